What follows belongs to an exercise in optimizing a design on an open flow for small area; a production flow would make more cautious choices. In this exercise RTL edits were held to simulation tests only and were not proved equivalent to the original. Order is by start time. A run may have started before the one above it ended, and the first run may already hold edits. Not every run is shown, and edits may drop behaviour that the tests do not exercise. Power is estimated from default activity; no workload was simulated. No driver is modelled on the clock port, so clocking that relies on it looks cheaper here than on a real chip.

$ cat flow/design.v
module apb_master #(parameter 
			ADDR_WIDTH = 16,
			DATA_WIDTH = 32 )
(
	input 	logic						pclk,
	input 	logic						preset_n,
	input 	logic						tx_valid,
	input 	logic	[1:0] 				tx_encode,
	input 	logic	[ADDR_WIDTH-1:0] 	tx_addr,
	input 	logic	[DATA_WIDTH-1:0] 	tx_wdata,
	output 	logic	[DATA_WIDTH-1:0] 	tx_rdata,
	output 	logic						tx_rvalid,
	output 	logic						psel,
	output 	logic						penable,
	output 	logic						pwrite,
	output 	logic	[ADDR_WIDTH-1:0] 	paddr,
	output 	logic	[DATA_WIDTH-1:0] 	pwdata,
	input  	logic	[DATA_WIDTH-1:0] 	prdata,
    input  	logic						pready,
	input  	logic						pslverr
	);
	typedef enum logic [1:0] {IDLE, SETUP, ACCESS} states;
	states state; 
	wire tx_bit;		
	assign tx_bit = (tx_valid && (tx_encode == 2'b01 || tx_encode==2'b00)) ;
	always @(posedge pclk or negedge preset_n)
	begin
		if(~preset_n) begin
			state 	<= IDLE;
			psel  	<= 1'b0;
			penable	<= 1'b0;
			pwrite 	<= 1'b0;
			paddr 	<= 'b0;
			pwdata 	<= 'b0;
			tx_rdata <= 'b0;
			tx_rvalid <= 1'b0;
		end
		else begin
			case(state)
			IDLE: begin
				psel	<= 1'b0;
				penable <= 1'b0;
				paddr	<= tx_addr;
				tx_rvalid <= 1'b0;
				if(tx_bit) begin
					state	<= SETUP;
					psel	<= 1'b1;
					penable	<= 1'b0;
					if(tx_encode==2'b00) begin
						pwrite <= 1'b0;		 
					end
					else begin
						pwrite <= 1'b1;		 
						pwdata <= tx_wdata;
					end
				end
			end
			SETUP: begin
				psel	<= 1'b1;
				penable	<= 1'b1;
				tx_rvalid <= 1'b0;			
				state	<= ACCESS;				 
			end
			ACCESS: begin
				if(pready) begin				 
					if (~pwrite && ~pslverr) begin			 
						tx_rdata	<= prdata;
						tx_rvalid	<= 1'b1;
					end
					penable <= 1'b0;
					if(tx_bit) begin
						state	<= SETUP;		 
						paddr <= tx_addr;		 
						if(tx_encode==2'b00) begin		 
							pwrite <= 1'b0;
						end
						else if(tx_encode == 2'b01) begin	 
							pwrite 	<= 1'b1;
							pwdata <= tx_wdata;
						end
					end
					else begin
						state	<= IDLE;		 
						psel 	<= 1'b0;
					end	
				end
				else begin
					state	<= ACCESS;
				end	
			end
			default: state	<= IDLE;
			endcase
		end
	end
endmodule
module CSR #(parameter 
            ADDR_WIDTH = 16, 
            DATA_WIDTH = 32
            )
(
    input   logic                       pclk,
    input   logic                       preset_n,
    input   logic                       psel,       
    input   logic                       penable,
    input   logic                       pwrite, 
    input   logic     [ADDR_WIDTH-1:0]  paddr,
    input   logic     [DATA_WIDTH-1:0]  pwdata,
    output  logic     [DATA_WIDTH-1:0]  prdata,
    output  logic                       pready,
    output  logic                       pslverr,
    output  logic                       Intr,             
    input   logic                       Tx_done_i,       
    input   logic                       Rx_done_i,
    input   logic                       Arb_done_i
);    
    localparam [(8-4+1)*ADDR_WIDTH-1:0] CFG_REG_ADDR = {16'h0010, 16'h0014, 16'h0018, 16'h001C, 16'h0020};
    reg [16:0]    config_reg0; 
    reg [20:0]    config_reg1; 
    reg [2:0]     status_reg;
    reg [2:0]     Interrupt_EN;
    reg [DATA_WIDTH-1:0]    config_reg[8:4];
    reg [DATA_WIDTH-1:0]   prdata_o;
    wire write_op = psel && penable && pwrite;
    wire read_op  = psel && penable && ~pwrite;
    wire pHigh;
    assign pready = psel && penable;
    assign Intr = |(status_reg[2:0] & Interrupt_EN[2:0]) ;       
    assign prdata = prdata_o;
    assign pHigh = psel && penable && pready ;                   
    always @(posedge pclk or negedge preset_n) begin
        if(~preset_n) begin  
            config_reg0 <= 'b0;
            config_reg1 <= 'b0;
            Interrupt_EN<= 'b0;
            for (int i = 4; i <= 8; i++) begin       
                config_reg[i] <= 16'b0;
            end
        end
        else if(write_op) begin
                if(paddr == 16'h0000) begin
                    config_reg0 <= {pwdata[24:16],pwdata[7:0]};
                end
                else if(paddr == 16'h0004) begin
                    config_reg1 <= pwdata[20:0];
                end
                else if(paddr == 16'h000C) begin
                    Interrupt_EN  <= pwdata[2:0];
                end
                else begin
                    for (int i = 4; i <= 8; i++) begin
                        if (paddr == CFG_REG_ADDR[(i-4)*ADDR_WIDTH +: ADDR_WIDTH]) begin
                            config_reg[i] <= pwdata ;
                        end
                    end
                end
        end
    end
    always @(*) begin
    prdata_o  = 'b0;
            case (paddr)
                16'h0000 : begin prdata_o = {7'b0, config_reg0[16:8], 8'b0, config_reg0[7:0]}; end
                16'h0004 : begin prdata_o = {11'b0, config_reg1[20:0]}; end
                16'h0008 : begin prdata_o  = {29'b0, status_reg[2:0]} ; end
                16'h000C : begin prdata_o = {29'b0, Interrupt_EN[2:0]}; end
                default : begin
                     for (int i = 4; i <= 8; i++) begin
                        if (paddr == CFG_REG_ADDR[(i-4)*ADDR_WIDTH +: ADDR_WIDTH]) begin
                            prdata_o = config_reg[i];
                        end
                    end
                end                  
            endcase
    end
    always @(posedge pclk or negedge preset_n) begin
      if(~preset_n) begin
        status_reg  <= 'b0;
      end else begin
        status_reg  <= {Arb_done_i, Rx_done_i, Tx_done_i}; 
        if(paddr == 16'h0008) begin
            if(write_op) begin
                    status_reg[2:0] <= status_reg[2:0] & ~pwdata[2:0];
            end else if(read_op) begin
                status_reg[2:0] <= 'b0;      
            end
        end
      end
    end
    always @(*) begin
       if(pHigh && (paddr > 16'h0020)) begin
            pslverr = 1'b1;
        end
        else begin
            pslverr = 1'b0;
        end
    end
endmodule
module apb_wrapper #(parameter 
            ADDR_WIDTH = 16,
            DATA_WIDTH = 32 )
(
    input   logic                       pclk,
    input   logic                       preset_n,
    input   logic                       tx_valid,
    input   logic   [1:0]               tx_encode,
    input   logic   [ADDR_WIDTH-1:0]    tx_addr,
    input   logic   [DATA_WIDTH-1:0]    tx_wdata,
    output  logic   [DATA_WIDTH-1:0]    tx_rdata,
    output  logic                       tx_rvalid, 
    output  logic                       Intr ,            
    input   logic                       Tx_done_i,       
    input   logic                       Rx_done_i,
    input   logic                       Arb_done_i
    );
    reg                    psel;
    reg                    penable;
    reg                    pwrite;
    reg[ADDR_WIDTH-1:0]    paddr;
    reg[DATA_WIDTH-1:0]    pwdata;
    reg[DATA_WIDTH-1:0]    prdata;
    reg                    pready;
    reg                    pslverr;
    apb_master master(.pclk(pclk), .preset_n(preset_n) , .tx_valid(tx_valid), .tx_encode(tx_encode), .tx_addr(tx_addr),
        .tx_wdata (tx_wdata), .tx_rdata(tx_rdata), .tx_rvalid(tx_rvalid), .psel(psel), .penable(penable), 
        .pwrite(pwrite), .paddr(paddr), .pwdata(pwdata), .prdata(prdata), .pready(pready) , .pslverr(pslverr));
    CSR slave(.pclk(pclk), .preset_n(preset_n), .psel(psel), .penable(penable), .pwrite(pwrite), .paddr(paddr), 
        .pwdata(pwdata), .prdata(prdata), .pready(pready), .pslverr(pslverr), .Intr(Intr), .Tx_done_i(Tx_done_i),
        .Rx_done_i (Rx_done_i), .Arb_done_i(Arb_done_i) );
endmodule
$ cat flow/run.sh
#!/bin/bash
# synth_recipe.tcl (not shown) runs the flow's synth.tcl, then flattens the netlist and writes it again
# the make line also repeats each setting of config.mk as NAME=value (left out here)
make -C /OpenROAD-flow-scripts/flow DESIGN_CONFIG=/design/flow/config.mk WORK_HOME=/design/flow/orfs CLKGATE_MAP_FILE= SYNTH_SCRIPT=/design/flow/synth_recipe.tcl finish
$ cat flow/config.mk
export PLATFORM = sky130hd
export DESIGN_NAME = apb_wrapper
export DESIGN_NICKNAME = apb_wrapper
export VERILOG_FILES = /design/flow/design.v
export SDC_FILE = /design/flow/constraint.sdc
export NUM_CORES = 4
export LEC_CHECK = 0
export CAP_MARGIN = 20
export CORE_MARGIN = 2
export CORE_UTILIZATION = 40
export SLEW_MARGIN = 20
$ cat flow/constraint.sdc
create_clock -name core_clock -period 5.0 [get_ports {pclk}]
set_input_delay 1.0000 -clock core_clock [delete_from_list [all_inputs] [get_ports {pclk}]]
set_output_delay 1.0000 -clock core_clock [all_outputs]
set_load 0.01 [all_outputs]
==> results of run 1 <==
## cell usage after synthesis (17+ instances only)
| library cell | n | area [sq um] |
|---|---|---|
| sky130_fd_sc_hd__clkbuf_1 | 21 | 78.8 |
| sky130_fd_sc_hd__nand3_1 | 18 | 90.1 |
| sky130_fd_sc_hd__buf_2 | 19 | 95.1 |
| sky130_fd_sc_hd__dfrtp_1 | 290 | 7260 |
| sky130_fd_sc_hd__mux2_1 | 33 | 372 |
| sky130_fd_sc_hd__nor2_1 | 35 | 131 |
| sky130_fd_sc_hd__mux2_2 | 205 | 2310 |
| sky130_fd_sc_hd__o21ai_0 | 17 | 85.1 |
| sky130_fd_sc_hd__mux2_4 | 20 | 300 |
| sky130_fd_sc_hd__a21oi_1 | 21 | 105 |
| sky130_fd_sc_hd__a221oi_1 | 17 | 149 |
| sky130_fd_sc_hd__nand2_1 | 21 | 78.8 |
| sky130_fd_sc_hd__a22o_1 | 21 | 184 |
## where the power goes
group | internal, mW | switching, mW
logic | 0.462 | 0.549
clock network | 1.46 | 0.956
registers | 2.56 | 0.483
## cells by family (layout without fill, tap and decap cells)
logic type	Yosys count	count (layout)
flip-flops	290	290
multiplexers	271	271
AO/OA/AOI/OAI	173	173
AND/OR/NAND/NOR	164	164
buffers and inverters	68	179
adder cells (fa/ha/maj)	5	5
## path summary, 6_finish.rpt
check | end | slack, ps | cells past startpoint
max in group asynchronous | slave.config_reg[6][31] | 3370 | 2
worst min register to register | master.tx_rdata[26] | 480 | 1
worst min-delay path | master.tx_rdata[26] | 480 | 1
worst max-delay path | slave.config_reg[5][5] | 1620 | 7
worst max register to register | slave.config_reg[5][5] | 1620 | 7
min in group asynchronous | master.pwdata[10] | 510 | 1
## final cells by class
| cell class | count | area, sq um | share of cell area [%] |
|---|---|---|---|
| Sequential cell | 290 | 7260 | 46.4 |
| Multi-Input combinational cell | 613 | 5580 | 35.7 |
| Timing Repair Buffer | 116 | 1140 | 7.27 |
| Clock buffer | 51 | 1020 | 6.50 |
| Tap cell | 442 | 553 | 3.54 |
| Clock inverter | 8 | 75.1 | 0.480 |
| Inverter | 4 | 15.0 | 0.0961 |
## per-stage QoR
stage               instance area, sq um  utilization, %  hold slack (ps)
floorplan                          13200               -              449
global placement                   14500            44.7              470
detailed placement                 14500            44.7              471
CTS                                15600            48.0              489
global route                       15600            48.0              507
finish                             15600            48.0              483
## layer usage
metal	global-route usage (%)	share of wire [%]	vias up
met5	0	0	-
met4	6.39	2.9	0
met3	2.97	4.2	61
met2	33.3	48	205
met1	27.8	45	4485
li1	-	-	3829
## cells in the final DEF (no fill, tap or decap), drive strengths merged, types with 15 or more instances in the layout
cell type / n
a22o: 21
nand3: 19
nor2: 38
nand2: 22
dfrtp: 290
o31ai: 15
mux2: 258
clkbuf: 51
buf: 28
clkdlybuf4s50: 88
a21o: 15
o21ai: 21
a21oi: 21
a221oi: 17
## worst reg2reg max path, cell delays in order, from the launching register on
cell and delay [ps]:
sky130_fd_sc_hd__dfrtp_1 410, sky130_fd_sc_hd__or4_1 960, sky130_fd_sc_hd__nor3_2 270, sky130_fd_sc_hd__buf_4 240, sky130_fd_sc_hd__nand3_1 110, sky130_fd_sc_hd__nor2_2 410
sky130_fd_sc_hd__buf_4 470, sky130_fd_sc_hd__mux2_2 390
==> flow_results.org, run 1 <==
** Status
- The run finished with no timing, DRC or antenna violations.

** GRT
- The first global-routing pass estimated 53,200 um of wire.
- Via count of the first global-routing pass :: 8,829
- Number of antenna violations at the first check in global routing :: 0
- For this run the aggregate overflow at the end of global routing stands at 0.
- Largest net degree at the start of global routing :: 91
- Aggregate global-route resource usage :: 20.3%

** Worst setup path
- Top cell by count, worst path :: sky130_fd_sc_hd__buf_4
- In this run the worst path has a maximum fanout of 23.
- On the critical path the largest part of the delay comes from simple AND/OR/NAND/NOR gates.
- CP Capture Type :: flop
- STA puts the critical path data arrival time at 3750 ps.
- The slowest stage of the critical path is the sky130_fd_sc_hd__or4_1 cell.
- Critical path class :: reg -> reg
- CP bufs+invs :: 2
- Data on the critical path is required at its endpoint by 5370 ps.
- Worst r2r src :: master.paddr[6]
- In this run the worst setup path begins at master.paddr[6].
- Traced cell by cell, the critical path runs through or4_1 > nor3_2 > buf_4 > nand3_1 > nor2_2 > buf_4 > mux2_2.
- Biggest cell delay along the critical path :: 960 ps
- STA classifies the critical path startpoint as a flop.

** Synthesis
- Post-Synth Simple-Gate Area :: 8.14%
- After synthesis, the largest family of logic cells by area is multiplexers.
- Async S/R FF share, synth :: 100%
- Most frequently used flop master after synthesis :: sky130_fd_sc_hd__dfrtp_1
- Post-synth EDFFs :: 0
- Summing the sequential cell areas from Yosys gives 55.0% of the chip area.
- A synthesized cell averages 13.6 sq um.
- Yosys cell types :: 68
- The cell count after synthesis came out at 971.
- Arithmetic-cell share of the synthesized area counting full adders, half adders and majority gates :: 0.474%
- After synthesis the netlist holds a flip-flop and latch count of 290.
- Multiplexer area fraction after synthesis :: 23.6%
- Post-synthesis net count :: 1,032
- The synthesized netlist devotes 9.92% of its cell area to compound gates.
- The synthesized netlist devotes 0% of its cell area to XOR and XNOR gates.
- After synthesis the cells add up to 13,200 sq um.
- Number of warnings reported in the yosys synthesis log :: 3

** Floorplan
- Total core area :: 32,500 sq um
- Die span in y :: 186 um
- Die span in x :: 186 um
- Die footprint :: 34,500 sq um
- In this run the count of I/O pins placed on the die edge is 90.
- Starting utilization of the core area :: 40.6%
- Number of placement rows :: 66

** Layout
- Share of post-route cells with drive strength above 1 :: 31.0%
- Number of antenna cells inserted :: 0
- The area growth from synthesis to layout is 18.4%.
- Number of cells in the finished layout apart from fillers :: 1,524
- The register with the most flip-flops in the layout has 160 of them.
- Post-layout net count :: 1,120
- The filler cells instantiated in the layout total 2,937.

** Routing
- Number of vias per cell :: 5.63
- After detailed routing, the number of remaining DRC violations is 0.
- The pre-antenna-repair detailed-routing pass consisted of 5 iterations.
- Once detail routing completed, the nets flagged for antenna violations numbered 0.
- Number of vias in the routed layout :: 8,580
- For this block, the initial DRC count from the detailed router was 471.
- The routed design has 34,000 um of wire.
- In the final routed layout, each cell accounts on average for 22.3 um.

** Hold path
- Worst min-delay path category :: reg -> reg
- The worst hold path begins at master.tx_rdata[26].

** Timing
- Setup violations remaining at the end of the flow were counted as 0.
- At the pin with the least slew margin, the transition time is 1100 ps.
- The final-report hold violation count came to 0.
- Counting I/O delays and the setup requirement, the final critical path takes 3380 ps.
- The count of final max-slew check failures is 0.
- Setup slack closes at 1620 ps.
- In this run the tightest slew margin relative to its limit is 26.3%.
- Clock skew on the completed layout was measured at 19.8 ps.
- Final Cycle Share :: 67.6%
- RSZ-0062 raised after global routing :: no
- Accumulated negative setup slack :: 0 ps
- Derived from the worst setup path, the maximum achievable clock frequency is 296 MHz.

** Pwr
- VDD sags by at most 0.000257 V.
- Leakage component of the power :: 7.38 nW
- Power spread over the standard cell area amounts to 414 nW/um^2.
- Total power after layout :: 6.47 mW

** Place
- Summed over all nets, the half-perimeter wirelength after detailed placement is 22,000 um.
- Setup slack after placement :: 1580 ps
- Total placed cells including tap cells :: 1,465
- Routability-driven placement congestion ratio :: 0.791
- The count of buffers added on input and output ports is 89.

** Clock tree
- The root buffer cell chosen for the clock tree is sky130_fd_sc_hd__clkbuf_16.
- Counting the buffers created by CTS gives 34.
- Resized Gates After CTS :: 0
- TritonCTS Sinks :: 290
- CTS built an H-tree with a depth of 2.
- After clock tree synthesis, the flow added hold-fix buffers numbering 0.
- The number of setup buffers added after CTS is 0.
- Clock slew at reported path FFs :: 60 ps
- Buffer levels on the longest clock path :: 3
- TritonCTS built the clock tree.
- The later pin in the worst-skew pair is clocked with a latency of 510 ps.

** Flow run
- Max capacitance violation total :: 0
==> inputs of run 2 (changes only) <==
==> flow/design.v (replaced) <==
module apb_wrapper #(parameter
            ADDR_WIDTH = 16,
            DATA_WIDTH = 32 )
(
    input   logic                       pclk,
    input   logic                       preset_n,
    input   logic                       tx_valid,
    input   logic   [1:0]               tx_encode,
    input   logic   [ADDR_WIDTH-1:0]    tx_addr,
    input   logic   [DATA_WIDTH-1:0]    tx_wdata,
    output  logic   [DATA_WIDTH-1:0]    tx_rdata,
    output  logic                       tx_rvalid,
    output  logic                       Intr ,            
    input   logic                       Tx_done_i,       
    input   logic                       Rx_done_i,
    input   logic                       Arb_done_i
    );
    localparam [3:0] OP_RZERO = 4'd9;
    localparam [3:0] OP_WST   = 4'd10;
    localparam [3:0] OP_WIE   = 4'd11;
    localparam [3:0] OP_NONE  = 4'd15;
    reg         s_setup;
    reg         s_acc;
    reg  [3:0]  op;
    reg  [2:0]  wd3;
    reg  [16:0] cfg0;
    reg  [20:0] cfg1;
    reg  [31:0] cfg4, cfg5, cfg6, cfg7, cfg8;
    reg  [6:0]  vld;             
    reg  [2:0]  status_reg;
    reg  [2:0]  intr_en;
    wire        req    = tx_valid & ~tx_encode[1];
    wire        take   = req & ~s_setup;
    wire        is_wr  = tx_encode[0];
    wire        in_map = (tx_addr[15:6] == 10'd0) && (tx_addr[1:0] == 2'b00)
                         && (~tx_addr[5] || (tx_addr[4:2] == 3'b000));
    wire [3:0]  idx    = tx_addr[5:2];
    wire        err    = (tx_addr > 16'h0020);
    wire        wtake  = take & is_wr & in_map;
    wire        we0 = wtake && (idx == 4'd0);
    wire        we1 = wtake && (idx == 4'd1);
    wire        we4 = wtake && (idx == 4'd4);
    wire        we5 = wtake && (idx == 4'd5);
    wire        we6 = wtake && (idx == 4'd6);
    wire        we7 = wtake && (idx == 4'd7);
    wire        we8 = wtake && (idx == 4'd8);
    reg  [3:0]  op_next;
    always @(*) begin
        if (is_wr) begin
            if (in_map && idx == 4'd2)      op_next = OP_WST;
            else if (in_map && idx == 4'd3) op_next = OP_WIE;
            else                            op_next = OP_NONE;
        end else begin
            if (in_map)                     op_next = idx;
            else if (err)                   op_next = OP_NONE;
            else                            op_next = OP_RZERO;
        end
    end
    always @(posedge pclk or negedge preset_n) begin
        if (~preset_n) begin
            s_setup <= 1'b0;
            s_acc   <= 1'b0;
        end else begin
            s_setup <= take;
            s_acc   <= s_setup;
        end
    end
    always @(posedge pclk) begin
        if (~s_setup) begin
            op  <= op_next;
            wd3 <= tx_wdata[2:0];
        end
    end
    always @(posedge pclk) begin
        if (we0) cfg0 <= {tx_wdata[24:16], tx_wdata[7:0]};
        if (we1) cfg1 <= tx_wdata[20:0];
        if (we4) cfg4 <= tx_wdata;
        if (we5) cfg5 <= tx_wdata;
        if (we6) cfg6 <= tx_wdata;
        if (we7) cfg7 <= tx_wdata;
        if (we8) cfg8 <= tx_wdata;
    end
    always @(posedge pclk or negedge preset_n) begin
        if (~preset_n) vld <= 7'b0;
        else           vld <= vld | {we8, we7, we6, we5, we4, we1, we0};
    end
    wire acc_rst = s_acc && (op == 4'd2);
    wire acc_wst = s_acc && (op == OP_WST);
    wire acc_wie = s_acc && (op == OP_WIE);
    always @(posedge pclk or negedge preset_n) begin
        if (~preset_n) begin
            status_reg <= 3'b0;
            intr_en    <= 3'b0;
        end else begin
            if (acc_rst)      status_reg <= 3'b0;
            else if (acc_wst) status_reg <= status_reg & ~wd3;
            else              status_reg <= {Arb_done_i, Rx_done_i, Tx_done_i};
            if (acc_wie)      intr_en    <= wd3;
        end
    end
    assign Intr = |(status_reg & intr_en);
    wire [31:0] rmux =
          ({32{op == 4'd0 && vld[0]}} & {7'b0, cfg0[16:8], 8'b0, cfg0[7:0]})
        | ({32{op == 4'd1 && vld[1]}} & {11'b0, cfg1})
        | ({32{op == 4'd2}}           & {29'b0, status_reg})
        | ({32{op == 4'd3}}           & {29'b0, intr_en})
        | ({32{op == 4'd4 && vld[2]}} & cfg4)
        | ({32{op == 4'd5 && vld[3]}} & cfg5)
        | ({32{op == 4'd6 && vld[4]}} & cfg6)
        | ({32{op == 4'd7 && vld[5]}} & cfg7)
        | ({32{op == 4'd8 && vld[6]}} & cfg8);
    always @(posedge pclk) begin
        tx_rdata <= rmux;
    end
    always @(posedge pclk or negedge preset_n) begin
        if (~preset_n) tx_rvalid <= 1'b0;
        else           tx_rvalid <= s_acc && !(op[3] && op[1]);
    end
endmodule
==> run 2 against run 1 <==
Net effect: clock skew shrank 11 ps; sequential share of layout area increased by 19 points; critical path depth fell by 2; sequential power shrank 25%; critical path type is now in -> reg; highest routed layer unchanged.
==> flow_results.org, run 2 <==
** GRT
- Via count of the first global-routing pass :: 5,182
- Aggregate global-route resource usage :: 16.0%
- Number of antenna violations at the first check in global routing :: 0
- For this run the aggregate overflow at the end of global routing stands at 0.
- The first global-routing pass estimated 29,100 um of wire.
- Largest net degree at the start of global routing :: 34

** Hold path
- Hold-critical path depth :: 0
- For hold timing, the worst endpoint is s_acc.
- Worst Min Path Start :: s_setup
- The path class of the tightest hold or removal check is reg -> reg.

** Timing
- Setup violations remaining at the end of the flow were counted as 0.
- Headroom to the max-slew limit came out at 29.0%.
- Min Tclk post-route :: 3180 ps
- Based on the critical path, the design can be clocked at up to 314 MHz.
- Across the routed clock network, the largest skew measured is 9.15 ps.
- Accumulated negative setup slack :: 0 ps
- In the finished design, the share of the clock period the worst path needs comes to 63.7%.
- The final-report hold violation count was 0.
- RSZ-0062 raised after global routing :: no
- Slew Viols, Final :: 0
- Hold_ws :: 439 ps
- At the pin with the least slew margin, the transition time is 1060 ps.

** Synthesis
- The number of nets in the synthesized netlist is 559.
- Leading cell types by total area after synthesis :: sky130_fd_sc_hd__edfxtp_1 (69%), sky130_fd_sc_hd__dfxtp_1 (7.2%), sky130_fd_sc_hd__a22oi_1 (5.6%)
- Synthesis inferred 253 register bits.
- The synthesized design devotes to its leading area cell type 69.1% of total area.
- Yosys cell types :: 48
- Cells after Synth :: 503
- Cell types with the highest counts after synthesis :: sky130_fd_sc_hd__edfxtp_1 (205), sky130_fd_sc_hd__a22oi_1 (67), sky130_fd_sc_hd__dfxtp_1 (32), sky130_fd_sc_hd__nand3_1 (32), sky130_fd_sc_hd__buf_2 (19)
- After synthesis, the largest family of logic cells by area is compound AO/OA/AOI/OAI gates.
- Summing the sequential cell areas from Yosys gives 80.7% of the chip area.
- Post-synth EDFFs :: 205
- Netlist Area Pre-Place :: 8910 sq um
- The most used flip-flop cell after synthesis is sky130_fd_sc_hd__edfxtp_1.
- Summing the areas of all xor and xnor instances in the mapped netlist gives 0% of the synthesized area.
- Measured against the total synthesized area, the mux share comes to 0.758%.
- Number of warnings reported in the yosys synthesis log :: 1
- Average instance area after synthesis :: 17.7 sq um
- For this run, asynchronously set or reset flops after synthesis account for 6.32%.
- In the post-synthesis netlist, the cell with the most instances is sky130_fd_sc_hd__edfxtp_1.
- Summing the areas of all compound-gate instances in the mapped netlist gives 9.18% of the synthesized area.
- Arithmetic-cell share of the synthesized area counting full adders, half adders and majority gates :: 0%
- Cell type with the highest aggregate area in the netlist :: sky130_fd_sc_hd__edfxtp_1
- Post-Synth Simple-Gate Area :: 7.59%

** Worst setup path
- CP required :: 5160 ps
- End of the worst register-to-register path :: tx_rdata[6]
- CP Capture Type :: flop
- The worst register-to-register path has a setup slack of 2350 ps.
- Data arrival time of the critical path :: 3340 ps
- Critical path peak fanout :: 33
- In this run the critical register-to-register path is launched from op[3].
- By startpoint and endpoint, the worst setup path is classified as in -> reg.
- The worst register-to-register path has a depth of 5.
- Type of origin of the critical path :: input port

** Layout
- Most common cell after layout, fill and taps aside :: sky130_fd_sc_hd__edfxtp_1
- Share of post-route cells with drive strength above 1 :: 11.3%
- For this run, the number of standard cells in the final layout without fillers is 907.
- Area growth, synth to finish :: 23.6%
- In the final design database the tool counted 663 nets.
- The number of antenna diodes in the final layout is 0.
- In the layout the commonest cells are sky130_fd_sc_hd__edfxtp_1 (205), sky130_fd_sc_hd__clkdlybuf4s50_1 (89), sky130_fd_sc_hd__a22oi_1 (67), sky130_fd_sc_hd__nand3_1 (32), sky130_fd_sc_hd__dfxtp_1 (32).

** Floorplan
- Die span in x :: 153 um
- Die footprint :: 23,500 sq um
- Die span in y :: 153 um
- Total core area :: 21,800 sq um
- In this run the core area contains 54 standard-cell rows.
- Starting utilization of the core area :: 40.8%
- Top-Level Pins :: 90

** Pwr
- In this run the static leakage power is 3.75 nW.
- Worst vdd rail ir drop :: 0.000217 V
- Power Density :: 390 nW/um^2
- Total power after layout :: 4.30 mW

** Routing
- Post-detailed-route wirelength per cell :: 20.7 um
- Antenna-violating nets left :: 0
- In the routed design, unresolved DRC markers number 0.
- Final Routed Wirelength :: 18,800 um
- The first routing iteration left 481 violations.
- Using the TritonRoute via totals, the vias-per-cell ratio works out to 5.49.
- First-pass iteration count of the detailed router :: 5
- Number of vias in the routed layout :: 4,976

** Clock tree
- Total clock buffers created by CTS :: 26
- In this run, post-CTS repair resized a total of 0 instances.
- Clock latency on the worst-skew pair, taken at its later pin, is 530 ps.
- Buffer levels on the longest clock path :: 3
- Clock slew at reported path FFs :: 60 ps
- Depth of the CTS H-tree :: 1
- Root Buffer :: sky130_fd_sc_hd__clkbuf_16
- Hold repair after CTS inserted 0 buffers.
- Once the clock tree was built, the setup fixing pass inserted 0 buffers.
- Clock tree from TritonCTS :: done
- TritonCTS Sinks :: 253

** Place
- Once detailed placement completed, the half-perimeter wirelength came to 10,800 um.
- At the end of routability-driven placement, the weighted congestion stood at 0.769.
- Port buffering added 89 buffers.
- Total placed cells including tap cells :: 859

** Flow run
- The tool flagged a number of max-cap violations equal to 0.

** Status
- Outcome :: finished clean
run 2: cells by family after synthesis:
kind of cell           count (synthesis)
flip-flops                           253
AND/OR/NAND/NOR                      112
AO/OA/AOI/OAI                        103
buffers and inverters                 29
multiplexers                           6
run 2: area by class of cell:
| cell class | instances | area (sq um) |
|---|---|---|
| sequential | 253 | 7200 |
| fill | 1791 | 10800 |
| multi-input combinational | 221 | 1600 |
| clock inverter | 10 | 136 |
| inverter | 3 | 11.3 |
| tap | 280 | 350 |
| timing repair buffer | 102 | 988 |
| clock buffer | 38 | 736 |
run 2: worst max path at each step:
stage	start	to	slack, ps	cells after the start
floorplan	tx_addr[11]	cfg8[0]	620	4
global placement	tx_encode[0]	cfg6[21]	1370	5
detailed placement	tx_encode[0]	cfg6[23]	1320	5
CTS	tx_encode[0]	cfg6[29]	1860	5
global route	tx_encode[0]	cfg6[7]	1670	5
finish	tx_encode[0]	cfg6[26]	1820	5
run 2: through the flow:
stage | cell area [sq um] | worst slack [ps] | utilization (%)
floorplan | 8910 | 623 | -
global placement | 10100 | 1370 | 46.5
detailed placement | 10100 | 1320 | 46.5
CTS | 11000 | 1860 | 50.5
global route | 11000 | 1670 | 50.5
finish | 11000 | 1820 | 50.5
run 2: report_power, final:
| group | internal [mW] | switching (mW) |
|---|---|---|
| clock network | 1.18 | 0.753 |
| registers | 2.28 | 0.00370 |
| logic | 0.0456 | 0.0419 |
run 2: critical path, cell delays in order:
cell	delay [ps]
sky130_fd_sc_hd__clkdlybuf4s50_1	620
sky130_fd_sc_hd__nand4bb_1	210
sky130_fd_sc_hd__or4_1	720
sky130_fd_sc_hd__nor4_4	280
sky130_fd_sc_hd__buf_4	500
run 2: metal layers:
metal | track usage (%) | routed length [um] | up-vias
li1 | - | - | 2255
met1 | 21.6 | 8170 | 2515
met2 | 27.0 | 9250 | 176
met3 | 2.50 | 998 | 30
met4 | 4.63 | 338 | 0
met5 | 0 | 0 | -
==> inputs of run 3 (changes only) <==
--- a/flow/config.mk
+++ b/flow/config.mk
@@ -5,6 +5,7 @@
 export SDC_FILE = /design/flow/constraint.sdc
 export NUM_CORES = 4
 export LEC_CHECK = 0
+export ABC_AREA = 1
 export CAP_MARGIN = 20
 export CORE_MARGIN = 2
 export CORE_UTILIZATION = 40
==> run 3 against run 2 <==
Net effect: total power is 3.7% lower; critical endpoint is now cfg5[9]; combinational power is 2% higher; critical path type unchanged; register-to-register slack worse by 130 ps; largest power group unchanged; sequential share of layout area is 2.2 points lower; hold slack worse by 34 ps; clock power is 8% lower; clock skew is 3.3 ps lower.
==> flow_results.org, run 3 <==
** Synthesis
- Post-synthesis net count :: 790
- Cell type with the highest aggregate area in the netlist :: sky130_fd_sc_hd__edfxtp_1
- Summed over its instances, the top area cell type makes up 65.9% of the synthesized netlist area.
- Average instance area after synthesis :: 12.7 sq um
- After synthesis the netlist holds a flip-flop and latch count of 253.
- After technology mapping, the gate count stands at 734.
- After synthesis the cells add up to 9350 sq um.
- Yosys cell types :: 28
- Counting flops with an async set or reset pin after synthesis yields a share of 6.32%.
- Cell types with the highest counts after synthesis :: sky130_fd_sc_hd__edfxtp_1 (205), sky130_fd_sc_hd__nand2_1 (158), sky130_fd_sc_hd__inv_1 (71), sky130_fd_sc_hd__nand3_1 (62), sky130_fd_sc_hd__nor2_1 (52)
- Most frequently used cell type in the post-synthesis netlist :: sky130_fd_sc_hd__edfxtp_1
- Register area share after synthesis :: 77.0%
- Number of warnings reported in the yosys synthesis log :: 1
- Leading cell types by total area after synthesis :: sky130_fd_sc_hd__edfxtp_1 (66%), sky130_fd_sc_hd__dfxtp_1 (6.9%), sky130_fd_sc_hd__nand2_1 (6.3%)
- Most frequently used flop master after synthesis :: sky130_fd_sc_hd__edfxtp_1
- In this run, synthesis inferred 205 flip-flops with an integrated enable.

** Layout
- Most common cell after layout, fill and taps aside :: sky130_fd_sc_hd__edfxtp_1
- In the final layout, flip-flops and latches occupy 7200 sq um.
- The finished cells cover 11,400 sq um.
- Area growth, synth to finish :: 22.0%
- Footprint of the multi-input gates :: 1790 sq um
- Counting the fill cells in the layout gives 2,032.
- Of the cells placed in the final design, the portion with a size suffix greater than 1 is 8.16%.
- In the layout the commonest cells are sky130_fd_sc_hd__edfxtp_1 (205), sky130_fd_sc_hd__nand2_1 (158), sky130_fd_sc_hd__clkdlybuf4s50_1 (89), sky130_fd_sc_hd__inv_1 (71), sky130_fd_sc_hd__nand3_1 (62).
- Post-layout net count :: 894
- Number of cells in the finished layout apart from fillers :: 1,171
- The repair_antennas step left the layout with diodes totalling 0.
- Cells fill 50.1% of the core in the end.

** Timing
- Setup repair after global routing left no endpoint under its margin.
- Min Tclk post-route :: 3220 ps
- Highest attainable clock frequency :: 311 MHz
- The final-report hold violation count is 0.
- Setup violations, final :: 0
- The worst pin sits at a relative slew slack of 33.4%.
- For the pin with the worst max-slew slack, the measured transition is 997 ps.
- Clock Skews :: 5.88 ps
- The count of final max-slew check failures was 0.
- Final Cycle Share :: 64.4%

** Floorplan
- Number of placement rows :: 55
- Die footprint :: 24,600 sq um
- In this run the count of I/O pins placed on the die edge is 90.
- The die is 157 um tall.
- Once the floorplan was initialized, standard cells occupied 41.0% of the core.
- The die is 157 um wide.
- Total core area :: 22,800 sq um

** Worst setup path
- Critical path peak fanout :: 25
- Slowest-stage cell, CP :: sky130_fd_sc_hd__nor2_4
- Type of origin of the critical path :: input port
- The critical path goes through clkdlybuf4s50_1 > nor2_2 > nand2_1 > nand2_1 > nand3_2 > nor2_1 > nand3_1 > nor2_4 > buf_4.
- The critical path is of the in -> reg type.
- Register-to-Register Setup Slack :: 2220 ps
- CP required :: 5220 ps
- Top cell family by delay on the critical path :: simple AND/OR/NAND/NOR gates
- CP Capture Type :: flop
- CP bufs+invs :: 2
- For the worst setup path, the data arrival time is 3440 ps.
- The largest single stage delay on the critical path is 700 ps.
- The cell that appears most often on the critical path is sky130_fd_sc_hd__nand2_1.

** Pwr
- Leakage component of the power :: 4.24 nW
- Power Density :: 363 nW/um^2
- VDD sags by at most 0.000282 V.

** Place
- DP HPWL :: 11,100 um
- Counting tap cells, the placed design contains a total of 1,123 instances.
- The placed instances occupy a cell area of 10,600 sq um.
- Routability-driven placement finished with a final weighted congestion of 0.800.
- Number of port buffers :: 89

** Clock tree
- Total clock buffers created by CTS :: 26
- Clock tree synthesis selected as its root buffer the cell sky130_fd_sc_hd__clkbuf_16.
- Clock-pin slew was measured on the worst setup and hold paths at 60 ps.
- TritonCTS Sinks :: 253
- Clock tree from TritonCTS :: done
- Buffers inserted by post-CTS timing repair :: 0
- Once the clock tree was built, the resizer swapped 0 gates to a different size.
- The clock passes through at most 3 buffers.
- Insertion delay of the later-clocked pin in the worst-skew pair :: 510 ps
- # hold bufs at CTS :: 0
- In this run the number of H-tree levels came out at 1.

** Flow run
- Across the run, the number of max-cap violations was 0.

** Hold path
- The path class of the tightest hold or removal check is reg -> reg.

** GRT
- Global routing finished with a remaining overflow of 0.
- Via count of the first global-routing pass :: 5,560
- Largest net degree at the start of global routing :: 34
- Number of antenna violations at the first check in global routing :: 0
- Aggregate global-route resource usage :: 16.1%
- Global-route wire length before repair :: 30,300 um

** Routing
- Final Routed Wirelength :: 19,300 um
- Post-detailed-route wirelength per cell :: 16.5 um
- Antenna-violating nets left :: 0
- Detailed routing inserted a total of 5,678 vias.
- Using the TritonRoute via totals, the vias-per-cell ratio works out to 4.85.
- In this run, the number of DRC markers left after iteration 0 of detailed routing was 383.
- First-pass iteration count of the detailed router :: 5
- In the routed design, unresolved DRC markers number 0.

** Status
- Outcome :: finished clean
## run 3: cell types whose count changed in the layout (fill, tap and decap cells not counted), moves of 9 or more
cell,delta
sky130_fd_sc_hd__a22oi_1,-66
sky130_fd_sc_hd__nand2_1,+140
sky130_fd_sc_hd__a21oi_1,+32
sky130_fd_sc_hd__nand3_1,+30
sky130_fd_sc_hd__nor2_1,+41
sky130_fd_sc_hd__a221oi_1,-9
sky130_fd_sc_hd__inv_1,+68
sky130_fd_sc_hd__a222oi_1,-11
sky130_fd_sc_hd__o21ai_0,+25
sky130_fd_sc_hd__nand4_1,+18
## run 3: path summary, 6_finish.rpt
| check | to | start | cells past startpoint |
|---|---|---|---|
| min reg2reg | s_acc | s_setup | 0 |
| max | cfg5[9] | tx_addr[2] | 9 |
| max in group asynchronous | s_acc | preset_n | 1 |
| max reg2reg | tx_rdata[16] | op[3] | 6 |
| min | s_acc | s_setup | 0 |
| min in group asynchronous | vld[2] | preset_n | 1 |
## run 3: cells by family (layout without fill, tap and decap cells)
family	count (synthesis)	in the layout	synth area share, %
flip-flops	253	253	77.0
AND/OR/NAND/NOR	319	319	15.2
buffers and inverters	98	222	4.34
AO/OA/AOI/OAI	64	64	3.52
## run 3: per-stage QoR
stage	setup WS [ps]	total power [mW]	TNS [ps]	hold slack [ps]
final	1780	4.14	0	405
after global routing	1580	4.27	0	428
after CTS	1790	4.18	0	406
after detailed placement	1260	2.42	0	393
after global placement	1310	2.42	0	391
after floorplan	-143	2.34	-12230	375
## run 3: area by class of cell
| class | count | area share, % |
|---|---|---|
| inverters | 77 | 2.53 |
| flip-flops and latches | 253 | 63.1 |
| multi-input cells | 383 | 15.7 |
| well taps | 313 | 3.43 |
| clock inverters | 11 | 0.494 |
| repair buffers | 97 | 8.34 |
| clock buffers | 37 | 6.43 |
## run 3: per-layer routing
layer / track usage [%] / share of wire, %
met2: 25.8 / 47
met4: 4.67 / 1.4
met1: 22.7 / 46
met5: 0 / 0
met3: 2.69 / 5.7
## run 3: report_power, final
part	internal, mW	total (mW)	switching [mW]
combinational	0.0444	0.0891	0.0448
sequential	2.28	2.28	0.00309
clock	1.02	1.77	0.749
total	3.34	4.14	0.797
==> inputs of run 4 (changes only) <==
--- a/flow/config.mk
+++ b/flow/config.mk
@@ -5,8 +5,10 @@
 export SDC_FILE = /design/flow/constraint.sdc
 export NUM_CORES = 4
 export LEC_CHECK = 0
-export ABC_AREA = 1
 export CAP_MARGIN = 20
 export CORE_MARGIN = 2
-export CORE_UTILIZATION = 40
+export CORE_UTILIZATION = 70
+export CTS_BUF_LIST = sky130_fd_sc_hd__clkbuf_8
+export CTS_CLUSTER_DIAMETER = 60
+export CTS_CLUSTER_SIZE = 16
 export SLEW_MARGIN = 20
==> run 4 against run 3 <==
Net effect: sequential cell count stayed put; first-iteration DRC count rose by 85%; sequential power about the same; synthesized cell count shrank 31%; hold slack better by 36 ps; critical path depth is 4 lower; area after synthesis fell by 4.6%; clock power down 46%; critical path type unchanged; largest cell class unchanged.
==> flow_results.org, run 4 <==
** Hold path
- The path with the worst hold slack has its endpoint at s_acc.
- The path class of the tightest hold or removal check is reg -> reg.
- Counting instances, the worst hold path has a depth of 0.
- The startpoint identified for the worst hold timing path is s_setup.

** Synthesis
- Netlist Area Pre-Place :: 8910 sq um
- Post-synth EDFFs :: 205
- Number of warnings reported in the yosys synthesis log :: 1
- Cells after Synth :: 503
- Share of the synthesized area in the top cell type :: 69.1%
- Dividing the synthesized area by the synthesized cell count gives 17.7 sq um.
- Summed over all instances, the cell type with the most area after synthesis is sky130_fd_sc_hd__edfxtp_1.
- By area the synthesized netlist is led by sky130_fd_sc_hd__edfxtp_1 (69%), sky130_fd_sc_hd__dfxtp_1 (7.2%), sky130_fd_sc_hd__a22oi_1 (5.6%).
- Of the synthesized area, sequential elements account for 80.7%.
- Yosys cell types :: 48
- Yosys instantiated no cell more often than sky130_fd_sc_hd__edfxtp_1.
- In the synthesized netlist, the cells that appear most often are sky130_fd_sc_hd__edfxtp_1 (205), sky130_fd_sc_hd__a22oi_1 (67), sky130_fd_sc_hd__dfxtp_1 (32), sky130_fd_sc_hd__nand3_1 (32), sky130_fd_sc_hd__buf_2 (19).
- Count of state elements after synthesis :: 253
- In the synthesized netlist the async set-or-reset flop fraction comes to 6.32%.
- Post-synthesis net count :: 559
- Most frequently used flop master after synthesis :: sky130_fd_sc_hd__edfxtp_1

** Timing
- After layout, the worst setup slack is 1820 ps.
- RSZ-0062 raised after global routing :: no
- The final-report hold violation count came to 0.
- The worst path uses 63.5% of the clock period.
- The count of final max-slew check failures is 0.
- In this run the tightest slew margin relative to its limit is 33.9%.
- Highest attainable clock frequency :: 315 MHz
- Accumulated negative setup slack :: 0 ps
- Min Tclk post-route :: 3180 ps
- At the pin with the least slew margin, the transition time is 991 ps.
- On the final layout, the worst clock skew is 7.53 ps.
- Setup violations, final :: 0

** Layout
- In the final design database the tool counted 656 nets.
- The layout has 644 filler cells.
- The library cell used most frequently in the layout, excluding fill and tap cells, is sky130_fd_sc_hd__edfxtp_1.
- Across the whole layout, storage elements account for 7200 sq um.
- Commonest non-fill, non-tap cells in the layout :: sky130_fd_sc_hd__edfxtp_1 (205), sky130_fd_sc_hd__clkdlybuf4s50_1 (89), sky130_fd_sc_hd__a22oi_1 (67), sky130_fd_sc_hd__nand3_1 (32), sky130_fd_sc_hd__dfxtp_1 (32)
- The post-route netlist has 8.48% of its cells at a drive strength greater than 1.
- In the final layout, the multi-input gates occupy 1600 sq um.
- Compared with the post-synthesis result, the final layout area differs by 16.1%.
- 0 antenna diodes ended up in the layout.

** Floorplan
- Total core area :: 12,500 sq um
- Starting utilization of the core area :: 71.2%
- The floorplan step set the die height to 117 um.
- Row generation in the floorplan step produced 41 rows.
- 90 I/O pins were placed.
- Die span in x :: 117 um
- Die footprint :: 13,700 sq um

** Worst setup path
- Register-to-Register Setup Slack :: 2390 ps
- Counting cells, the worst reg-to-reg path comes to 5.
- Type of origin of the critical path :: input port
- Data arrives at the worst endpoint at 3380 ps.
- CP required :: 5210 ps
- Worst r2r src :: op[0]
- End of the worst register-to-register path :: tx_rdata[7]
- CP Capture Type :: flop
- Critical path peak fanout :: 26
- The critical path in this run is classified as in -> reg.

** Routing
- Post-detailed-route wirelength per cell :: 21.4 um
- Number of vias per cell :: 6.26
- For this block, the routed nets add up to 16,800 um of wire.
- In this run the remaining antenna-violating nets after routing total 0.
- First-pass iteration count of the detailed router :: 7
- Iteration-0 DRC Markers :: 709
- The routed layout has 4,916 vias.
- In the routed design, unresolved DRC markers number 0.

** Place
- Before CTS, the worst setup slack after placement is 1320 ps.
- At the end of routability-driven placement, the weighted congestion stood at 0.823.
- Port buffering added 89 buffers.
- DP HPWL :: 9980 um

** GRT
- Global-route met1 utilization :: 35.6%
- GRT Max-Usage Layer :: met2
- Entering global routing, the biggest net connects 34 pins.
- The via count of the first global-routing pass came to 4,979.
- Number of antenna violations at the first check in global routing :: 0
- For this run, global-route usage on met2 was measured as 42.4%.
- For met3 alone, demand over resource in global routing was 3.76%.
- Across every metal layer, demand over resource in global routing totals 25.3%.
- Total congestion overflow after global routing :: 0
- The first global-routing pass estimated 26,000 um of wire.

** Clock tree
- After clock tree synthesis, the setup repair step added 0 buffers.
- Depth of the CTS H-tree :: 1
- The tree is rooted in a sky130_fd_sc_hd__clkbuf_8.
- TritonCTS Sinks :: 253
- Clock tree synthesis inserted a total of 19 buffers.
- Resized Gates After CTS :: 0
- For the worst-skew pair, the clock arrives at the later sink with an insertion delay of 500 ps.
- In this run, post-CTS hold repair placed 0 buffers.
- Clock-pin slew was measured on the worst setup and hold paths at 90 ps.
- The clock passes through at most 3 buffers.
- TritonCTS built the clock tree.

** Pwr
- Power Density :: 321 nW/um^2
- Worst vdd rail ir drop :: 0.000243 V
- The analysis attributes to cell leakage a power of 3.54 nW.

** Flow run
- Across the run, the number of max-cap violations was 0.

** Status
- The flow ran to the end and the layout has no timing, DRC or antenna violations.
-- run 4: cell types whose count changed after synthesis, sizes merged, moves of 7 or more --
cell	before	now
a221oi	0	9
a222oi	0	11
a22oi	1	67
nor2	59	8
buf	15	22
nand2	158	18
o21ai	27	1
a21oi	33	1
nand3	66	32
nand4	20	2
inv	77	3
or2	0	8
-- run 4: logic make-up after synthesis --
family,after synthesis,synth area share (%)
and+or+nand+nor,112,7.59
buffers and inverters,29,1.74
DFF,253,80.7
muxes,6,0.758
AOI/OAI and AO/OA,103,9.18
-- run 4: cell type report --
class,instances,area share [%]
Clock buffer,19,2.53
Multi-Input combinational cell,221,15.5
Timing Repair Buffer,102,9.67
Clock inverter,15,0.593
Tap cell,172,2.08
Inverter,3,0.109
Sequential cell,253,69.6
-- run 4: through the flow --
step	area, sq um	hold slack, ps	util [%]	instances	power [mW]
6_report	10300	441	82.7	785	3.32
5_1_grt	10300	460	82.7	785	3.43
4_1_cts	10300	438	82.7	785	3.33
3_5_place_dp	10000	412	80.1	751	2.41
3_3_place_gp	10000	418	80.1	751	2.41
2_1_floorplan	8910	388	-	503	2.34
-- run 4: metal layers --
metal | vias to the layer above | routed length (um)
li1 | 2226 | -
met1 | 2445 | 6690
met2 | 217 | 8560
met3 | 28 | 1220
met4 | 0 | 323
met5 | - | 0
-- run 4: worst max-delay path, stage by stage --
cell	delay [ps]
sky130_fd_sc_hd__clkdlybuf4s50_1	620
sky130_fd_sc_hd__nand4bb_1	190
sky130_fd_sc_hd__or4_1	710
sky130_fd_sc_hd__nor3_4	560
sky130_fd_sc_hd__buf_12	280
-- run 4: worst max path at each step --
stage	start	end	slack (ps)	cells after the start
floorplan	tx_addr[11]	cfg8[0]	620	4
CTS	tx_encode[0]	cfg6[17]	1860	5
global placement	tx_encode[0]	cfg5[31]	1400	5
detailed placement	tx_encode[0]	cfg5[31]	1320	5
finish	tx_encode[0]	cfg5[0]	1820	5
global route	tx_encode[0]	cfg6[17]	1750	5
-- run 4: report_power, final --
group          switching [mW]  internal [mW]  total, mW
Combinational          0.0399         0.0456     0.0855
Clock                   0.599          0.360      0.959
Sequential            0.00374           2.28       2.28
==> inputs of run 5 (changes only) <==
--- a/flow/config.mk
+++ b/flow/config.mk
@@ -8,7 +8,7 @@
 export CAP_MARGIN = 20
 export CORE_MARGIN = 2
 export CORE_UTILIZATION = 70
-export CTS_BUF_LIST = sky130_fd_sc_hd__clkbuf_8
-export CTS_CLUSTER_DIAMETER = 60
-export CTS_CLUSTER_SIZE = 16
+export CTS_BUF_LIST = sky130_fd_sc_hd__clkbuf_4
+export CTS_CLUSTER_DIAMETER = 40
+export CTS_CLUSTER_SIZE = 8
 export SLEW_MARGIN = 20
==> run 5 against run 4 <==
Net effect: still clean on timing, DRC and antenna; critical endpoint is now cfg6[12]; hold slack improved by 0.53 ps; maximum frequency rose by 2.0%; final cell count rose by 4.1%; via count rose by 4.6%; synthesized cell count did not move; largest cell class unchanged; final area rose by 1.8%; wire length rose by 5.3%; total power rose by 9.7%; clock power rose by 33%; die area did not move.
==> flow_results.org, run 5 <==
** Status
- The run finished with no timing, DRC or antenna violations.

** Synthesis
- Cell types with the highest counts after synthesis :: sky130_fd_sc_hd__edfxtp_1 (205), sky130_fd_sc_hd__a22oi_1 (67), sky130_fd_sc_hd__dfxtp_1 (32), sky130_fd_sc_hd__nand3_1 (32), sky130_fd_sc_hd__buf_2 (19)
- After synthesis, the largest area contributor takes up 69.1% of total cell area.
- Yosys cell types :: 48
- Count of state elements after synthesis :: 253
- Netlist Area Pre-Place :: 8910 sq um
- The largest total area in the synthesized netlist belongs to sky130_fd_sc_hd__edfxtp_1.
- Average instance area after synthesis :: 17.7 sq um
- Among all cell types in the netlist, the one instantiated most often is sky130_fd_sc_hd__edfxtp_1.
- Synthesis produced a netlist with a net count of 559.
- Most frequently used flop master after synthesis :: sky130_fd_sc_hd__edfxtp_1
- Async S/R FF share, synth :: 6.32%
- Synthesis produced 503 cells.
- In this run, synthesis inferred 205 flip-flops with an integrated enable.
- Leading cell types by total area after synthesis :: sky130_fd_sc_hd__edfxtp_1 (69%), sky130_fd_sc_hd__dfxtp_1 (7.2%), sky130_fd_sc_hd__a22oi_1 (5.6%)
- Number of warnings reported in the yosys synthesis log :: 1
- The share of the Yosys chip area taken by registers is 80.7%.

** Clock tree
- Clock-pin slew was measured on the worst setup and hold paths at 90 ps.
- The later pin in the worst-skew pair is clocked with a latency of 590 ps.
- Once the clock tree was built, the resizer swapped 0 gates to a different size.
- Buffer levels on the longest clock path :: 3
- TritonCTS Sinks :: 253
- The number of clock buffers added by TritonCTS is 37.
- TritonCTS built the clock tree.
- The number of setup buffers added after CTS is 0.
- The H-tree generated during clock tree synthesis spans 2 levels.
- Root Buffer :: sky130_fd_sc_hd__clkbuf_4
- After clock tree synthesis, the flow added hold-fix buffers numbering 0.

** Floorplan
- From bottom edge to top edge, the die measures 117 um.
- Starting utilization of the core area :: 71.2%
- From left edge to right edge, the die measures 117 um.
- Top-Level Pins :: 90
- The floorplan has 41 rows.
- Total core area :: 12,500 sq um
- Die footprint :: 13,700 sq um

** Timing
- In the finished design, the share of the clock period the worst path needs comes to 62.3%.
- Min Tclk post-route :: 3110 ps
- Setup repair after global routing left no endpoint under its margin.
- For the pin with the worst max-slew slack, the measured transition is 1010 ps.
- Rel. slew slack :: 32.9%
- Hold_ws :: 442 ps
- The count of final max-slew check failures is 0.
- Highest attainable clock frequency :: 321 MHz
- In the final timing run, aggregate negative setup slack is 0 ps.
- Final count of hold timing violations :: 0
- Clock Skews :: 33.8 ps
- Setup violations, final :: 0

** Hold path
- For hold timing, the worst endpoint is s_acc.
- Counting instances, the worst hold path has a depth of 0.
- Worst min-delay path category :: reg -> reg
- The startpoint identified for the worst hold timing path is s_setup.

** Pwr
- Reg power frac :: 62.5%
- P_int :: 2.94 mW
- Dividing total power by cell area gives a power density of 346 nW/um^2.
- P_sw :: 0.700 mW
- Proportion of total power due to net switching :: 19.2%
- VDD sags by at most 0.000231 V.
- Logic gate share of total power :: 2.4%
- The clock network is responsible for 35.1% of the overall power.
- Leakage component of the power :: 3.63 nW

** GRT
- Global routing used 27.0% of the available tracks.
- Global-route wire length before repair :: 27,400 um
- Entering global routing, the biggest net connects 34 pins.
- The via count of the first global-routing pass was 5,312.
- The number of antenna violations at the first check in global routing was 1.
- The total overflow left after global routing is 0.

** Routing
- The routed design has 17,700 um of wire.
- In the routed layout, each cell is associated on average with a via count of 6.29.
- Iteration-0 DRC Markers :: 648
- The count of nets left with antenna violations once routing finished came out at 0.
- The first detailed-routing pass took 7 iterations.
- The detailed router placed 5,140 vias in this run.
- Post-detailed-route wirelength per cell :: 21.6 um
- DRC viols :: 0

** Worst setup path
- By startpoint and endpoint, the worst setup path is classified as in -> reg.
- CP bufs+invs :: 2
- The endpoint identified for the worst register-to-register timing path is tx_rdata[7].
- At the worst endpoint, the required time is 5210 ps.
- Biggest cell delay along the critical path :: 710 ps
- At the worst endpoint, the arrival time is 3320 ps.
- Register-to-Register Setup Slack :: 2380 ps
- The number of cells on the worst reg-to-reg path is 5.
- Critical path peak fanout :: 33
- Slowest-stage cell, CP :: sky130_fd_sc_hd__or4_1
- In this run the critical register-to-register path is launched from op[0].
- The worst setup path is captured at a flop.
- The signal on the critical path passes through clkdlybuf4s50_1 > nand4bb_1 > or4_1 > nor4_4 > buf_4.
- The worst setup path is launched from an input port.
- The kind of cell with the highest combined delay along the critical path is simple AND/OR/NAND/NOR gates.

** Layout
- For this run, the post-layout net count is 674.
- Most common cell after layout, fill and taps aside :: sky130_fd_sc_hd__edfxtp_1
- Number of fillers in the final layout :: 618
- Commonest non-fill, non-tap cells in the layout :: sky130_fd_sc_hd__edfxtp_1 (205), sky130_fd_sc_hd__clkdlybuf4s50_1 (89), sky130_fd_sc_hd__a22oi_1 (67), sky130_fd_sc_hd__clkbuf_4 (64)
- Cells with a size suffix above 1 make up 14.9% of the layout.
- Footprint of the multi-input gates :: 1600 sq um
- In the final layout, flip-flops and latches occupy 7200 sq um.
- Relative to the synthesized area, the layout overhead comes to 18.2%.

** Place
- DP HPWL :: 9980 um
- At the end of routability-driven placement, the weighted congestion stood at 0.823.
- Number of port buffers :: 89

** Flow run
- Max capacitance violation total :: 0
==> run 5: area by class of cell <==
cell class                 instances  share of cell area (%)
timing repair buffer             102                    9.50
clock buffer                      64                    4.56
sequential                       253                    68.3
inverter                           3                   0.107
clock inverter                     1                   0.285
multi-input combinational        221                    15.2
antenna                            1                  0.0238
tap                              172                    2.04
==> run 5: cell families after synthesis <==
logic type | share of synthesized area, %
AO/OA/AOI/OAI | 9.18
multiplexers | 0.758
flip-flops | 80.7
AND/OR/NAND/NOR | 7.59
buffers and inverters | 1.74
==> run 5: power groups by stage <==
stage / logic (mW) / clock network, mW / registers (mW)
after floorplan: 0.0145 / 0 / 2.33
after global placement: 0.0811 / 0 / 2.33
after detailed placement: 0.0853 / 0 / 2.33
after CTS: 0.0856 / 1.30 / 2.28
after global routing: 0.0932 / 1.39 / 2.28
final: 0.0864 / 1.28 / 2.28
==> run 5: how the worst max path moves through the flow <==
stage / slack, ps / cells past startpoint / end / start
detailed placement: 1320 / 5 / cfg5[31] / tx_encode[0]
global route: 1840 / 5 / cfg6[11] / tx_encode[0]
finish: 1890 / 5 / cfg6[12] / tx_encode[0]
CTS: 1930 / 5 / cfg6[8] / tx_encode[0]
floorplan: 620 / 4 / cfg8[0] / tx_addr[11]
global placement: 1400 / 5 / cfg5[31] / tx_encode[0]
==> run 5: layer usage <==
metal	GRT usage, %	routed length (um)	vias up
li1	-	-	2282
met1	35.8	6770	2517
met2	45.0	9050	295
met3	5.51	1400	46
met4	10.5	465	0
met5	0	0	-
==> run 5: through the flow <==
step | area (sq um) | instances | power, mW | util, % | setup WS [ps]
2_1_floorplan | 8910 | 503 | 2.34 | - | 623
4_1_cts | 10500 | 816 | 3.66 | 84.2 | 1930
3_3_place_gp | 10000 | 751 | 2.41 | 80.1 | 1400
5_1_grt | 10500 | 817 | 3.76 | 84.2 | 1840
6_report | 10500 | 817 | 3.64 | 84.2 | 1890
3_5_place_dp | 10000 | 751 | 2.41 | 80.1 | 1320
==> inputs of run 6 (changes only) <==
==> flow/flow/run.sh (new file) <==
#!/bin/bash
# The standard layout (standard.sh, unchanged synthesis and steps), with one
# change: the input and output port buffers that global placement inserts are
# made from the smallest buffer cell (sky130_fd_sc_hd__buf_1) instead of the one
# buffer_ports picks by default. Every port still gets its own buffer.
# make's full output (all ORFS steps) goes to flow_make.log here; each ORFS step
# also keeps its own log under orfs/logs/.
set -euo pipefail
export BUFFER_PORTS_ARGS="-buffer_cell sky130_fd_sc_hd__buf_1"
bash standard.sh > flow_make.log 2>&1
==> flow/standard.sh (new file) <==
#!/bin/bash
# synth_recipe.tcl (not shown) runs the flow's synth.tcl, then flattens the netlist and writes it again
# the make line also repeats each setting of config.mk as NAME=value (left out here)
make -C /OpenROAD-flow-scripts/flow DESIGN_CONFIG=/design/flow/config.mk WORK_HOME=/design/flow/orfs CLKGATE_MAP_FILE= SYNTH_SCRIPT=/design/flow/synth_recipe.tcl "${@:-finish}"
--- a/flow/config.mk
+++ b/flow/config.mk
@@ -8,7 +8,7 @@
 export CAP_MARGIN = 20
 export CORE_MARGIN = 2
 export CORE_UTILIZATION = 70
-export CTS_BUF_LIST = sky130_fd_sc_hd__clkbuf_4
-export CTS_CLUSTER_DIAMETER = 40
-export CTS_CLUSTER_SIZE = 8
+export CTS_BUF_LIST = sky130_fd_sc_hd__clkbuf_8
+export CTS_CLUSTER_DIAMETER = 60
+export CTS_CLUSTER_SIZE = 16
 export SLEW_MARGIN = 20
removed: flow/run.sh
==> run 6 against run 5 <==
Net effect: still clean on timing, DRC and antenna; via count fell by 5.2%; register-to-register slack got worse by 120 ps; utilization fell by 6.0 points; die area did not move; wire length fell by 3.7%; total power fell by 9.1%; global-route usage fell by 1.5 points; synthesized cell count did not move; non-clock buffer count did not move; sequential share of layout area rose by 5.2 points; hold slack got worse by 8.0 ps; critical endpoint is now cfg0[5]; largest power group unchanged.
==> flow_results.org, run 6 <==
** Status
- The run finished with no timing, DRC or antenna violations.

** Synthesis
- Most frequently used flop master after synthesis :: sky130_fd_sc_hd__edfxtp_1
- Netlist Area Pre-Place :: 8910 sq um
- Most frequently used cell type in the post-synthesis netlist :: sky130_fd_sc_hd__edfxtp_1
- In this run the mean area of a mapped cell was 17.7 sq um.
- Share of the synthesized area in the top cell type :: 69.1%
- Counting every instance in the synthesized netlist gives 503.
- Number of warnings reported in the yosys synthesis log :: 1
- The netlist uses 48 different library cells.
- Async S/R FF share, synth :: 6.32%
- By count the netlist is led by sky130_fd_sc_hd__edfxtp_1 (205), sky130_fd_sc_hd__a22oi_1 (67), sky130_fd_sc_hd__dfxtp_1 (32), sky130_fd_sc_hd__nand3_1 (32), sky130_fd_sc_hd__buf_2 (19).
- For this run, the register share of the synthesized area comes to 80.7%.
- Cell type with the highest aggregate area in the netlist :: sky130_fd_sc_hd__edfxtp_1
- In this run, synthesis inferred 205 flip-flops with an integrated enable.
- In this run, synthesis produced a sequential element count of 253.
- Synthesis produced a netlist with a net count of 559.
- By area the synthesized netlist is led by sky130_fd_sc_hd__edfxtp_1 (69%), sky130_fd_sc_hd__dfxtp_1 (7.2%), sky130_fd_sc_hd__a22oi_1 (5.6%).

** Hold path
- The tightest min-delay check is of the reg -> reg type.
- The worst hold path terminates at s_acc.
- Hold-critical path depth :: 0
- Worst Min Path Start :: s_setup

** Layout
- Most common cell after layout, fill and taps aside :: sky130_fd_sc_hd__edfxtp_1
- Post-layout net count :: 656
- Commonest non-fill, non-tap cells in the layout :: sky130_fd_sc_hd__edfxtp_1 (205), sky130_fd_sc_hd__buf_1 (89), sky130_fd_sc_hd__a22oi_1 (67), sky130_fd_sc_hd__nand3_1 (32), sky130_fd_sc_hd__dfxtp_1 (32)
- Final instance area :: 9790 sq um
- The repair_antennas step left the layout with diodes totalling 0.
- Share of post-route cells with drive strength above 1 :: 8.48%
- Area growth, synth to finish :: 9.77%

** Routing
- DRC viols :: 0
- The count of nets left with antenna violations once routing finished came out at 0.
- After detailed routing, the average wire length per cell comes to 21.7 um.
- In this run, the number of DRC markers left after iteration 0 of detailed routing was 469.
- First-pass iteration count of the detailed router :: 7
- Number of vias in the routed layout :: 4,875
- For this block, the routed nets add up to 17,000 um of wire.
- In the routed layout, each cell is associated on average with a via count of 6.21.

** GRT
- The first global-routing pass estimated 25,700 um of wire.
- The number of antenna violations at the first check in global routing came to 0.
- GRT Max-Usage Layer :: met2
- In the global route stage, overall resource usage came out at 25.5%.
- Total congestion overflow after global routing :: 0
- Largest net degree at the start of global routing :: 34
- Via count of the first global-routing pass :: 4,874
- Global routing used 43.0% of the available met2 tracks.
- GR Layer Usage met3 :: 4.48%
- For met1 alone, demand over resource in global routing was 34.8%.

** Floorplan
- Total core area :: 12,500 sq um
- Top-Level Pins :: 90
- For this configuration, the core starts out at a cell density of 71.2%.
- The floorplan has 41 rows.
- Die span in x :: 117 um
- Die footprint :: 13,700 sq um
- Die span in y :: 117 um

** Timing
- Setup violations, final :: 0
- The worst path needs 2990 ps of the cycle, external delays included.
- The final-report hold violation count was 0.
- Slew Viols, Final :: 0
- Setup repair after global routing left no endpoint under its margin.
- The clock arrives with 21.6 ps of skew.
- At the pin with the least slew margin, the transition time is 1070 ps.
- The final critical path takes up 59.7% of the cycle.
- Static timing analysis puts the maximum clock frequency at 335 MHz.
- For the final routed database, the setup TNS stands at 0 ps.
- Rel. slew slack :: 28.7%

** Clock tree
- Buffers inserted by post-CTS timing repair :: 0
- Buffer levels on the longest clock path :: 3
- # hold bufs at CTS :: 0
- For the worst-skew pair, the clock arrives at the later sink with an insertion delay of 520 ps.
- For this design, the sink count on the clock tree is 253.
- The root buffer cell chosen for the clock tree is sky130_fd_sc_hd__clkbuf_8.
- TritonCTS built the clock tree.
- Clock tree synthesis inserted a total of 19 buffers.
- Depth of the CTS H-tree :: 1
- Clock slew at reported path FFs :: 100 ps
- Gates resized during post-CTS repair numbered 0.

** Worst setup path
- Measured in cells, the most critical reg-to-reg path has a length of 5.
- In this run the worst path has a maximum fanout of 18.
- The critical path in this run is classified as in -> reg.
- The startpoint identified for the worst register-to-register timing path is op[0].
- Type of origin of the critical path :: input port
- The worst register-to-register path ends at tx_rdata[8].
- Register-to-Register Setup Slack :: 2260 ps
- CP required :: 5140 ps
- Data arrival time of the critical path :: 3120 ps
- CP Capture Type :: flop

** Pwr
- The clock network burns 29.5% of the power.
- Leakage component of the power :: 3.31 nW
- P_sw :: 0.646 mW
- Net switching is 19.5% of the power.
- P_int :: 2.67 mW
- Reg power frac :: 68.8%
- Combinational cells account for 1.7% of the total power.
- Power Density :: 339 nW/um^2
- Worst vdd rail ir drop :: 0.000294 V

** Place
- Once placement finished, the instance area stood at 9450 sq um.
- DP HPWL :: 10,000 um
- Number of port buffers :: 89
- Routability-driven placement congestion ratio :: 0.834

** Flow run
- Max-cap violations in this run came to 0.
==> run 6: cell counts after synthesis <==
No cell type changed its count.
==> run 6: worst max path at each step <==
stage                            start        to  slack [ps]  cells past startpoint
after global placement    tx_encode[0]  cfg0[14]        1590                      4
after global routing      tx_encode[0]  cfg0[13]        1920                      4
after detailed placement  tx_encode[0]  cfg0[13]        1500                      4
after CTS                 tx_encode[0]   cfg0[5]        2050                      4
after floorplan            tx_addr[11]   cfg8[0]         620                      4
final                     tx_encode[0]   cfg0[5]        2010                      4
==> run 6: through the flow <==
stage               hold WS (ps)  setup slack, ps  std cells  total power [mW]  util (%)
finish                       434             2010        785              3.31      78.2
detailed placement           414             1500        751              2.38      75.5
floorplan                    388              623        503              2.34         -
global placement             412             1590        751              2.38      75.5
global route                 461             1920        785              3.42      78.2
CTS                          437             2050        785              3.34      78.2
==> run 6: cells by family after synthesis <==
logic type	after synthesis	synth area share, %
buffers and inverters	29	1.74
AOI/OAI and AO/OA	103	9.18
DFF	253	80.7
and+or+nand+nor	112	7.59
muxes	6	0.758
==> run 6: per-layer routing <==
| layer | vias to the layer above | part of all wire (%) | wire length [um] |
|---|---|---|---|
| li1 | 2224 | - | - |
| met1 | 2428 | 40 | 6830 |
| met2 | 202 | 51 | 8690 |
| met3 | 21 | 7.6 | 1300 |
| met4 | 0 | 1.2 | 211 |
| met5 | - | 0 | 0 |
==> run 6: layout make-up <==
type                       instances  area (sq um)
timing repair buffer             102           432
tap                              172           215
inverter                           3          11.3
clock inverter                    14          56.3
clock buffer                      20           275
fill                             735          2730
multi-input combinational        221          1600
sequential                       253          7200
==> run 6: critical path, cell delays in order <==
cell,delay (ps)
sky130_fd_sc_hd__buf_1,260
sky130_fd_sc_hd__nand4bb_1,180
sky130_fd_sc_hd__or4_1,710
sky130_fd_sc_hd__nor3_4,950
==> run 6: power groups by stage <==
stage               clock network [mW]  logic (mW)  registers (mW)
floorplan                            0      0.0145            2.33
global placement                     0      0.0510            2.33
detailed placement                   0      0.0556            2.33
CTS                               1.01      0.0557            2.28
global route                      1.08      0.0623            2.28
finish                           0.978      0.0557            2.28
==> inputs of run 7 (changes only) <==
--- a/flow/design.v
+++ b/flow/design.v
@@ -21,8 +21,7 @@
     localparam [3:0] OP_NONE  = 4'd15;
     reg         s_setup;
     reg         s_acc;
-    reg  [3:0]  op;
-    reg  [2:0]  wd3;
+    reg  [4:0]  op;
     reg  [16:0] cfg0;
     reg  [20:0] cfg1;
     reg  [31:0] cfg4, cfg5, cfg6, cfg7, cfg8;
@@ -44,16 +43,15 @@
     wire        we6 = wtake && (idx == 4'd6);
     wire        we7 = wtake && (idx == 4'd7);
     wire        we8 = wtake && (idx == 4'd8);
-    reg  [3:0]  op_next;
+    reg  [4:0]  op_next;
     always @(*) begin
         if (is_wr) begin
-            if (in_map && idx == 4'd2)      op_next = OP_WST;
-            else if (in_map && idx == 4'd3) op_next = OP_WIE;
-            else                            op_next = OP_NONE;
+            if (in_map && idx[3:1] == 3'd1) op_next = {1'b1, idx[0], tx_wdata[2:0]};
+            else                            op_next = {1'b0, OP_NONE};
         end else begin
-            if (in_map)                     op_next = idx;
-            else if (err)                   op_next = OP_NONE;
-            else                            op_next = OP_RZERO;
+            if (in_map)                     op_next = {1'b0, idx};
+            else if (err)                   op_next = {1'b0, OP_NONE};
+            else                            op_next = {1'b0, OP_RZERO};
         end
     end
     always @(posedge pclk or negedge preset_n) begin
@@ -68,7 +66,6 @@
     always @(posedge pclk) begin
         if (~s_setup) begin
             op  <= op_next;
-            wd3 <= tx_wdata[2:0];
         end
     end
     always @(posedge pclk) begin
@@ -84,9 +81,10 @@
         if (~preset_n) vld <= 7'b0;
         else           vld <= vld | {we8, we7, we6, we5, we4, we1, we0};
     end
-    wire acc_rst = s_acc && (op == 4'd2);
-    wire acc_wst = s_acc && (op == OP_WST);
-    wire acc_wie = s_acc && (op == OP_WIE);
+    wire acc_rst = s_acc && (op == 5'd2);
+    wire acc_wst = s_acc && op[4] && !op[3];
+    wire acc_wie = s_acc && op[4] && op[3];
+    wire [2:0] wd3 = op[2:0];
     always @(posedge pclk or negedge preset_n) begin
         if (~preset_n) begin
             status_reg <= 3'b0;
@@ -99,21 +97,31 @@
         end
     end
     assign Intr = |(status_reg & intr_en);
+    wire lo   = ~op[3];
+    wire sel0 = lo && op[2:0] == 3'd0 && vld[0];
+    wire sel1 = lo && op[2:0] == 3'd1 && vld[1];
+    wire sel2 = lo && op[2:0] == 3'd2;
+    wire sel3 = lo && op[2:0] == 3'd3;
+    wire sel4 = lo && op[2:0] == 3'd4 && vld[2];
+    wire sel5 = lo && op[2:0] == 3'd5 && vld[3];
+    wire sel6 = lo && op[2:0] == 3'd6 && vld[4];
+    wire sel7 = lo && op[2:0] == 3'd7 && vld[5];
+    wire sel8 = op[3] && !op[0] && vld[6];
     wire [31:0] rmux =
-          ({32{op == 4'd0 && vld[0]}} & {7'b0, cfg0[16:8], 8'b0, cfg0[7:0]})
-        | ({32{op == 4'd1 && vld[1]}} & {11'b0, cfg1})
-        | ({32{op == 4'd2}}           & {29'b0, status_reg})
-        | ({32{op == 4'd3}}           & {29'b0, intr_en})
-        | ({32{op == 4'd4 && vld[2]}} & cfg4)
-        | ({32{op == 4'd5 && vld[3]}} & cfg5)
-        | ({32{op == 4'd6 && vld[4]}} & cfg6)
-        | ({32{op == 4'd7 && vld[5]}} & cfg7)
-        | ({32{op == 4'd8 && vld[6]}} & cfg8);
+          ({32{sel0}} & {7'b0, cfg0[16:8], 8'b0, cfg0[7:0]})
+        | ({32{sel1}} & {11'b0, cfg1})
+        | ({32{sel2}} & {29'b0, status_reg})
+        | ({32{sel3}} & {29'b0, intr_en})
+        | ({32{sel4}} & cfg4)
+        | ({32{sel5}} & cfg5)
+        | ({32{sel6}} & cfg6)
+        | ({32{sel7}} & cfg7)
+        | ({32{sel8}} & cfg8);
     always @(posedge pclk) begin
         tx_rdata <= rmux;
     end
     always @(posedge pclk or negedge preset_n) begin
         if (~preset_n) tx_rvalid <= 1'b0;
-        else           tx_rvalid <= s_acc && !(op[3] && op[1]);
+        else           tx_rvalid <= s_acc && !op[4] && !(op[3] && op[1]);
     end
 endmodule
==> run 7 against run 6 <==
Net effect: non-clock buffer count unchanged; sequential share of layout area is 0.82 points higher; utilization grew 1.4 points; die area shrank 2.2%; area after synthesis shrank 2.2%; worst setup slack gained 320 ps.
==> flow_results.org, run 7 <==
** Clock tree
- The root buffer cell chosen for the clock tree is sky130_fd_sc_hd__clkbuf_8.
- TritonCTS built the clock tree.
- Buffers inserted by post-CTS timing repair :: 0
- TritonCTS Sinks :: 251
- Resized Gates After CTS :: 0
- Depth of the CTS H-tree :: 1
- # hold bufs at CTS :: 0
- The later pin in the worst-skew pair is clocked with a latency of 510 ps.
- Clock-pin slew was measured on the worst setup and hold paths at 90 ps.
- Total clock buffers created by CTS :: 19
- Buffer levels on the longest clock path :: 3

** Synthesis
- Netlist Area Pre-Place :: 8720 sq um
- The biggest area contributor in the post-synthesis netlist is sky130_fd_sc_hd__edfxtp_1.
- Share of the synthesized area in the top cell type :: 69.9%
- Count of state elements after synthesis :: 251
- Ranked by instance count, the synthesized netlist is headed by sky130_fd_sc_hd__edfxtp_1 (203), sky130_fd_sc_hd__a22oi_1 (66), sky130_fd_sc_hd__dfxtp_1 (32), sky130_fd_sc_hd__nand3_1 (29), sky130_fd_sc_hd__a222oi_1 (21).
- Most frequently used flop master after synthesis :: sky130_fd_sc_hd__edfxtp_1
- A synthesized cell averages 18.1 sq um.
- Among all cell types in the netlist, the one instantiated most often is sky130_fd_sc_hd__edfxtp_1.
- Number of warnings reported in the yosys synthesis log :: 1
- Register area share after synthesis :: 81.9%
- Yosys mapped the design onto 41 distinct sky130hd cell types.
- For this run, asynchronously set or reset flops after synthesis account for 6.37%.
- Yosys mapped a number of flops with a built-in enable equal to 203.
- Counting every instance in the synthesized netlist gives 481.
- Post-synthesis net count :: 537
- Ranked by total cell area, the synthesized netlist is headed by sky130_fd_sc_hd__edfxtp_1 (70%), sky130_fd_sc_hd__dfxtp_1 (7.3%), sky130_fd_sc_hd__a22oi_1 (5.7%).

** Layout
- Most common cell after layout, fill and taps aside :: sky130_fd_sc_hd__edfxtp_1
- Final design utilization :: 79.6%
- After routing the design area is 9600 sq um.
- Share of post-route cells with drive strength above 1 :: 9.32%
- Number of cells in the finished layout apart from fillers :: 758
- After filler insertion, the fill cell instance count of the layout stands at 680.
- Relative to the synthesized area, the layout overhead comes to 10.1%.
- For this run, the post-layout net count is 635.
- The repair_antennas step left the layout with diodes totalling 0.
- In the layout the commonest cells are sky130_fd_sc_hd__edfxtp_1 (203), sky130_fd_sc_hd__buf_1 (89), sky130_fd_sc_hd__a22oi_1 (66), sky130_fd_sc_hd__dfxtp_1 (32), sky130_fd_sc_hd__nand3_1 (29).

** Pwr
- Clock network fraction of total power :: 29.5%
- P_int :: 2.65 mW
- Reg power frac :: 68.6%
- Proportion of total power due to net switching :: 19.6%
- Worst vdd rail ir drop :: 0.000298 V
- Total power after layout :: 3.30 mW
- Power Density :: 344 nW/um^2
- P_sw :: 0.646 mW
- Leakage component of the power :: 3.12 nW
- Of the total power, combinational logic draws 1.9%.

** Worst setup path
- Register-to-Register Setup Slack :: 2610 ps
- The worst setup path is captured at a flop.
- The startpoint identified for the worst register-to-register timing path is s_setup.
- Data on the critical path arrives at its endpoint at 2880 ps.
- Critical path class :: in -> reg
- Critical path peak fanout :: 14
- Type of origin of the critical path :: input port
- STA puts the critical path data required time at 5210 ps.
- Critical Path Start :: tx_addr[7]

** Floorplan
- After floorplanning, the core was divided into 40 placement rows.
- Die span in x :: 116 um
- The die covers 13,400 sq um.
- 90 I/O pins were placed.
- From bottom edge to top edge, the die measures 116 um.
- The initial utilization of the core area, before any placement, comes to 72.3%.
- The total area inside the core boundary comes to 12,100 sq um.

** Place
- In this run, placement finished with an instance count of 726.
- The congestion estimate from routability-driven global placement came to 0.802.
- Summing all placed instances gives a cell area of 9270 sq um.
- Number of port buffers :: 89
- Before CTS, the worst setup slack after placement is 1800 ps.
- DP HPWL :: 9110 um

** Timing
- Final Cycle Share :: 53.3%
- Accumulated negative setup slack :: 0 ps
- Slew at the pin with the worst max-slew slack :: 1040 ps
- RSZ-0062 raised after global routing :: no
- Hold timing on the final database bottoms out at a slack of 422 ps.
- Final worst setup slack :: 2340 ps
- Setup violations remaining at the end of the flow were counted as 0.
- Final count of hold timing violations :: 0
- Highest attainable clock frequency :: 375 MHz
- Rel. slew slack :: 30.4%
- For the final database, setup skew stands at 14.3 ps.
- Min Tclk post-route :: 2660 ps
- The count of final max-slew check failures is 0.

** Hold path
- The startpoint identified for the worst hold timing path is s_setup.
- Worst min-delay path category :: reg -> reg

** GRT
- Entering global routing, the biggest net connects 34 pins.
- The number of antenna violations at the first check in global routing was 0.
- Global-route wire length before repair :: 25,300 um
- After global routing the overflow that remains totals 0.
- The via count of the first global-routing pass is 4,722.
- Aggregate global-route resource usage :: 25.2%

** Routing
- Dividing the detail-routed via count by the number of cells gives 6.22.
- The detailed router placed 4,716 vias in this run.
- After the first detailed-routing iteration, the DRC count stood at 596.
- The count of nets left with antenna violations once routing finished came out at 0.
- DRC viols :: 0
- Final Routed Wirelength :: 16,300 um
- For this run, the detailed router's first-pass iteration total came to 8.
- After detailed routing, the average wire length per cell comes to 21.5 um.

** Flow run
- Max-cap violations in this run came to 0.

** Status
- The flow ran to the end and the layout has no timing, DRC or antenna violations.
## run 7: critical path: stages
cell,delay (ps)
sky130_fd_sc_hd__buf_1,80
sky130_fd_sc_hd__nor4_2,330
sky130_fd_sc_hd__nand4_2,420
sky130_fd_sc_hd__nor3_2,730
sky130_fd_sc_hd__buf_4,320
## run 7: routing by layer
metal	up-vias	track usage (%)	share of wire [%]
met3	21	4.13	7.5
met2	220	41.7	50
met5	-	0	0
met4	0	7.31	1.6
li1	2154	-	-
met1	2321	35.5	41
## run 7: path summary, 6_finish.rpt
path,end,cells past startpoint
min in group asynchronous,vld[2],1
max,cfg0[8],5
max in group asynchronous,status_reg[0],1
max reg2reg,cfg0[8],4
min,s_acc,0
min reg2reg,s_acc,0
## run 7: cell type report
class / count / area (sq um) / area share (%)
Clock buffer: 20 / 275 / 2.87
Clock inverter: 12 / 50.0 / 0.522
Inverter: 5 / 18.8 / 0.196
Multi-Input combinational cell: 200 / 1470 / 15.4
Sequential cell: 251 / 7140 / 74.4
Tap cell: 168 / 210 / 2.19
Timing Repair Buffer: 102 / 432 / 4.50
## run 7: power by group through the flow
stage	clock [mW]	sequential [mW]	combinational [mW]
after floorplan	0	2.31	0.0191
final	0.972	2.27	0.0628
after CTS	0.989	2.26	0.0628
after global routing	1.06	2.27	0.0707
after global placement	0	2.31	0.0582
after detailed placement	0	2.31	0.0628
## run 7: cells by family (layout without fill, tap and decap cells)
family,count (synthesis),count (layout),share of synthesized area [%]
AO/OA/AOI/OAI,103,103,9.43
AND/OR/NAND/NOR,92,92,6.19
buffers and inverters,30,139,1.85
flip-flops,251,251,81.9
multiplexers,5,5,0.646
==> inputs of run 8 (changes only) <==
==> flow/flow/run.sh (replaced) <==
#!/bin/bash
set -euo pipefail
export BUFFER_PORTS_ARGS="-buffer_cell sky130_fd_sc_hd__buf_1"
export CTS_ARGS="-sink_clustering_enable -repair_clock_nets -sink_clustering_size 30 -sink_clustering_max_diameter 80 -buf_list sky130_fd_sc_hd__clkbuf_16 -dont_use_dummy_load"
bash standard.sh > flow_make.log 2>&1
--- a/flow/config.mk
+++ b/flow/config.mk
@@ -8,7 +8,4 @@
 export CAP_MARGIN = 20
 export CORE_MARGIN = 2
 export CORE_UTILIZATION = 70
-export CTS_BUF_LIST = sky130_fd_sc_hd__clkbuf_8
-export CTS_CLUSTER_DIAMETER = 60
-export CTS_CLUSTER_SIZE = 16
 export SLEW_MARGIN = 20
==> run 8 against run 7 <==
Net effect: maximum frequency is 2.0% lower; die area unchanged; sequential cell count did not move; largest cell class unchanged; final area down 0.26%; critical path type unchanged.
==> flow_results.org, run 8 <==
** Synthesis
- Leading cell types by total area after synthesis :: sky130_fd_sc_hd__edfxtp_1 (70%), sky130_fd_sc_hd__dfxtp_1 (7.3%), sky130_fd_sc_hd__a22oi_1 (5.7%)
- Async S/R FF share, synth :: 6.37%
- Most frequently used cell type in the post-synthesis netlist :: sky130_fd_sc_hd__edfxtp_1
- Averaged over all synthesized cells, the footprint is 18.1 sq um.
- Counting flops and latches in the post-synthesis netlist gives 251.
- The number of nets in the synthesized netlist is 537.
- After synthesis, the netlist uses 41 different library cells.
- Most frequently used flop master after synthesis :: sky130_fd_sc_hd__edfxtp_1
- Cell type with the highest aggregate area in the netlist :: sky130_fd_sc_hd__edfxtp_1
- Netlist Area Pre-Place :: 8720 sq um
- Sequential elements use 81.9% of the synthesized area.
- Post-synth EDFFs :: 203
- Number of warnings reported in the yosys synthesis log :: 1
- Cells after Synth :: 481
- Cell types with the highest counts after synthesis :: sky130_fd_sc_hd__edfxtp_1 (203), sky130_fd_sc_hd__a22oi_1 (66), sky130_fd_sc_hd__dfxtp_1 (32), sky130_fd_sc_hd__nand3_1 (29), sky130_fd_sc_hd__a222oi_1 (21)
- Of the post-synthesis cell area, the dominant cell type holds 69.9%.

** Timing
- The final-report hold violation count came to 0.
- Slew Viols, Final :: 0
- Setup violations, final :: 0
- Timing would allow up to 368 MHz.
- Rel. slew slack :: 29.6%
- RSZ-0062 raised after global routing :: no
- Clock Skews :: 47.3 ps
- Min Tclk post-route :: 2720 ps
- Hold_ws :: 427 ps
- Accumulated negative setup slack :: 0 ps
- Final Cycle Share :: 54.4%
- For the pin with the worst max-slew slack, the measured transition is 1050 ps.

** Clock tree
- Total clock buffers created by CTS :: 12
- Depth of the CTS H-tree :: 1
- # hold bufs at CTS :: 0
- Clock tree from TritonCTS :: done
- Clock-pin slew was measured on the worst setup and hold paths at 110 ps.
- Root Buffer :: sky130_fd_sc_hd__clkbuf_16
- Buffers inserted by post-CTS timing repair :: 0
- Counting along the longest clock path gives a buffer depth of 3.
- Clock tree synthesis found a total of 251 sinks.
- The clock reaches the later pin of the worst-skew pair after 460 ps.
- The number of gates resized after CTS was 0.

** Pwr
- Proportion of total power due to net switching :: 18.4%
- Cell internal power was estimated by the tool at 2.72 mW.
- In this run, flip-flops and latches consume 68.1% of the power.
- Clock network fraction of total power :: 30.0%
- Overall power consumption after layout is estimated at 3.33 mW.
- Combinational cells account for 1.9% of the total power.
- In this run the power spent charging and discharging nets is 0.611 mW.
- In this run the power density over the cells is 347 nW/um^2.
- Worst vdd rail ir drop :: 0.000314 V
- Summed over all cells, the static leakage comes to 3.07 nW.

** Layout
- Commonest non-fill, non-tap cells in the layout :: sky130_fd_sc_hd__edfxtp_1 (203), sky130_fd_sc_hd__buf_1 (89), sky130_fd_sc_hd__a22oi_1 (66), sky130_fd_sc_hd__dfxtp_1 (32), sky130_fd_sc_hd__nand3_1 (29)
- Share of post-route cells with drive strength above 1 :: 7.89%
- After filler insertion, the fill cell instance count of the layout stands at 672.
- Post-layout net count :: 628
- The finished cells cover 9570 sq um.
- Number of antenna cells inserted :: 0
- Area growth, synth to finish :: 9.82%
- The library cell used most frequently in the layout, excluding fill and tap cells, is sky130_fd_sc_hd__edfxtp_1.

** Routing
- DRC viols :: 0
- Number of vias in the routed layout :: 4,648
- Dividing the detail-routed wire length by the instance count gives 22.1 um.
- First-pass iteration count of the detailed router :: 8
- Summed over all layers, the routed wires come to 16,300 um.
- In this run the remaining antenna-violating nets after routing total 0.
- After the first detailed-routing iteration, the DRC count stood at 584.
- Number of vias per cell :: 6.30

** Worst setup path
- Critical path class :: in -> reg
- In this run the critical register-to-register path is launched from s_setup.
- Setup slack on the worst reg-to-reg path comes out at 2610 ps.
- STA classifies the critical path endpoint as a flop.
- Along the worst path, the maximum fanout reaches 14.
- At the worst endpoint, the arrival time is 2890 ps.
- STA classifies the critical path startpoint as an input port.
- Data on the critical path is required at its endpoint by 5170 ps.
- Measured in cells, the most critical reg-to-reg path has a length of 4.
- End of the worst register-to-register path :: cfg0[9]

** Floorplan
- From bottom edge to top edge, the die measures 116 um.
- The initialized floorplan defines 40 standard-cell rows.
- The die covers 13,400 sq um.
- The total area inside the core boundary comes to 12,100 sq um.
- 90 I/O pins were placed.
- Starting utilization of the core area :: 72.3%
- Die span in x :: 116 um

** Hold path
- Worst Hold Path EP :: s_acc
- The worst hold path begins at s_setup.
- Worst min-delay path category :: reg -> reg
- Along the worst hold path, the cell count comes to 0.

** Flow run
- Max-cap violations in this run came to 0.

** GRT
- The first global-routing pass estimated 25,100 um of wire.
- Number of antenna violations at the first check in global routing :: 0
- Via count of the first global-routing pass :: 4,623
- Aggregate global-route resource usage :: 25.3%
- After global routing the overflow that remains totals 0.
- Largest net degree at the start of global routing :: 34

** Status
- The flow ran to the end and the layout has no timing, DRC or antenna violations.

** Place
- Summed over all nets, the half-perimeter wirelength after detailed placement is 9110 um.
- During placement, the flow inserted port buffers numbering 89.
- In this run the cell area measured after placement is 9270 sq um.
- Routability-driven placement congestion ratio :: 0.802
==> run 8: cells by family (layout without fill, tap and decap cells) <==
family	after synthesis	in the layout	synth area share, %
multiplexers	5	5	0.646
AND/OR/NAND/NOR	92	92	6.19
AO/OA/AOI/OAI	103	103	9.43
flip-flops	251	251	81.9
buffers and inverters	30	119	1.85
==> run 8: worst max path at each step <==
stage                     from       end  slack, ps  cells past startpoint
floorplan           tx_addr[7]   cfg4[0]        600                      4
global placement    tx_addr[7]  cfg0[12]       1850                      5
detailed placement  tx_addr[7]   cfg0[6]       1800                      5
CTS                 tx_addr[7]  cfg0[12]       2290                      5
global route        tx_addr[7]  cfg0[12]       2110                      5
finish              tx_addr[7]   cfg0[9]       2280                      5
==> run 8: metrics by stage <==
step | setup WS, ps | util [%] | cells
floorplan | 599 | - | 481
global placement | 1850 | 76.9 | 726
detailed placement | 1800 | 76.9 | 726
CTS | 2290 | 79.4 | 738
global route | 2110 | 79.4 | 738
finish | 2280 | 79.4 | 738
==> run 8: final cells by class <==
class	instances	area, sq um	share of cell area [%]
sequential	251	7140	74.6
clock buffer	12	300	3.14
multi-input combinational	200	1470	15.4
inverter	5	18.8	0.196
tap	168	210	2.20
timing repair buffer	102	432	4.51
==> run 8: power by group through the flow <==
stage | logic [mW] | clock network, mW | registers (mW)
after floorplan | 0.0191 | 0 | 2.31
after global placement | 0.0582 | 0 | 2.31
after detailed placement | 0.0628 | 0 | 2.31
after CTS | 0.0628 | 1.01 | 2.27
after global routing | 0.0707 | 1.08 | 2.27
final | 0.0630 | 0.998 | 2.27
==> run 8: critical path, stage by stage <==
cell	delay, ps
sky130_fd_sc_hd__buf_1	80
sky130_fd_sc_hd__nor4_2	330
sky130_fd_sc_hd__nand4_2	420
sky130_fd_sc_hd__nor3_2	730
sky130_fd_sc_hd__buf_4	320
==> run 8: per-layer routing <==
layer | vias to the layer above | track usage, % | wire length, um
met5 | - | 0 | 0
met4 | 0 | 7.55 | 260
met3 | 25 | 4.39 | 1230
met2 | 192 | 42.0 | 8200
met1 | 2300 | 35.2 | 6640
li1 | 2131 | - | -
==> inputs of run 9 (changes only) <==
==> flow/flow/run.sh (replaced) <==
#!/bin/bash
set -euo pipefail
export BUFFER_PORTS_ARGS="-buffer_cell sky130_fd_sc_hd__buf_1"
export CTS_ARGS="-sink_clustering_enable -repair_clock_nets -sink_clustering_size 20 -sink_clustering_max_diameter 60 -buf_list sky130_fd_sc_hd__clkbuf_8 -dont_use_dummy_load"
bash standard.sh > flow_make.log 2>&1
--- a/flow/config.mk
+++ b/flow/config.mk
@@ -5,7 +5,7 @@
 export SDC_FILE = /design/flow/constraint.sdc
 export NUM_CORES = 4
 export LEC_CHECK = 0
-export CAP_MARGIN = 20
+export CAP_MARGIN = 0
 export CORE_MARGIN = 2
 export CORE_UTILIZATION = 70
-export SLEW_MARGIN = 20
+export SLEW_MARGIN = 0
==> run 9 against run 8 <==
Net effect: critical path depth did not move; largest power group unchanged; first-iteration DRC count rose by 8.6%; combinational power barely moved; final area fell by 0.84%; critical endpoint is now cfg0[8]; still clean.
==> flow_results.org, run 9 <==
** Status
- Outcome :: finished clean

** Pwr
- Power Density :: 334 nW/um^2
- The clock network accounts for 26.5% of the total power.
- In this run switching power makes up 18.8% of total power.
- Logic gate share of total power :: 2.0%
- The worst-case IR drop observed on VDD is 0.000261 V.
- Reg power frac :: 71.5%
- P_sw :: 0.595 mW
- The internal power of the cells totals 2.57 mW.
- Leakage component of the power :: 3.03 nW

** Timing
- Min Tclk post-route :: 2700 ps
- Setup repair after global routing left no endpoint under its margin.
- Clock Skews :: 32.8 ps
- Accumulated negative setup slack :: 0 ps
- Hold_ws :: 426 ps
- Final Cycle Share :: 54.0%
- Highest attainable clock frequency :: 370 MHz
- At the pin with the least slew margin, the transition time is 1060 ps.
- The count of final max-slew check failures came to 0.
- Rel. slew slack :: 29.0%
- Final count of hold timing violations :: 0
- Setup violations remaining at the end of the flow were counted as 0.
- The worst path meets setup with 2300 ps of slack.

** Synthesis
- Average instance area after synthesis :: 18.1 sq um
- Share of the synthesized area in the top cell type :: 69.9%
- After synthesis, the share of flip-flops with an asynchronous set or reset is 6.37%.
- For this run, the leading register cell type out of synthesis is sky130_fd_sc_hd__edfxtp_1.
- The number of nets handed over by synthesis was 537.
- Fraction of the mapped netlist area in compound gates :: 9.43%
- Number of warnings reported in the yosys synthesis log :: 1
- Combinational family with the most area after synthesis :: compound AO/OA/AOI/OAI gates
- Cell type with the highest aggregate area in the netlist :: sky130_fd_sc_hd__edfxtp_1
- Of the post-synthesis cell area, the part taken by muxes is 0.646%.
- Netlist Area Pre-Place :: 8720 sq um
- Post-Synth Simple-Gate Area :: 6.19%
- Yosys cell types :: 41
- Post-synth EDFFs :: 203
- The synthesized netlist devotes 0% of its cell area to adder and majority cells.
- Summing the areas of all xor and xnor instances in the mapped netlist gives 0% of the synthesized area.
- Counting every instance in the synthesized netlist gives 481.
- Counting instances in the post-synthesis netlist gives the leading cell types as sky130_fd_sc_hd__edfxtp_1 (203), sky130_fd_sc_hd__a22oi_1 (66), sky130_fd_sc_hd__dfxtp_1 (32), sky130_fd_sc_hd__nand3_1 (29), sky130_fd_sc_hd__a222oi_1 (21).
- In the post-synthesis netlist, the biggest area contributors are sky130_fd_sc_hd__edfxtp_1 (70%), sky130_fd_sc_hd__dfxtp_1 (7.3%), sky130_fd_sc_hd__a22oi_1 (5.7%).
- Count of state elements after synthesis :: 251
- Most frequently used cell type in the post-synthesis netlist :: sky130_fd_sc_hd__edfxtp_1
- Of the synthesized area, sequential elements account for 81.9%.

** Routing
- Using the TritonRoute via totals, the vias-per-cell ratio works out to 6.35.
- The count of nets left with antenna violations once routing finished came out at 0.
- In the final routing, the length of wire on met1 measures 6620 um.
- Met2 wirelength from detailed routing :: 8250 um
- Number of vias in the routed layout :: 4,708
- Iteration-0 DRC Markers :: 634
- Detailed routing placed a total of 1160 um of wire on met3.
- After detailed routing, the total wire length is 16,300 um.
- Post-detailed-route wirelength per cell :: 21.9 um
- After detailed routing, the number of remaining DRC violations is 0.
- The first detailed-routing pass took 6 iterations.
- The detailed router used layers up to and including met4.

** Worst setup path
- In this run the critical register-to-register path is launched from op[3].
- Critical-path cell list :: buf_1 > nor4_2 > nand4_2 > nor3_2 > buf_4
- Critical Path Start :: tx_addr[7]
- STA classifies the critical path startpoint as an input port.
- By startpoint and endpoint, the worst setup path is classified as in -> reg.
- Slowest-stage cell, CP :: sky130_fd_sc_hd__nor3_2
- Register-to-Register Setup Slack :: 2620 ps
- STA classifies the critical path endpoint as a flop.
- Critical path peak fanout :: 14
- Data arrives at the worst endpoint at 2880 ps.
- In this design, the largest share of critical-path delay is due to simple AND/OR/NAND/NOR gates.
- End of the worst register-to-register path :: tx_rdata[5]
- Data on the critical path is required at its endpoint by 5180 ps.
- Length in cells of the worst reg-to-reg path :: 4
- Together, buffers and inverters on the worst path number 2.
- On the worst path, the slowest cell contributes a delay of 720 ps.

** Place
- Routability-driven placement congestion ratio :: 0.802
- Prior to clock tree synthesis, the placed netlist has a worst setup slack of 1800 ps.
- Number of port buffers :: 89
- The HPWL after detailed placement is 9110 um.
- Placed Area :: 9270 sq um

** Layout
- Sequential cell area :: 7140 sq um
- Most common cell after layout, fill and taps aside :: sky130_fd_sc_hd__edfxtp_1
- Final design utilization :: 78.7%
- Of the cells placed in the final design, the portion with a size suffix greater than 1 is 8.54%.
- Area growth, synth to finish :: 8.90%
- In the final design database the tool counted 632 nets.
- The library cells used most frequently in the layout, excluding fill and tap cells, are sky130_fd_sc_hd__edfxtp_1 (203), sky130_fd_sc_hd__buf_1 (89), sky130_fd_sc_hd__a22oi_1 (66), sky130_fd_sc_hd__dfxtp_1 (32), sky130_fd_sc_hd__nand3_1 (29).
- Final instance area :: 9490 sq um
- Number of antenna cells inserted :: 0
- Footprint of the multi-input gates :: 1470 sq um
- Number of fillers in the final layout :: 688

** Hold path
- Worst Hold Path EP :: s_acc
- Worst Min Path Start :: s_setup
- In this run the worst hold path is classified as reg -> reg.
- Counting instances, the worst hold path has a depth of 0.

** Floorplan
- The floorplan step defined a die boundary enclosing 13,400 sq um.
- The die is 116 um tall.
- The region available for standard cell placement spans 12,100 sq um.
- Starting utilization of the core area :: 72.3%
- For this design the top-level I/O count stands at 90.
- The initialized floorplan defines 40 standard-cell rows.
- The floorplan step set the die width to 116 um.

** GRT
- Via count of the first global-routing pass :: 4,657
- Largest net degree at the start of global routing :: 34
- Global-route wire length before repair :: 25,100 um
- Global routing used 25.1% of the available tracks across all layers.
- Number of antenna violations at the first check in global routing :: 0
- Total congestion overflow after global routing :: 0

** Clock tree
- In this run, post-CTS repair resized a total of 0 instances.
- Root Buffer :: sky130_fd_sc_hd__clkbuf_8
- No sink is reached through more buffers than the 3 on the longest clock path.
- Total clock buffers created by CTS :: 16
- CTS built an H-tree with a depth of 1.
- Buffers inserted to repair hold after CTS numbered 0.
- Buffers inserted by post-CTS timing repair :: 0
- The clock drives 251 sinks.
- TritonCTS built the clock tree.
- After clock tree synthesis, the clock-pin slew on the worst setup and hold paths is 100 ps.
- For the worst-skew pair, the clock arrives at the later sink with an insertion delay of 500 ps.

** Flow run
- Max capacitance violation total :: 0
[run 9: cell counts after synthesis]
Identical to the previous run, type by type.
[run 9: how the worst max path moves through the flow]
stage,endpoint,slack [ps],cells past startpoint
6_report,cfg0[8],2300,5
5_1_grt,cfg0[9],2130,5
4_1_cts,cfg0[8],2310,5
3_5_place_dp,cfg0[6],1800,5
3_3_place_gp,cfg0[12],1850,5
2_1_floorplan,cfg4[0],600,4
[run 9: area by class of cell]
type                       instances  area share [%]
inverter                           5           0.198
tap                              168            2.21
clock buffer                      16            2.32
timing repair buffer             102            4.55
multi-input combinational        200            15.5
sequential                       251            75.2
[run 9: logic make-up (layout without fill, tap and decap cells)]
group / after synthesis / in the layout
flip-flops: 251 / 251
AO/OA/AOI/OAI: 103 / 103
AND/OR/NAND/NOR: 92 / 92
buffers and inverters: 30 / 123
multiplexers: 5 / 5
[run 9: power groups by stage]
| stage | logic [mW] | clock network (mW) | registers [mW] |
|---|---|---|---|
| 6_report | 0.0630 | 0.839 | 2.27 |
| 5_1_grt | 0.0707 | 0.925 | 2.27 |
| 4_1_cts | 0.0628 | 0.856 | 2.27 |
| 3_5_place_dp | 0.0628 | 0 | 2.31 |
| 3_3_place_gp | 0.0582 | 0 | 2.31 |
| 2_1_floorplan | 0.0191 | 0 | 2.31 |
[run 9: routing by layer]
metal / GRT usage, % / up-vias
met5: 0 / -
met4: 7.71 / 0
met3: 3.09 / 22
met2: 41.8 / 205
met1: 35.7 / 2347
li1: - / 2134
[run 9: through the flow]
| stage | power, mW | cells |
|---|---|---|
| after global routing | 3.26 | 742 |
| after detailed placement | 2.38 | 726 |
| after floorplan | 2.33 | 481 |
| after CTS | 3.18 | 742 |
| final | 3.17 | 742 |
| after global placement | 2.37 | 726 |
==> inputs of run 10 (changes only) <==
==> flow/flow/run.sh (replaced) <==
#!/bin/bash
set -euo pipefail
export BUFFER_PORTS_ARGS="-buffer_cell sky130_fd_sc_hd__buf_1"
export CTS_ARGS="-sink_clustering_enable -repair_clock_nets -sink_clustering_size 36 -sink_clustering_max_diameter 100 -buf_list sky130_fd_sc_hd__clkbuf_16 -dont_use_dummy_load"
bash standard.sh > flow_make.log 2>&1
==> run 10 against run 9 <==
Net effect: still clean; hold slack improved by 5.3 ps; utilization grew 0.25 points; wire length shrank 1.7%; clock skew is 6.9 ps lower; worst setup slack worse by 28 ps; clock power rose by 7.6%; area after synthesis unchanged; largest cell class unchanged; highest routed layer unchanged.
==> flow_results.org, run 10 <==
** Status
- Outcome :: finished clean

** Layout
- Commonest non-fill, non-tap cells in the layout :: sky130_fd_sc_hd__edfxtp_1 (203), sky130_fd_sc_hd__buf_1 (89), sky130_fd_sc_hd__a22oi_1 (66), sky130_fd_sc_hd__dfxtp_1 (32), sky130_fd_sc_hd__nand3_1 (29)
- Cells with a size suffix above 1 make up 7.57% of the layout.
- Leaving out fill and tap cells, the most frequent cell in the layout is sky130_fd_sc_hd__edfxtp_1.
- The area growth from synthesis to layout is 9.24%.
- Number of antenna cells inserted :: 0
- Leaving out filler cells and counting taps, the final layout contains 736.
- Final design utilization :: 78.9%
- Post-layout net count :: 626

** Clock tree
- Clock slew at reported path FFs :: 120 ps
- Root Buffer :: sky130_fd_sc_hd__clkbuf_16
- Buffers added to address setup during post-CTS repair amount to 0.
- Insertion delay of the later-clocked pin in the worst-skew pair :: 480 ps
- Resized Gates After CTS :: 0
- TritonCTS Sinks :: 251
- Buffer levels on the longest clock path :: 3
- Total clock buffers created by CTS :: 10
- For this design, the CTS-stage hold fixing added 0 buffers.
- CTS built an H-tree with a depth of 1.
- TritonCTS built the clock tree.

** Routing
- Met1 Routed Length :: 6570 um
- Final Routed Wirelength :: 16,000 um
- Detailed-routed wire length on met3 :: 1100 um
- Summed over all nets, wire length on met2 after detailed routing comes to 8080 um.
- Post-detailed-route wirelength per cell :: 21.7 um
- Dividing the detail-routed via count by the number of cells gives 6.36.
- The highest layer touched by signal routing is met4.
- First-pass iteration count of the detailed router :: 7
- After detailed routing, the number of remaining DRC violations is 0.
- Detailed routing inserted a total of 4,679 vias.
- Iteration-0 DRC Markers :: 619
- In this run the remaining antenna-violating nets after routing total 0.

** Timing
- Rel. slew slack :: 31.0%
- Final Cycle Share :: 54.5%
- The count of final max-slew check failures came to 0.
- Derived from the worst setup path, the maximum achievable clock frequency is 367 MHz.
- For the final routed database, the setup TNS stands at 0 ps.
- Slew at the pin with the worst max-slew slack :: 1030 ps
- Setup violations, final :: 0
- Final count of hold timing violations :: 0
- Setup repair after global routing left no endpoint under its margin.
- Min Tclk post-route :: 2730 ps
- On the final layout, the worst clock skew is 26.0 ps.

** Synthesis
- Counting distinct cell types in the post-synthesis netlist gives 41.
- In the synthesized netlist, the number of instances is 481.
- For this run, the number of Yosys warnings is 1.
- Post-synthesis net count :: 537
- Netlist Area Pre-Place :: 8720 sq um
- Cell types with the highest counts after synthesis :: sky130_fd_sc_hd__edfxtp_1 (203), sky130_fd_sc_hd__a22oi_1 (66), sky130_fd_sc_hd__dfxtp_1 (32), sky130_fd_sc_hd__nand3_1 (29), sky130_fd_sc_hd__a222oi_1 (21)
- Cell type with the highest aggregate area in the netlist :: sky130_fd_sc_hd__edfxtp_1
- Most frequently used cell type in the post-synthesis netlist :: sky130_fd_sc_hd__edfxtp_1
- In this run, synthesis inferred 203 flip-flops with an integrated enable.
- Average instance area after synthesis :: 18.1 sq um
- Share of the synthesized area in the top cell type :: 69.9%
- For this run, asynchronously set or reset flops after synthesis account for 6.37%.
- Synthesis inferred 251 register bits.
- Register area share after synthesis :: 81.9%
- Most frequently used flop master after synthesis :: sky130_fd_sc_hd__edfxtp_1
- Leading cell types by total area after synthesis :: sky130_fd_sc_hd__edfxtp_1 (70%), sky130_fd_sc_hd__dfxtp_1 (7.3%), sky130_fd_sc_hd__a22oi_1 (5.7%)

** Worst setup path
- The critical path starts at tx_addr[7].
- The critical path in this run is classified as in -> reg.
- STA puts the critical path data required time at 5170 ps.
- In this run the critical register-to-register path is launched from s_setup.
- End of the worst register-to-register path :: cfg0[6]
- Measured in cells, the most critical reg-to-reg path has a length of 4.
- Data arrival time of the critical path :: 2900 ps
- Critical path peak fanout :: 14
- CP Capture Type :: flop
- The worst setup path is launched from an input port.
- Register-to-Register Setup Slack :: 2610 ps
- In this run the worst setup path terminates at cfg0[6].

** Pwr
- Overall power consumption after layout is estimated at 3.23 mW.
- Leakage component of the power :: 3.04 nW
- Power Density :: 339 nW/um^2
- Across the VDD grid, the largest voltage drop is 0.000287 V.

** Place
- The wire-length estimate of the detail-placed layout is 9110 um.
- The congestion estimate from routability-driven global placement came to 0.802.
- Total placed cells including tap cells :: 726
- Input and output buffers added on the ports amount to 89.

** GRT
- Number of antenna violations at the first check in global routing :: 0
- Largest net degree at the start of global routing :: 37
- For this run the aggregate overflow at the end of global routing stands at 0.
- Global-route wire length before repair :: 25,000 um
- Global routing consumed, over all layers together, 24.9% of the routing resources.
- Via count of the first global-routing pass :: 4,672

** Floorplan
- Total core area :: 12,100 sq um
- The die covers 13,400 sq um.
- Die span in x :: 116 um
- Number of placement rows :: 40
- Die span in y :: 116 um
- Starting utilization of the core area :: 72.3%
- Top-Level Pins :: 90

** Hold path
- The min-delay analysis places its worst path in the category reg -> reg.

** Flow run
- Max capacitance violation total :: 0
[run 10: per-layer routing]
metal,up-vias,track usage (%)
met5,-,0
met4,0,7.23
met3,25,3.92
met2,186,41.8
met1,2343,34.7
li1,2125,-
[run 10: cell families (layout without fill, tap and decap cells)]
kind of cell,Yosys count,count (layout),synth area share (%)
flip-flops,251,251,81.9
AO/OA/AOI/OAI,103,103,9.43
AND/OR/NAND/NOR,92,92,6.19
buffers and inverters,30,117,1.85
multiplexers,5,5,0.646
[run 10: area by class of cell]
cell class / count / area [sq um]
Sequential cell: 251 / 7140
Fill cell: 674 / 2540
Multi-Input combinational cell: 200 / 1470
Timing Repair Buffer: 102 / 432
Clock buffer: 10 / 250
Tap cell: 168 / 210
Inverter: 5 / 18.8
[run 10: power breakdown]
| part | internal, mW | switching [mW] |
|---|---|---|
| registers | 2.26 | 0.00569 |
| logic | 0.0215 | 0.0415 |
| clock network | 0.365 | 0.538 |
[run 10: worst min-delay path by stage]
stage	start	cells after the start	slack, ps	to
floorplan	s_setup	0	370	s_acc
finish	s_setup	0	430	s_acc
global route	s_setup	0	440	s_acc
detailed placement	s_setup	0	400	s_acc
CTS	s_setup	0	430	s_acc
global placement	s_setup	0	390	s_acc
[run 10: worst max-delay path, stage by stage]
cell and delay, ps:
sky130_fd_sc_hd__buf_1 80, sky130_fd_sc_hd__nor4_2 330, sky130_fd_sc_hd__nand4_2 420, sky130_fd_sc_hd__nor3_2 740
sky130_fd_sc_hd__buf_4 320
[run 10: through the flow]
step                hold slack [ps]  cell area [sq um]  setup WS [ps]
floorplan                       375               8720            599
global placement                386               9270           1850
detailed placement              400               9270           1800
CTS                             428               9520           2280
global route                    445               9520           2090
finish                          431               9520           2270
==> inputs of run 11 (changes only) <==
==> flow/flow/run.sh (replaced) <==
#!/bin/bash
# The standard layout (standard.sh: unchanged synthesis and ORFS steps) with
# two changes made through ORFS's own variables:
#  * the port buffers that global placement inserts (one per input and output
#    port, as in the standard flow) use the smallest buffer cell, buf_1;
#  * clock tree synthesis uses clkbuf_8 for clusters of up to 20 sinks and
#    inserts no dummy loads. The tree is still built by TritonCTS, balanced
#    for all registers alike; no register's clock is skewed on purpose.
# make's full output goes to flow_make.log here; each ORFS step also writes its
# own log under orfs/logs/.
set -euo pipefail
export BUFFER_PORTS_ARGS="-buffer_cell sky130_fd_sc_hd__buf_1"
export CTS_ARGS="-sink_clustering_enable -repair_clock_nets -sink_clustering_size 20 -sink_clustering_max_diameter 60 -buf_list sky130_fd_sc_hd__clkbuf_8 -dont_use_dummy_load"
bash standard.sh > flow_make.log 2>&1
==> run 11 against run 10 <==
Net effect: still clean; via count rose by 0.62%; clock skew rose by 6.9 ps; worst setup slack improved by 28 ps; critical path depth did not move; register-to-register slack barely moved; global-route usage rose by 0.15 points; total power fell by 2.0%; final cell count rose by 0.82%; sequential cell count did not move; final area fell by 0.32%; critical path type unchanged.
==> flow_results.org, run 11 <==
** Status
- Outcome :: finished clean

** GRT
- Number of antenna violations at the first check in global routing :: 0
- Global routing used 25.1% of the available tracks.
- Entering global routing, the biggest net connects 34 pins.
- Global-route wire length before repair :: 25,100 um
- Summed over all layers, the global routing overflow is 0.
- Via count of the first global-routing pass :: 4,657

** Worst setup path
- Slowest-stage cell, CP :: sky130_fd_sc_hd__nor3_2
- Critical path peak fanout :: 14
- The worst setup path is captured at a flop.
- At the worst endpoint, the required time is 5180 ps.
- Critical path class :: in -> reg
- Data arrival time of the critical path :: 2880 ps
- For this run, the slowest stage of the critical path takes 720 ps.
- Counting cells, the worst reg-to-reg path comes to 4.
- Type of origin of the critical path :: input port
- Critical-path cell list :: buf_1 > nor4_2 > nand4_2 > nor3_2 > buf_4

** Synthesis
- The synthesized design devotes to its leading area cell type 69.9% of total area.
- Synthesis instantiated 41 different standard cells from the library.
- Average instance area after synthesis :: 18.1 sq um
- Most frequently used flop master after synthesis :: sky130_fd_sc_hd__edfxtp_1
- Yosys instantiated no cell more often than sky130_fd_sc_hd__edfxtp_1.
- Netlist Area Pre-Place :: 8720 sq um
- Number of warnings reported in the yosys synthesis log :: 1
- Async S/R FF share, synth :: 6.37%
- Cell type with the highest aggregate area in the netlist :: sky130_fd_sc_hd__edfxtp_1
- The number of nets handed over by synthesis was 537.
- Sequential cells were found to cover 81.9% of the synthesized design area.
- Counting flops with a built-in enable in the synthesized netlist gives 203.
- Cell types with the highest counts after synthesis :: sky130_fd_sc_hd__edfxtp_1 (203), sky130_fd_sc_hd__a22oi_1 (66), sky130_fd_sc_hd__dfxtp_1 (32), sky130_fd_sc_hd__nand3_1 (29), sky130_fd_sc_hd__a222oi_1 (21)
- Cells after Synth :: 481
- By area the synthesized netlist is led by sky130_fd_sc_hd__edfxtp_1 (70%), sky130_fd_sc_hd__dfxtp_1 (7.3%), sky130_fd_sc_hd__a22oi_1 (5.7%).
- Count of state elements after synthesis :: 251

** Place
- Port buffering added 89 buffers.
- Routability-driven placement congestion ratio :: 0.802
- DP HPWL :: 9110 um

** Clock tree
- Root Buffer :: sky130_fd_sc_hd__clkbuf_8
- In this run, CTS created clock tree buffers numbering 16.
- TritonCTS built the clock tree.
- In this run the number of H-tree levels came out at 1.
- Resized Gates After CTS :: 0
- TritonCTS Sinks :: 251
- For the worst-skew pair, the clock arrives at the later sink with an insertion delay of 500 ps.
- Clock-pin slew was measured on the worst setup and hold paths at 100 ps.
- # hold bufs at CTS :: 0
- No sink is reached through more buffers than the 3 on the longest clock path.
- Buffers added to address setup during post-CTS repair amount to 0.

** Layout
- Commonest non-fill, non-tap cells in the layout :: sky130_fd_sc_hd__edfxtp_1 (203), sky130_fd_sc_hd__buf_1 (89), sky130_fd_sc_hd__a22oi_1 (66), sky130_fd_sc_hd__dfxtp_1 (32), sky130_fd_sc_hd__nand3_1 (29)
- Final design utilization :: 78.7%
- Number of fillers in the final layout :: 688
- Post-layout net count :: 632
- 0 antenna diodes ended up in the layout.
- Area growth, synth to finish :: 8.90%
- The library cell used most frequently in the layout, excluding fill and tap cells, is sky130_fd_sc_hd__edfxtp_1.
- In the final layout, the share of cells above drive strength 1 is 8.54%.

** Pwr
- Across the VDD grid, the largest voltage drop is 0.000261 V.
- The clock network is responsible for 26.5% of the overall power.
- In this run switching power makes up 18.8% of total power.
- Reg power frac :: 71.5%
- P_int :: 2.57 mW
- Logic gate share of total power :: 2.0%
- Leakage component of the power :: 3.03 nW
- In this run the power density over the cells is 334 nW/um^2.
- In this run the power spent charging and discharging nets is 0.595 mW.

** Floorplan
- Number of placement rows :: 40
- Starting utilization of the core area :: 72.3%
- The die is 116 um wide.
- Die span in y :: 116 um
- The core region is 12,100 sq um.
- Die footprint :: 13,400 sq um
- 90 I/O pins were placed.

** Routing
- Met2 wirelength from detailed routing :: 8250 um
- Number of vias per cell :: 6.35
- Detailed-routed wire length on met3 :: 1160 um
- Once detail routing completed, the nets flagged for antenna violations numbered 0.
- First-pass iteration count of the detailed router :: 6
- Routed signal wires occupy layers up through met4.
- After detailed routing, the wire length on met1 is 6620 um.
- In the routed design, unresolved DRC markers number 0.
- Final Routed Wirelength :: 16,300 um
- Post-detailed-route wirelength per cell :: 21.9 um
- Across all layers, the routed design uses 4,708 vias.
- The first routing iteration left 634 violations.

** Timing
- Final Cycle Share :: 54.0%
- The final-report hold violation count came to 0.
- For the final database, setup skew stands at 32.8 ps.
- Final hold analysis gives a worst-case slack of 426 ps.
- RSZ-0062 raised after global routing :: no
- Setup violations, final :: 0
- Slew at the pin with the worst max-slew slack :: 1060 ps
- The count of final max-slew check failures was 0.
- Highest attainable clock frequency :: 370 MHz
- Min Tclk post-route :: 2700 ps
- In the final timing run, aggregate negative setup slack is 0 ps.
- Headroom to the max-slew limit came out at 29.0%.

** Flow run
- Max capacitance violation total :: 0

** Hold path
- The worst hold path was traced through 0 stages.
- The tightest min-delay check is of the reg -> reg type.
[run 11: worst max-delay path, delay by kind of cell]
| kind | cells | cell delay, ps |
|---|---|---|
| buffers and inverters | 2 | 400 |
| and+or+nand+nor | 3 | 1480 |
[run 11: logic make-up after synthesis]
| group | share of synthesized area [%] |
|---|---|
| DFF | 81.9 |
| AOI/OAI and AO/OA | 9.43 |
| and+or+nand+nor | 6.19 |
| buffers and inverters | 1.85 |
| muxes | 0.646 |
[run 11: area by class of cell]
cell class                 count  area [sq um]  share of cell area, %
multi-input combinational    200          1470                   15.5
inverter                       5          18.8                  0.198
tap                          168           210                   2.21
sequential                   251          7140                   75.2
clock buffer                  16           220                   2.32
timing repair buffer         102           432                   4.55
[run 11: power by group through the flow]
| stage | Combinational (mW) | Sequential [mW] | Clock (mW) |
|---|---|---|---|
| after floorplan | 0.0191 | 2.31 | 0 |
| final | 0.0630 | 2.27 | 0.839 |
| after CTS | 0.0628 | 2.27 | 0.856 |
| after detailed placement | 0.0628 | 2.31 | 0 |
| after global routing | 0.0707 | 2.27 | 0.925 |
| after global placement | 0.0582 | 2.31 | 0 |
[run 11: per-stage QoR]
stage               power (mW)  area, sq um  cells  setup WS (ps)
floorplan                 2.33         8720    481            599
global placement          2.37         9270    726           1850
CTS                       3.18         9490    742           2310
global route              3.26         9490    742           2130
detailed placement        2.38         9270    726           1800
finish                    3.17         9490    742           2300
[run 11: per-layer routing]
layer  GRT usage [%]  up-vias
met1            35.7     2347
met2            41.8      205
li1                -     2134
met3            3.09       22
met5               0        -
met4            7.71        0
[run 11: path summary, 6_finish.rpt]
| path | from | to | slack [ps] |
|---|---|---|---|
| max | tx_addr[7] | cfg0[8] | 2300 |
| min | s_setup | s_acc | 430 |
| max reg2reg | op[3] | tx_rdata[5] | 2620 |
| min reg2reg | s_setup | s_acc | 430 |
| max in group asynchronous | preset_n | vld[1] | 3900 |
| min in group asynchronous | preset_n | vld[0] | 570 |
==> inputs of run 12 (changes only) <==
--- a/flow/flow/run.sh
+++ b/flow/flow/run.sh
@@ -10,5 +10,5 @@
 # own log under orfs/logs/.
 set -euo pipefail
 export BUFFER_PORTS_ARGS="-buffer_cell sky130_fd_sc_hd__buf_1"
-export CTS_ARGS="-sink_clustering_enable -repair_clock_nets -sink_clustering_size 20 -sink_clustering_max_diameter 60 -buf_list sky130_fd_sc_hd__clkbuf_8 -dont_use_dummy_load"
+export CTS_ARGS="-sink_clustering_enable -repair_clock_nets -sink_clustering_size 24 -sink_clustering_max_diameter 45 -buf_list sky130_fd_sc_hd__clkbuf_8 -dont_use_dummy_load"
 bash standard.sh > flow_make.log 2>&1
==> run 12 against run 11 <==
Net effect: still clean; non-clock buffer count stayed put; critical path depth stayed put; hold slack better by 13 ps; count of clock-buffer cells in the layout is 3 higher; utilization is 0.34 points higher; via count is 0.13% lower; critical path type unchanged; largest power group unchanged.
==> flow_results.org, run 12 <==
** Timing
- RSZ-0062 raised after global routing :: no
- Setup violations, final :: 0
- The final-report hold violation count was 0.
- Clock Skews :: 35.6 ps
- For the pin with the worst max-slew slack, the measured transition is 1060 ps.
- Accumulated negative setup slack :: 0 ps
- The clock period could shrink to 2680 ps.
- Final Cycle Share :: 53.6%
- Rel. slew slack :: 29.3%
- Hold is met by 439 ps.
- Timing would allow up to 373 MHz.
- The count of final max-slew check failures is 0.

** Worst setup path
- Data on the critical path arrives at its endpoint at 2880 ps.
- CP bufs+invs :: 2
- Biggest cell delay along the critical path :: 720 ps
- In this run the critical register-to-register path is launched from s_setup.
- In this run the worst path has a maximum fanout of 14.
- The worst setup path is captured at a flop.
- Top cell family by delay on the critical path :: simple AND/OR/NAND/NOR gates
- For the worst flop-to-flop path, the logic depth is 4.
- CP required :: 5200 ps
- In this run the register-to-register setup slack is 2610 ps.
- End of the worst register-to-register path :: cfg0[8]
- Slowest-stage cell, CP :: sky130_fd_sc_hd__nor3_2
- Critical Path Start :: tx_addr[7]
- Walking the worst path, the cells encountered are buf_1 > nor4_2 > nand4_2 > nor3_2 > buf_4.
- The worst setup path is launched from an input port.
- Critical path class :: in -> reg

** Floorplan
- Die footprint :: 13,400 sq um
- The die is 116 um tall.
- After floorplanning, the core was divided into 40 placement rows.
- Die span in x :: 116 um
- Top-Level Pins :: 90
- The initial utilization of the core area, before any placement, comes to 72.3%.
- Total core area :: 12,100 sq um

** GRT
- Global-route wire length before repair :: 25,200 um
- Summed over all layers, the global routing overflow is 0.
- Number of antenna violations at the first check in global routing :: 0
- Largest net degree at the start of global routing :: 34
- Via count of the first global-routing pass :: 4,744
- For this run, the total global-route usage over all layers was measured as 25.1%.

** Layout
- Post-layout net count :: 635
- From synthesis to final layout, the design area changed by 9.37%.
- Final instance area :: 9530 sq um
- The number of antenna diodes in the final layout is 0.
- Commonest non-fill, non-tap cells in the layout :: sky130_fd_sc_hd__edfxtp_1 (203), sky130_fd_sc_hd__buf_1 (89), sky130_fd_sc_hd__a22oi_1 (66), sky130_fd_sc_hd__dfxtp_1 (32), sky130_fd_sc_hd__nand3_1 (29)
- Most common cell after layout, fill and taps aside :: sky130_fd_sc_hd__edfxtp_1
- In the final layout, the share of cells above drive strength 1 is 9.01%.
- The layout has 683 filler cells.

** Synthesis
- In this run, synthesis inferred 203 flip-flops with an integrated enable.
- Most frequently used cell type in the post-synthesis netlist :: sky130_fd_sc_hd__edfxtp_1
- Async S/R FF share, synth :: 6.37%
- Average instance area after synthesis :: 18.1 sq um
- Cell type with the highest aggregate area in the netlist :: sky130_fd_sc_hd__edfxtp_1
- Number of warnings reported in the yosys synthesis log :: 1
- Summed over its instances, the top area cell type makes up 69.9% of the synthesized netlist area.
- Counting flops and latches in the post-synthesis netlist gives 251.
- Post-synthesis net count :: 537
- Cells after Synth :: 481
- After synthesis, the netlist uses 41 different library cells.
- Cell types with the highest counts after synthesis :: sky130_fd_sc_hd__edfxtp_1 (203), sky130_fd_sc_hd__a22oi_1 (66), sky130_fd_sc_hd__dfxtp_1 (32), sky130_fd_sc_hd__nand3_1 (29), sky130_fd_sc_hd__a222oi_1 (21)
- The most used flip-flop cell after synthesis is sky130_fd_sc_hd__edfxtp_1.
- The synthesized netlist occupies a cell area of 8720 sq um.
- Register area share after synthesis :: 81.9%
- In the post-synthesis netlist, the biggest area contributors are sky130_fd_sc_hd__edfxtp_1 (70%), sky130_fd_sc_hd__dfxtp_1 (7.3%), sky130_fd_sc_hd__a22oi_1 (5.7%).

** Clock tree
- The longest clock path from root to sink contains 3 buffers.
- Post-CTS timing repair inserted 0 buffers for setup.
- Gates resized during post-CTS repair numbered 0.
- Clock tree from TritonCTS :: done
- Root Buffer :: sky130_fd_sc_hd__clkbuf_8
- At the later pin of the worst-skew pair, clock insertion delay measures 520 ps.
- Total clock buffers created by CTS :: 19
- TritonCTS Sinks :: 251
- # hold bufs at CTS :: 0
- In this run the number of H-tree levels came out at 1.
- Clock-pin slew was measured on the worst setup and hold paths at 80 ps.

** Routing
- After detailed routing, the number of vias per cell comes to 6.31.
- After detailed routing, the met2 layer carries 8130 um of wire.
- In this run the remaining antenna-violating nets after routing total 0.
- First-pass iteration count of the detailed router :: 7
- After detailed routing, the number of remaining DRC violations is 0.
- Final Routed Wirelength :: 16,300 um
- Iteration-0 DRC Markers :: 546
- The highest metal layer carrying signal wires in the routed design is met4.
- Post-detailed-route wirelength per cell :: 21.8 um
- In the final routing, the length of wire on met1 measures 6600 um.
- Detailed-routed wire length on met3 :: 1140 um
- Number of vias in the routed layout :: 4,702

** Hold path
- In this run the worst hold path is classified as reg -> reg.
- Hold-critical path depth :: 0
- Worst Min Path Start :: s_setup
- The path with the worst hold slack has its endpoint at s_acc.

** Pwr
- P_sw :: 0.606 mW
- Total power after layout :: 3.23 mW
- Per report_power, the sequential group accounts for 70.2% of the total.
- Power Density :: 339 nW/um^2
- Proportion of total power due to net switching :: 18.8%
- Logic gate share of total power :: 2.0%
- Clock network fraction of total power :: 27.9%
- The internal portion of the total power is 2.62 mW.
- VDD sags by at most 0.000301 V.
- Leakage component of the power :: 3.06 nW

** Place
- Number of port buffers :: 89
- Once detailed placement completed, the half-perimeter wirelength came to 9110 um.
- Routability-driven placement congestion ratio :: 0.802
- In this run the cell area measured after placement is 9270 sq um.

** Flow run
- Across the run, the number of max-cap violations was 0.

** Status
- Outcome :: finished clean
## run 12: final cells by class
type / instances / area (sq um) / share of cell area [%]
Tap cell: 168 / 210 / 2.21
Inverter: 5 / 18.8 / 0.197
Clock buffer: 19 / 262 / 2.74
Sequential cell: 251 / 7140 / 74.9
Multi-Input combinational cell: 200 / 1470 / 15.5
Timing Repair Buffer: 102 / 432 / 4.53
## run 12: worst max-delay path by stage
stage | to | slack, ps | cells after the start
2_1_floorplan | cfg4[0] | 600 | 4
3_3_place_gp | cfg0[12] | 1850 | 5
3_5_place_dp | cfg0[6] | 1800 | 5
4_1_cts | cfg0[10] | 2320 | 5
5_1_grt | cfg0[8] | 2130 | 5
6_report | cfg0[8] | 2320 | 5
## run 12: metal layers
metal | track usage [%] | vias up
li1 | - | 2139
met1 | 34.6 | 2324
met2 | 42.0 | 201
met3 | 3.97 | 38
met4 | 8.59 | 0
met5 | 0 | -
## run 12: cell families after synthesis
family	after synthesis	share of synthesized area [%]
DFF	251	81.9
muxes	5	0.646
AOI/OAI and AO/OA	103	9.43
and+or+nand+nor	92	6.19
buffers and inverters	30	1.85
## run 12: metrics by stage
| stage | cells | worst slack [ps] | utilization (%) |
|---|---|---|---|
| after global placement | 726 | 1850 | 76.9 |
| after global routing | 745 | 2130 | 79.0 |
| after CTS | 745 | 2320 | 79.0 |
| after floorplan | 481 | 599 | - |
| after detailed placement | 726 | 1800 | 76.9 |
| final | 745 | 2320 | 79.0 |
## run 12: power groups by stage
stage / logic [mW] / registers [mW] / clock network [mW]
2_1_floorplan: 0.0191 / 2.31 / 0
6_report: 0.0632 / 2.27 / 0.900
3_5_place_dp: 0.0628 / 2.31 / 0
4_1_cts: 0.0629 / 2.27 / 0.916
5_1_grt: 0.0707 / 2.27 / 0.983
3_3_place_gp: 0.0582 / 2.31 / 0
==> inputs of run 13 (changes only) <==
--- a/flow/flow/run.sh
+++ b/flow/flow/run.sh
@@ -10,5 +10,5 @@
 # own log under orfs/logs/.
 set -euo pipefail
 export BUFFER_PORTS_ARGS="-buffer_cell sky130_fd_sc_hd__buf_1"
-export CTS_ARGS="-sink_clustering_enable -repair_clock_nets -sink_clustering_size 24 -sink_clustering_max_diameter 45 -buf_list sky130_fd_sc_hd__clkbuf_8 -dont_use_dummy_load"
+export CTS_ARGS="-sink_clustering_enable -repair_clock_nets -sink_clustering_size 20 -sink_clustering_max_diameter 60 -buf_list sky130_fd_sc_hd__clkbuf_8 -dont_use_dummy_load"
 bash standard.sh > flow_make.log 2>&1
--- a/flow/config.mk
+++ b/flow/config.mk
@@ -8,4 +8,5 @@
 export CAP_MARGIN = 0
 export CORE_MARGIN = 2
 export CORE_UTILIZATION = 70
+export PLACE_DENSITY = 0.85
 export SLEW_MARGIN = 0
==> run 13 against run 12 <==
Net effect: still clean on timing, DRC and antenna; register-to-register slack worse by 40 ps; sequential share of layout area up 0.37 points; hold slack worse by 11 ps; via count up 2.4%; sequential power about the same; synthesized cell count unchanged; clock skew up 15 ps; critical path depth unchanged; die area unchanged; non-clock buffer count down 1; final area down 0.49%; largest cell class unchanged.
==> flow_results.org, run 13 <==
** Synthesis
- Cells after Synth :: 481
- The synthesized design contains 203 enable-type register cells.
- After synthesis, the cell types taking the most area are sky130_fd_sc_hd__edfxtp_1 (70%), sky130_fd_sc_hd__dfxtp_1 (7.3%), sky130_fd_sc_hd__a22oi_1 (5.7%).
- Netlist Area Pre-Place :: 8720 sq um
- Share of the synthesized area in the top cell type :: 69.9%
- Post-synthesis net count :: 537
- Of all flip-flops after synthesis, the portion carrying an async set or reset was 6.37%.
- Yosys cell types :: 41
- Cell types with the highest counts after synthesis :: sky130_fd_sc_hd__edfxtp_1 (203), sky130_fd_sc_hd__a22oi_1 (66), sky130_fd_sc_hd__dfxtp_1 (32), sky130_fd_sc_hd__nand3_1 (29), sky130_fd_sc_hd__a222oi_1 (21)
- Average instance area after synthesis :: 18.1 sq um
- Most frequently used cell type in the post-synthesis netlist :: sky130_fd_sc_hd__edfxtp_1
- Among all flip-flop cells after synthesis, the most frequent one is sky130_fd_sc_hd__edfxtp_1.
- For this run, the number of Yosys warnings is 1.
- Synthesis inferred 251 register bits.
- For this run, the register share of the synthesized area comes to 81.9%.
- The synthesized design spends more area on one cell type than any other, namely sky130_fd_sc_hd__edfxtp_1.

** Timing
- In this run the tightest slew margin relative to its limit is 38.2%.
- Setup repair after global routing left no endpoint under its margin.
- Final count of hold timing violations :: 0
- Timing would allow up to 400 MHz.
- The count of final max-slew check failures was 0.
- Final Cycle Share :: 50.0%
- For the final routed database, the setup TNS stands at 0 ps.
- Min Tclk post-route :: 2500 ps
- Setup violations remaining at the end of the flow were counted as 0.
- At the pin with the least slew margin, the transition time is 926 ps.
- Between clock sinks in the finished design, the worst skew comes to 50.8 ps.

** Worst setup path
- Together, buffers and inverters on the worst path number 2.
- Critical path class :: in -> reg
- End of the worst register-to-register path :: tx_rdata[2]
- CP Capture Type :: flop
- CP required :: 5100 ps
- Biggest cell delay along the critical path :: 470 ps
- Endpoint of the worst setup timing path :: cfg4[28]
- The worst register-to-register path has a setup slack of 2570 ps.
- Type of origin of the critical path :: input port
- In this run the number of cells on the critical path is 5.
- In this design, the largest share of critical-path delay is due to simple AND/OR/NAND/NOR gates.
- In this run the worst path has a maximum fanout of 33.
- Critical-path cell list :: buf_1 > nor4_2 > nand4_2 > nor3_2 > buf_4
- The critical path starts at tx_addr[7].
- Counting cells, the worst reg-to-reg path comes to 4.
- STA puts the critical path data arrival time at 2600 ps.
- In this run the critical register-to-register path is launched from op[3].
- Slowest-stage cell, CP :: sky130_fd_sc_hd__buf_4

** Pwr
- Across the VDD grid, the largest voltage drop is 0.000271 V.
- Power Density :: 334 nW/um^2
- Leakage component of the power :: 3.03 nW
- Overall power consumption after layout is estimated at 3.17 mW.

** Floorplan
- Die footprint :: 13,400 sq um
- In this run the core area contains 40 standard-cell rows.
- Total core area :: 12,100 sq um
- From bottom edge to top edge, the die measures 116 um.
- The die is 116 um wide.
- Starting utilization of the core area :: 72.3%
- Top-Level Pins :: 90

** Layout
- Most common cell after layout, fill and taps aside :: sky130_fd_sc_hd__edfxtp_1
- Number of fillers in the final layout :: 621
- Commonest non-fill, non-tap cells in the layout :: sky130_fd_sc_hd__edfxtp_1 (203), sky130_fd_sc_hd__buf_1 (89), sky130_fd_sc_hd__a22oi_1 (66), sky130_fd_sc_hd__dfxtp_1 (32), sky130_fd_sc_hd__nand3_1 (29)
- Number of cells in the finished layout apart from fillers :: 742
- Cells fill 78.7% of the core in the end.
- Compared with the post-synthesis result, the final layout area differs by 8.84%.
- Post-layout net count :: 631
- The post-route netlist has 8.38% of its cells at a drive strength greater than 1.

** Routing
- Dividing the detail-routed wire length by the instance count gives 21.8 um.
- Final Routed Wirelength :: 16,200 um
- The count of nets left with antenna violations once routing finished came out at 0.
- Iteration-0 DRC Markers :: 625
- Number of vias in the routed layout :: 4,814
- In the routed design, unresolved DRC markers number 0.
- The first detailed-routing pass ran for 6 iterations.
- After detailed routing, the number of vias per cell comes to 6.49.

** Place
- After detailed placement, the design holds a cell count of 725.
- The congestion estimate from routability-driven global placement came to 0.851.
- In this run the tool buffered the top-level ports with 89 buffer cells.
- DP HPWL :: 9140 um

** GRT
- The via count of the first global-routing pass is 4,692.
- For this run, global-route usage on met3 was measured as 3.97%.
- Grt met2 use :: 40.9%
- Global-route met1 utilization :: 34.2%
- Total congestion overflow after global routing :: 0
- Entering global routing, the biggest net connects 34 pins.
- GRT Max-Usage Layer :: met2
- Number of antenna violations at the first check in global routing :: 1
- Aggregate global-route resource usage :: 24.7%
- Global-route wire length before repair :: 24,500 um

** Clock tree
- In this run the number of H-tree levels came out at 1.
- TritonCTS Sinks :: 251
- Root Buffer :: sky130_fd_sc_hd__clkbuf_8
- Post-CTS timing repair inserted 0 buffers for setup.
- After clock tree synthesis, the repair step resized 0 gates.
- Clock slew at reported path FFs :: 120 ps
- Clock tree from TritonCTS :: done
- Total clock buffers created by CTS :: 16
- # hold bufs at CTS :: 0
- Buffer levels on the longest clock path :: 3
- At the later pin of the worst-skew pair, clock insertion delay measures 510 ps.

** Hold path
- Worst min-delay path category :: reg -> reg

** Flow run
- The tool flagged a number of max-cap violations equal to 0.

** Status
- Outcome :: finished clean
## run 13: stage by stage
step	area (sq um)	hold slack, ps	worst slack, ps
after floorplan	8720	375	599
after global placement	9260	389	2120
after detailed placement	9260	390	2020
after CTS	9480	424	2520
after global routing	9480	456	2310
final	9490	428	2500
## run 13: worst min-delay path by stage
stage,from,endpoint,slack (ps),cells past startpoint
floorplan,s_setup,s_acc,370,0
global placement,s_setup,s_acc,390,0
detailed placement,s_setup,s_acc,390,0
CTS,s_setup,s_acc,420,0
global route,s_setup,s_acc,460,0
finish,s_setup,s_acc,430,0
## run 13: where the power goes
group	switching [mW]	internal, mW
registers	0.00619	2.26
logic	0.0420	0.0215
clock network	0.545	0.291
## run 13: cell families after synthesis
family                 count (synthesis)  share of synthesized area, %
and+or+nand+nor                       92                          6.19
muxes                                  5                         0.646
AOI/OAI and AO/OA                    103                          9.43
buffers and inverters                 30                          1.85
DFF                                  251                          81.9
## run 13: area by class of cell
class	instances	area [sq um]	share of cell area, %
well taps	168	210	2.22
diodes	1	2.50	0.0264
inverters	5	18.8	0.198
multi-input cells	200	1470	15.5
flip-flops and latches	251	7140	75.2
repair buffers	101	424	4.47
clock buffers	16	220	2.32
## run 13: worst reg2reg max path, stage by stage (launching register included)
cell,delay (ps)
sky130_fd_sc_hd__edfxtp_1,600
sky130_fd_sc_hd__nor2_1,400
sky130_fd_sc_hd__and4b_1,880
sky130_fd_sc_hd__a222oi_1,220
sky130_fd_sc_hd__nand4_1,230
## run 13: routing by layer
metal,up-vias,wire length (um)
met5,-,0
met4,0,376
met3,37,1360
met2,266,8070
met1,2380,6350
li1,2131,-

-- separate check: timing with driven ports --
The results above use ideal ports. As a check the final layouts listed here were re-extracted and re-timed, cells and wires unchanged. Step 1 sets driving cells, clkbuf_16 on the clock port and buf_2 on the other inputs (assumed; they add their load-dependent delay and slew). Step 2 also shifts input and output timing later by t, the mid clock arrival at the registers, as if the neighbouring blocks saw the same clock. Three values: no drivers, after step 1, after step 2; two values: the first two.
run	t, ns	slack for setup (ns)	worst hold slack (ns)	worst data-port slew with drivers (ns)	cell pins on the clock port's net
run 1	0.546	1.618 / 1.618 / 1.618	0.483 / 0.483 / 0.483	0.05	1
run 2	0.567	1.817 / 1.841 / 1.274	0.439 / 0.439 / 0.439	0.04	1
run 3	0.556	1.780 / 1.796 / 1.241	0.405 / 0.405 / 0.405	0.05	1
run 4	0.534	1.825 / 1.831 / 1.297	0.441 / 0.441 / 0.441	0.04	1
run 5	0.615	1.887 / 1.898 / 1.282	0.442 / 0.442 / 0.442	0.05	1
run 6	0.546	2.013 / 2.027 / 1.481	0.434 / 0.434 / 0.434	0.05	1
run 7	0.544	2.335 / 2.347 / 1.804	0.422 / 0.422 / 0.422	0.05	1
run 8	0.496	2.281 / 2.306 / 1.810	0.427 / 0.427 / 0.427	0.06	1
run 9	0.516	2.301 / 2.310 / 1.794	0.426 / 0.426 / 0.426	0.05	1
run 10	0.503	2.273 / 2.290 / 1.787	0.431 / 0.431 / 0.431	0.06	1
run 11	0.516	2.301 / 2.310 / 1.794	0.426 / 0.426 / 0.426	0.05	1
run 12	0.530	2.319 / 2.332 / 1.802	0.439 / 0.439 / 0.439	0.05	1
run 13	0.516	2.500 / 2.512 / 1.995	0.428 / 0.428 / 0.428	0.05	1
After both steps setup and hold are still met in every run listed. For run 5, which loses most, drivers alone change the setup slack by +0.011 ns; drivers and shift together by -0.605 ns.
